This is an optimization exercise on Yosys and OpenROAD, whose aim is small area, not a production implementation. At most, simulation tests tie the RTL to the original design; equivalence was not proved. The runs stand in the order in which they began. Some may have run side by side, so a run need not build on the results above it, and the first need not be the original design. The series may have gaps, and a smaller design here may also do less where the tests do not look. No functional check of the RTL was part of run 3. The clock port is modelled as an ideal driver; clocking choices that lean on that would not hold on a real chip.

## design/flow/run.sh

```bash
#!/bin/bash
# synth_recipe.tcl (not shown) runs the flow's synth.tcl, then flattens the netlist and writes it again
# the make line also repeats each setting of config.mk as NAME=value (left out here)
make -C /OpenROAD-flow-scripts/flow DESIGN_CONFIG=/design/flow/config.mk WORK_HOME=/design/flow/orfs CLKGATE_MAP_FILE= SYNTH_SCRIPT=/design/flow/synth_recipe.tcl finish
```

## design/flow/config.mk

```make
export PLATFORM = sky130hd
export DESIGN_NAME = MPU_accel_controller
export DESIGN_NICKNAME = MPU_accel_controller
export VERILOG_FILES = /design/flow/design.v
export SDC_FILE = /design/flow/constraint.sdc
export NUM_CORES = 4
export LEC_CHECK = 0
export CAP_MARGIN = 20
export CORE_MARGIN = 2
export CORE_UTILIZATION = 40
export SLEW_MARGIN = 20
```

## design/flow/constraint.sdc

```tcl
create_clock -name core_clock -period 5.0 [get_ports {clk}]
set_input_delay 1.0000 -clock core_clock [delete_from_list [all_inputs] [get_ports {clk}]]
set_output_delay 1.0000 -clock core_clock [all_outputs]
set_load 0.01 [all_outputs]
```

## design/flow/design.v

```verilog
`timescale 1ns / 1ps
`timescale 1ns / 1ps
module SPI_IF_accel( 
	input clk,
	input rst,
	input [6:0] mpu_address,		 
	input [7:0] mpu_wr_data,		 
	input mpu_rd_wr_sel,				 
	input start,						 
	output busy,					 
	output SPI_SS_a,						 
	output SPI_CK_a,						 
	output SPI_DO_a,						 
	input SPI_DI_a,						 
	output [7:0] mpu_rd_data				 
    );
	 reg [7:0] mpu_rd_data_buff; 		 
	 reg [7:0] SPIstate;
	 reg [11:0] counter;		 
	 reg MPUclk;				 
	 reg  do_reg;				 
	 reg  ss_reg;				 
	 reg  ck_reg;				 
	 reg busy_bf;				 
	 reg [4:0] i;				 
	 reg [4:0] j;				 
parameter SPI_HALF_CLK = 50;  
parameter SPI_CLK = SPI_HALF_CLK*2;
wire halfCLKpassed = (counter == SPI_HALF_CLK-1);
always@(posedge clk)
begin
	if(rst)
	begin
		counter <= 0;
		MPUclk <= 0;
	end
	else
	begin
		if(start==1) begin
			counter <= 0;		
			MPUclk <= 1;			
		end
		else if(halfCLKpassed)begin			
			counter <= 0;		
			MPUclk <= ~MPUclk;
			end
		else begin
			counter <= counter + 1;
		end
	end
end
always @(posedge clk)
	begin
		if(rst)
		begin
			SPIstate <= 0;
		end
		else
		begin		
			case(SPIstate)
				0:if(start == 1) SPIstate <= 1;	 
				1:SPIstate <= 3;	 
				3:begin
					if(i==0 && mpu_rd_wr_sel == 1)SPIstate <= 4;				 
					if(i==0 && mpu_rd_wr_sel == 0)SPIstate <= 5;				 
				end
				4:if(j==0)SPIstate <= 6;				 
				5:if(j==0)SPIstate <= 6;
				6:if(halfCLKpassed)SPIstate <= 7;				 
				7:SPIstate <= 0;			 
			endcase
		end
	end
always @ (posedge clk)
begin 
	if(rst)
		begin
			do_reg <= 0;
			ck_reg <= 1;
			ss_reg <= 1;
			busy_bf <= 0;
			mpu_rd_data_buff <= 0;
			i <= 16;
			j <= 17;
		end
	else
		case(SPIstate)
			0:begin					 
				do_reg <= 0;
				ss_reg <= 1; 
				busy_bf <= 0;
			   i <= 16;
				j <= 17;
			  end
			1:begin					 
					busy_bf <= 1;
					ss_reg <= 0;
					end
			3:begin					 
				if(halfCLKpassed)
				begin
					case (i)
						16:do_reg <= mpu_rd_wr_sel;
						14:do_reg <= mpu_address[6];
						12:do_reg <= mpu_address[5];
						10:do_reg <= mpu_address[4];
						8: do_reg <= mpu_address[3];
						6: do_reg <= mpu_address[2];
						4: do_reg <= mpu_address[1];
						2: do_reg <= mpu_address[0];
						0: do_reg <= 0;
					endcase
					if(i!=0) i<=i-1;
				end
			  end
			4:begin				 
				if(halfCLKpassed)
				begin
					case (j)
						16:mpu_rd_data_buff[7] <= SPI_DI_a;
						14:mpu_rd_data_buff[6] <= SPI_DI_a;
						12:mpu_rd_data_buff[5] <= SPI_DI_a;
						10:mpu_rd_data_buff[4] <= SPI_DI_a;
						8:mpu_rd_data_buff[3] <= SPI_DI_a;
						6:mpu_rd_data_buff[2] <= SPI_DI_a;
						4:mpu_rd_data_buff[1] <= SPI_DI_a;
						2:mpu_rd_data_buff[0] <= SPI_DI_a;						
					endcase
					if(j!=0) j<=j-1;
				end
			end	
			5:begin				 
				if(halfCLKpassed)
				begin
					case (j)
						16:do_reg <= mpu_wr_data[7]; 
						14:do_reg <= mpu_wr_data[6]; 
						12:do_reg <= mpu_wr_data[5]; 
						10:do_reg <= mpu_wr_data[4]; 
						8:do_reg <= mpu_wr_data[3]; 
						6:do_reg <= mpu_wr_data[2]; 
						4:do_reg <= mpu_wr_data[1]; 
						2:do_reg <= mpu_wr_data[0]; 
						0:do_reg <= 0;
					endcase
					if(j!=0) j<=j-1;
				end
			end
			6:begin				 
				ck_reg <=1;
				do_reg <=0;
				ss_reg <= 1;
			  end
			7:begin		 
			end
		endcase
end
assign SPI_DO_a = do_reg;
assign SPI_CK_a = MPUclk | ss_reg;
assign SPI_SS_a = ss_reg;
assign busy = busy_bf | start;
assign mpu_rd_data = mpu_rd_data_buff;
endmodule
`timescale 1ns / 1ps
 `timescale 1ns / 1ps
module MPU_accel_controller(
    input clk,
    input reset,
	 output reg [15:0] accel_x,	 
 	 output reg [15:0] accel_y,	 
 	 output reg [15:0] accel_z,	 
	output SPI_SS_a,						 
	output SPI_CK_a,						 
	output SPI_DO_a,						 
	input SPI_DI_a,						 
	output reg arm_read_enable_a
	);
	parameter 	SETUP_ACC_X_H = 0,
					WAIT_ACC_X_H = 1,
					READ_ACC_X_H = 2,
					SETUP_ACC_X_L = 3,
					WAIT_ACC_X_L = 4,
					READ_ACC_X_L = 5,
					SETUP_ACC_Y_H = 6,
					WAIT_ACC_Y_H = 7,
					READ_ACC_Y_H = 8,
					SETUP_ACC_Y_L = 9,
					WAIT_ACC_Y_L = 10,
					READ_ACC_Y_L = 11,
					SETUP_ACC_Z_H = 12,
					WAIT_ACC_Z_H = 13,
					READ_ACC_Z_H = 14,
					SETUP_ACC_Z_L = 15,
					WAIT_ACC_Z_L = 16,
					READ_ACC_Z_L = 17;			
	wire mpu_busy;						 
	wire [7:0] mpu_read_data;				 
	reg [31:0] IDLEcounter;			 
	parameter MAX_IDLEcounter = 32'd1000000;
	reg [4:0] state;
	reg [5:0] read_counter;			 
	reg [6:0] mpu_address_reg;		 
	reg [7:0] mpu_write_data;		 
	reg mpu_rd_wr_select;			 
	reg mpu_start;				 
	reg [7:0] accel_x_H;				 
	reg [7:0] accel_y_H;				 
	reg [7:0] accel_z_H;				 
	reg [7:0] whoami;
SPI_IF_accel SPI_IF_accel( 
	.clk(clk), 
	.rst(reset),
	.mpu_address(mpu_address_reg),
	.mpu_wr_data(mpu_write_data),
	.mpu_rd_data(mpu_read_data), 
	.mpu_rd_wr_sel(mpu_rd_wr_select),
	.start(mpu_start),
	.busy(mpu_busy),
	.SPI_SS_a(SPI_SS_a),						 
	.SPI_CK_a(SPI_CK_a),						 
	.SPI_DO_a(SPI_DO_a),						 
	.SPI_DI_a(SPI_DI_a)						 
); 
always@ (posedge clk)
begin
	if(reset)
		state <= 0;
	else 
	begin	
		case(state)
			0:if(mpu_busy == 0) state <= 1;		 
			1: state <= 2;								 
			2:if(mpu_busy == 0) state <= 16;		 
			16:state <= 17;			             
			17:if(mpu_busy == 0) state <= 18;	 
			18:state <= 19;								 
			19:state <= 20;							 
			20:if(mpu_busy == 0) state <= 3;	 
			3:if(mpu_busy == 0)state <= 4;		 
 			4:if(read_counter == 6 && mpu_busy == 0) state <= 5;		 
			5:if(read_counter == 12 && mpu_busy == 0) state <= 6;		 
			6:if(read_counter == 18 && mpu_busy == 0) state <= 10;		 
			10:if(IDLEcounter == MAX_IDLEcounter) state <= 3;
			default state <= 0;
		endcase
	end
end
always@ (posedge clk)
begin
	if(reset)
	begin
		accel_x <= 0;
		accel_y <= 0;
		accel_z <= 0;
		mpu_address_reg <= 0;
		mpu_write_data <= 0;
		mpu_rd_wr_select <= 1;	 
		mpu_start <= 0;
		read_counter <= 0;
		arm_read_enable_a <= 0;
	end
	else
	begin 
		case (state)
			0:begin		 
					accel_x <= 0;
					accel_y <= 0;
					accel_z <= 0;
					accel_x_H <= 0;
					accel_y_H <= 0;
					accel_z_H <= 0;
					mpu_address_reg <= 0;
					mpu_write_data	<= 0;
					mpu_start <= 0;
					read_counter <= 0;
					IDLEcounter <= 0; 
					arm_read_enable_a <= 0;
			  end
			1:begin		 
				mpu_start <= 1;
				mpu_rd_wr_select <= 0;  
				mpu_address_reg <= 8'h6B;
				mpu_write_data <= 8'h00;
			  end			
			2:begin		 
				mpu_start <= 0;
			  end
			16:begin		 
				mpu_start <= 1;
				mpu_rd_wr_select <= 1;  
				mpu_address_reg   <= 8'h75;   
			 end
			17:begin		 
				mpu_start <= 0;
			  end
			18:begin		 
				whoami <= mpu_read_data;
			  end
			19:begin		 
				mpu_start <= 1;
				mpu_rd_wr_select <= 0;  
				mpu_address_reg <= 8'h37;  
				mpu_write_data <= 8'h02;
			  end			
			20:begin		 
				mpu_start <= 0;
			   end
			3:begin			 
					arm_read_enable_a <= 0;
					accel_x_H <= 0;
					accel_y_H <= 0;
					accel_z_H <= 0;
					read_counter <= 0;
					IDLEcounter <= 0; 
			  end
			4:begin		 
					case(read_counter)
						SETUP_ACC_X_H:begin						
							if(mpu_busy == 0)		 
							begin
								mpu_start <= 1;
								mpu_rd_wr_select <= 1;
								mpu_address_reg <= 8'h3B; 		 
								read_counter <= read_counter + 1;
							end
						end
						WAIT_ACC_X_H:begin						
							mpu_start <= 0;
							if(mpu_busy == 0) read_counter <= read_counter + 1;
						end
						READ_ACC_X_H:begin
							accel_x_H <= mpu_read_data;
							read_counter <= read_counter + 1;
						end
						SETUP_ACC_X_L:begin						
							if(mpu_busy == 0)		 
							begin
								mpu_start <= 1;
								mpu_rd_wr_select <= 1;
								mpu_address_reg <= 8'h3C; 		 
								read_counter <= read_counter + 1;
							end
						end
						WAIT_ACC_X_L:begin						
							mpu_start <= 0;
							if(mpu_busy == 0) read_counter <= read_counter + 1;
						end
						READ_ACC_X_L:begin
							accel_x <= {mpu_read_data,accel_x_H};
							read_counter <= read_counter + 1;
						end
					endcase
			end
			5:begin		 
					case(read_counter)
						SETUP_ACC_Y_H:begin						
							if(mpu_busy == 0)		 
							begin
								mpu_start <= 1;
								mpu_rd_wr_select <= 1;
								mpu_address_reg <= 8'h3D; 		 
								read_counter <= read_counter + 1;
							end
						end
						WAIT_ACC_Y_H:begin						
							mpu_start <= 0;
							if(mpu_busy == 0) read_counter <= read_counter + 1;
						end
						READ_ACC_Y_H:begin
							accel_y_H <= mpu_read_data;
							read_counter <= read_counter + 1;
						end
						SETUP_ACC_Y_L:begin						
							if(mpu_busy == 0)		 
							begin
								mpu_start <= 1;
								mpu_rd_wr_select <= 1;
								mpu_address_reg <= 8'h3E; 		 
								read_counter <= read_counter + 1;
							end
						end
						WAIT_ACC_Y_L:begin						
							mpu_start <= 0;
							if(mpu_busy == 0) read_counter <= read_counter + 1;
						end
						READ_ACC_Y_L:begin
							accel_y <= {mpu_read_data,accel_y_H};
							read_counter <= read_counter + 1;
						end
					endcase
			end
		6:begin		 
					case(read_counter)
						SETUP_ACC_Z_H:begin						
							if(mpu_busy == 0)		 
							begin
								mpu_start <= 1;
								mpu_rd_wr_select <= 1;
								mpu_address_reg <= 8'h3F; 		 
								read_counter <= read_counter + 1;
							end
						end
						WAIT_ACC_Z_H:begin						
							mpu_start <= 0;
							if(mpu_busy == 0) read_counter <= read_counter + 1;
						end
						READ_ACC_Z_H:begin
							accel_z_H <= mpu_read_data;
							read_counter <= read_counter + 1;
						end
						SETUP_ACC_Z_L:begin						
							if(mpu_busy == 0)		 
							begin
								mpu_start <= 1;
								mpu_rd_wr_select <= 1;
								mpu_address_reg <= 8'h40; 		 
								read_counter <= read_counter + 1;
							end
						end
						WAIT_ACC_Z_L:begin						
							mpu_start <= 0;
							if(mpu_busy == 0) read_counter <= read_counter + 1;
						end
						READ_ACC_Z_L:begin
							accel_z <= {mpu_read_data,accel_z_H};
							read_counter <= read_counter + 1;
						end
					endcase
			end
			10:begin  
				if(IDLEcounter == (MAX_IDLEcounter -1000)) 
				begin
						arm_read_enable_a <= 1;
						IDLEcounter <= IDLEcounter + 1;		
				end
				else begin
						IDLEcounter <= IDLEcounter + 1;		
				end
			 end
			endcase
	end
end
endmodule
```

==> impl_metrics.ini, run 1 <==
[worst_hold_path]
hold_path_end = accel_x[8]
worst_hold_path.num_cells = 2
hold_path_startpoint = accel_x[8]
holdCritPathClass = reg -> reg

[outcome]
status = complete, no violations

[clock_tree]
cts_setup_buffers = 0
clk_pin_slew_ns = 0.07
htreeDepth = 4
cts_resized = 0
cts_hold_buf = 0
clockBufferDepth = 2
cts_sinks = 163
cts_root_buf = clkbuf_16
numCtsBuffers = 17
tritoncts = built
clkLatencyLatePin_ns = 0.43

[sta]
rsz0062_at_grt = false
slew_headroom = 0.3414
fin_skew_ns = 0.01124
setup_viol = 0
fin_crit_ns = 3.184
finalMaxSlewViolations = 0
holdWs_ns = 0.4562
hold_viol_final = 0
worst_slew_pin_slew_ns = 0.9751
fmax_mhz = 314.0
final.setup.tns_ns = 0
min_period_over_period = 0.6369
setup_ws_ns = 1.816

[detailed_routing]
wl_um = 19950
drc_errors = 0
via_per_inst = 5.479
routedWlPerCell_um = 15.97
drtIter0Drc = 511
detail_route.first_pass.iterations = 5
vias = 6843
final_antenna_net_count = 0

[synth]
syn_area_um2 = 8284
synth_ff_type = dfxtp_1
synth_cell_types = 78
seq_area_frac_synth = 0.4616
syn_inst = 946
synthArstFlopShare = 0
yosysTopAreaCell = dfxtp_1
yosys_warnings = 2
synth_top_area_frac = 0.2586
synth-edff-count = 56
syn_avg_cell_area_um2 = 8.757
syn_nets = 963
ys_ff_latch = 163
synth.area.top_cells = dfxtp_1 (26%), edfxtp_1 (20%), a21oi_1 (5.9%)

[grt]
grt_first_pass_wirelength_um = 32680
grt_max_degree = 61
grtUsageMet1 = 0.2646
grt_pass1_vias = 6323
grt_busiest_layer = met2
grt.total_usage = 0.1840
antenna_found_initial = 1
grt_remaining_overflow = 0
grtUsageMet2 = 0.2830
gr-usage-met3 = 0.03272

[worst_setup_path]
cp.required_ns = 5.06
r2r_start = state[2]
reg2reg_depth = 4
cp-end-kind = flop
cp.arrival_ns = 3.24
slowest_stage = dfxtp_1
critPathMaxFanout = 23
crit_buf_inv = 0
crit_family = simple AND/OR/NAND/NOR gates
slowest_delay_ns = 0.78
path_class = reg -> reg
r2r_slack_ns = 1.82
startpoint_type = flop
rr_endpoint = accel_x_H[6]
crit_chain = or3b_2 -> nor2_1 -> nand4_1 -> a21oi_1

[die]
std_cell_rows = 52
start_util = 0.4081
ioPinCount = 55
core-area_um2 = 20300
dieArea_um2 = 21880
fp.dieH_um = 147.9
dieWidth_um = 147.9

[cells_and_area]
regArea_um2 = 3824
largest_register_ffs = 32
fin_nets = 983
utilization = 0.4712
drive_gt1_frac = 0.07048
top_register = IDLEcounter
fill_cells = 2031
area_delta_synth_final_pct = 15.47
final_common_cell = nand2_1
antennaDiodeCount = 0
most-common-layout-cells = nand2_1 (109), dfxtp_1 (107), a21oi_1 (96), nor2_1 (95), nand3_1 (64)
multiInputGateArea_um2 = 4125

[placed_design]
io_buffers = 54
place_congestion = 0.9263
place_ws_ns = 1.867
dp_hpwl_um = 13510

[job]
maxCapViolCount = 0
-- cell type report --
type | count | share of cell area
clock buffers | 19 | 0.04748
repair buffers | 63 | 0.06305
clock inverters | 13 | 0.01413
well taps | 270 | 0.03532
multi-input cells | 698 | 0.4313
inverters | 23 | 0.009026
flip-flops and latches | 163 | 0.3997
-- worst register-to-register path: stages, from the launching register on --
cell	delay (ns)
dfxtp_1	0.78
or3b_2	0.56
nor2_1	0.67
nand4_1	0.17
a21oi_1	0.63
-- synthesized netlist by cell type (7+ instances only) --
cell,number
nand2_1,109
and2_1,8
dfxtp_1,107
or2_2,7
clkbuf_1,44
nor2_1,95
buf_2,12
nor3_1,18
inv_1,22
mux2i_1,12
xnor2_1,16
nand4_1,17
xor2_1,29
and3_1,37
or3_1,14
edfxtp_1,56
nand3_1,64
a21oi_1,97
nand2b_1,10
o21ai_0,39
ha_1,14
nor4b_1,8
-- through the flow --
step / std cells / area, um^2
global placement: 1217 / 8976
global route: 1249 / 9565
finish: 1249 / 9565
CTS: 1249 / 9565
floorplan: 946 / 8284
detailed placement: 1217 / 8976
-- cells by family (layout without fill, tap and decap cells) --
kind of cell	Yosys count	in the layout	share of synthesized area
xor gates and xnor gates	45	45	0.04757
muxes	14	14	0.01858
buffers and inverters	85	118	0.04093
adders and majority gates	14	14	0.02115
AOI/OAI and AO/OA	197	197	0.1467
and+or+nand+nor	428	428	0.2636
DFF	163	163	0.4616
-- worst max path at each step --
stage	startpoint	end	cells past startpoint	slack (ns)
after global routing	state[2]	accel_x_H[3]	4	1.60
after detailed placement	state[2]	accel_x_H[7]	4	1.87
after CTS	state[2]	accel_x_H[3]	4	1.84
final	state[2]	accel_x_H[6]	4	1.82
after floorplan	reset	IDLEcounter[0]	3	1.64
after global placement	state[2]	accel_x_H[6]	4	1.88
-- per-layer routing --
| metal | up-vias | share of wire |
|---|---|---|
| li1 | 3438 | - |
| met1 | 3248 | 0.49 |
| met2 | 136 | 0.45 |
| met3 | 21 | 0.038 |
| met4 | 0 | 0.014 |
| met5 | - | 0 |
Power of run 1 is not shown: the default activity estimate is doubtful for this run.
==> inputs of run 2 (changes only) <==
==> design/flow/design.v (replaced) <==
`timescale 1ns / 1ps
`timescale 1ns / 1ps
module MPU_accel_controller(
    input clk,
    input reset,
    output reg [15:0] accel_x,
    output reg [15:0] accel_y,
    output reg [15:0] accel_z,
    output SPI_SS_a,
    output SPI_CK_a,
    output SPI_DO_a,
    input SPI_DI_a,
    output reg arm_read_enable_a
    );
localparam [2:0] F_A = 3'd0, F_B = 3'd1, F_XH = 3'd2, F_XL = 3'd3,
                 F_YH = 3'd4, F_YL = 3'd5, F_ZH = 3'd6, F_ZL = 3'd7;
reg [5:0]  c;
reg [14:0] t;
reg [2:0]  f;
reg        ss;
reg [15:0] sr;       
wire tick   = (c == 6'd49);
wire t_zero = (t == 15'd0);
wire t_low  = (t[14:6] == 9'd0);
reg [5:0] gap;
always @* begin
    case (f)
        F_A:                gap = 6'd5;
        F_B, F_XL, F_YL:    gap = 6'd4;
        default:            gap = 6'd3;
    endcase
end
wire start = (f == F_ZL) ? (t == 15'd20034 && c == 6'd6)
                         : (t[5:0] == 6'd34 && c == gap);
always @(posedge clk) begin
    if (reset) begin
        c <= 6'd58;          
        t <= 15'd0;
        f <= F_A;
    end else if (start) begin
        c <= 6'd0;
        t <= 15'd0;
        f <= (f == F_ZL) ? F_XH : f + 3'd1;
    end else begin
        c <= tick ? 6'd0 : c + 6'd1;
        if (tick) t <= t + 15'd1;
    end
end
always @(posedge clk) begin
    if (reset)
        ss <= 1'b1;
    else if (t_zero && (c == 6'd0 || c == 6'd61))
        ss <= 1'b0;
    else if (t[5:0] == 6'd33 && c == 6'd1)
        ss <= 1'b1;
end
reg [6:0] addr;
always @* begin
    case (f)
        F_A:     addr = 7'h75;
        F_B:     addr = 7'h37;
        F_XH:    addr = 7'h3B;
        F_XL:    addr = 7'h3C;
        F_YH:    addr = 7'h3D;
        F_YL:    addr = 7'h3E;
        F_ZH:    addr = 7'h3F;
        default: addr = 7'h40;
    endcase
end
wire [7:0] wdata = 8'h02;
reg dbit;
always @* begin
    if (t[5:0] == 6'd0)
        dbit = 1'b0;
    else if (t[5:0] <= 6'd2)
        dbit = (f != F_B);
    else if (t[5:0] <= 6'd16)
        dbit = addr[6 - ((t[5:0] - 6'd3) >> 1)];
    else if (t[5:0] == 6'd17 || f != F_B)
        dbit = addr[0];
    else
        dbit = wdata[7 - ((t[5:0] - 6'd18) >> 1)];
end
assign SPI_SS_a = ss;
assign SPI_CK_a = ss | ~t[0];
assign SPI_DO_a = ~ss & dbit;
wire sample = tick && t_low && t[5:4] == 2'b01 && t[0] && f != F_B;
always @(posedge clk)
    if (sample) sr <= {sr[14:0], SPI_DI_a};
wire ld   = t_zero && c == 6'd1;
wire ld_x = reset | (ld && f == F_XL);
wire ld_y = reset | (ld && f == F_YL);
wire ld_z = reset | (ld && f == F_ZL);
wire [15:0] word = reset ? 16'd0 : {sr[7:0], sr[15:8]};
always @(posedge clk) begin
    if (ld_x) accel_x <= word;
    if (ld_y) accel_y <= word;
    if (ld_z) accel_z <= word;
end
always @(posedge clk) begin
    if (reset)
        arm_read_enable_a <= 1'b0;
    else if (f == F_ZL && t == 15'd20014 && c == 6'd3)
        arm_read_enable_a <= 1'b1;
    else if (f == F_ZL && t == 15'd20034 && c == 6'd4)
        arm_read_enable_a <= 1'b0;
end
endmodule
==> run 2 against run 1 <==
Via count is 63% lower. Setup slack worse by 1.4 ns. First-iteration DRC count fell by 68%. Count of clock-buffer cells in the layout down 10. Design area fell by 50%. Sequential cell count decreased by 73. Clock skew hardly changed. Utilization grew 2.5 points. Largest cell class is now registers.
==> impl_metrics.ini, run 2 <==
[synth]
synth_ff_type = edfxtp_1
syn_avg_cell_area_um2 = 12.55
synth_commonest_cells = edfxtp_1 (64), dfxtp_1 (26), nor2_1 (20), ha_1 (19), nor2b_1 (19)
yosysMostFrequentCell = edfxtp_1
synth_cell_types = 50
yosys_warnings = 1
yosysTopAreaCell = edfxtp_1
syn_inst = 319
synth_top_area_frac = 0.4800
syn_area_um2 = 4004
syn_nets = 341
seq_area_frac_synth = 0.6100
ys_ff_latch = 90
synth-edff-count = 64
synth.area.top_cells = edfxtp_1 (48%), dfxtp_1 (13%), ha_1 (5.9%)
synthArstFlopShare = 0

[clock_tree]
cts_sinks = 90
numCtsBuffers = 9
clk_pin_slew_ns = 0.09
clockBufferDepth = 2
cts_resized = 0
clkLatencyLatePin_ns = 0.36
tritoncts = built
cts_root_buf = clkbuf_8
htreeDepth = 3
cts_hold_buf = 0
cts_setup_buffers = 0

[cells_and_area]
final_common_cell = edfxtp_1
antennaDiodeCount = 0
most-common-layout-cells = edfxtp_1 (64), clkdlybuf4s50_1 (54), dfxtp_1 (26), nor2_1 (20)
fill_cells = 892
drive_gt1_frac = 0.1108
area_delta_synth_final_pct = 20.62
fin_nets = 396

[detailed_routing]
via_per_inst = 4.898
routedWlPerCell_um = 14.75
detail_route.first_pass.iterations = 4
wl_um = 7551
drc_errors = 0
drtIter0Drc = 166
vias = 2508
final_antenna_net_count = 0

[worst_setup_path]
startpoint_type = flop
slowest_delay_ns = 0.60
cp.arrival_ns = 3.60
crit_chain = inv_1 -> ha_1 -> ha_1 -> xnor2_1 -> xnor2_1 -> a211o_1 -> a211oi_1 -> o22ai_1 -> a221oi_2 -> clkdlybuf4s50_1
path_class = reg -> out
critPathMaxFanout = 12
cp-end-kind = output port
slowest_stage = dfxtp_1
cp.required_ns = 4.00

[grt]
antenna_found_initial = 0
grt.total_usage = 0.1456
grt_remaining_overflow = 0
grt_pass1_vias = 2458
grt_max_degree = 18
grt_first_pass_wirelength_um = 12680

[sta]
finalMaxSlewViolations = 0
fin_crit_ns = 4.603
rsz0062_at_grt = false
setup_viol = 0
slew_headroom = 0.3987
hold_viol_final = 0
fmax_mhz = 217.2
min_period_over_period = 0.9207
worst_slew_pin_slew_ns = 0.9019
final.setup.tns_ns = 0
fin_skew_ns = 0.01120

[placed_design]
io_buffers = 54
dp_hpwl_um = 5346
place_congestion = 0.8160

[die]
std_cell_rows = 36
fp.dieH_um = 104.0
dieArea_um2 = 10830
ioPinCount = 55
start_util = 0.4115
core-area_um2 = 9729
dieWidth_um = 104.0

[job]
maxCapViolCount = 0

[outcome]
status = complete, no violations

[worst_hold_path]
holdCritPathClass = reg -> reg
==> run 2: kinds of logic (layout without fill, tap and decap cells) <==
| family | after synthesis | count (layout) | share of synthesized area |
|---|---|---|---|
| and+or+nand+nor | 122 | 122 | 0.1716 |
| DFF | 90 | 90 | 0.6100 |
| AOI/OAI and AO/OA | 40 | 40 | 0.07625 |
| buffers and inverters | 26 | 86 | 0.03468 |
| xor gates and xnor gates | 22 | 22 | 0.04813 |
| adders and majority gates | 19 | 19 | 0.05938 |
==> run 2: cell type report <==
type / count / area, um^2 / area share
flip-flops and latches: 90 / 2442 / 0.5057
clock buffers: 9 / 123.9 / 0.02565
clock inverters: 7 / 61.31 / 0.01269
repair buffers: 56 / 555.5 / 0.1150
inverters: 14 / 52.55 / 0.01088
multi-input cells: 203 / 1428 / 0.2956
well taps: 133 / 166.4 / 0.03446
==> run 2: worst max-delay path, delay by kind of cell (launching register included) <==
kind                     cells  cell delay, ns
flip-flops                   1            0.60
AO/OA/AOI/OAI                4            0.92
XOR/XNOR                     2            0.33
buffers and inverters        2            0.74
adder cells (fa/ha/maj)      2            0.68
==> run 2: worst paths after layout <==
kind / from / end / slack, ns / cells past startpoint
max: t[0] / SPI_DO_a / 0.40 / 10
min: sr[0] / sr[1] / 0.45 / 0
max reg2reg: f[0] / c[2] / 2.35 / 8
min reg2reg: sr[0] / sr[1] / 0.45 / 0
==> run 2: metal layers <==
| layer | share of wire | vias to the layer above | wire length, um | GRT usage |
|---|---|---|---|---|
| li1 | - | 1250 | - | - |
| met1 | 0.47 | 1202 | 3583 | 0.1866 |
| met2 | 0.48 | 51 | 3607 | 0.2448 |
| met3 | 0.040 | 5 | 301 | 0.03697 |
| met4 | 0.0078 | 0 | 59 | 0.04054 |
| met5 | 0 | - | 0 | 0 |
==> run 2: metrics by stage <==
stage	hold slack (ns)	util	area [um^2]	worst slack, ns	std cells
2_1_floorplan	0.4180	-	4004	1.612	319
3_3_place_gp	0.4255	0.4774	4644	0.8474	496
3_5_place_dp	0.4257	0.4774	4644	0.8025	496
4_1_cts	0.4420	0.4964	4830	0.3784	512
5_1_grt	0.4633	0.4964	4830	0.1424	512
6_report	0.4485	0.4964	4830	0.3967	512
Power of run 2 is not shown: the default activity estimate is doubtful for this run.
==> inputs of run 3 (changes only) <==
==> design/flow/design.v (replaced) <==
`timescale 1ns / 1ps
`timescale 1ns / 1ps
module MPU_accel_controller(
    input clk,
    input reset,
    output reg [15:0] accel_x,
    output reg [15:0] accel_y,
    output reg [15:0] accel_z,
    output SPI_SS_a,
    output SPI_CK_a,
    output SPI_DO_a,
    input SPI_DI_a,
    output reg arm_read_enable_a
    );
reg [5:0]  c;
reg [5:0]  lo;
reg [7:0]  hi;
reg        ss;
reg [15:0] sr;       
wire [2:0] f = hi[2:0];
wire g      = (hi[7:3] == 5'd0);                     
wire tick   = (c == 6'b001001);
wire lo1    = (lo == 6'd1);
wire [5:0] c_adv = {c[4:0], ~(c[5] ^ c[4])};
wire cgap   = (f == 3'd0) ? c[4] :                   
              f[0]        ? c[3] :                   
                            c[2];                    
wire start  = g & ~(&f) & lo[5] & lo[1] & lo[0] & cgap;
wire hi255  = &hi;
wire lo42   = lo[5] & lo[3] & lo[1];                 
wire zlend  = hi255 & lo42 & (c == 6'b111110);
always @(posedge clk) begin
    if (reset) begin
        c  <= 6'b010101;     
        lo <= 6'd1;
        hi <= 8'd0;
    end else if (zlend) begin
        c  <= 6'd0;
        lo <= 6'd1;
        hi <= 8'd2;
    end else begin
        c  <= (start | (g & tick)) ? 6'd0 : c_adv;
        if (start) begin
            lo <= 6'd1;
            hi <= hi + 8'd1;
        end else if (tick)
            {hi, lo} <= {hi, lo} + 14'd1;
    end
end
always @(posedge clk) begin
    if (reset)
        ss <= 1'b1;
    else if (g && lo1 && (c == 6'b000000 || c == 6'b101000))
        ss <= 1'b0;
    else if (lo == 6'd34 && c == 6'b000001)
        ss <= 1'b1;
end
wire isA = (f == 3'd0), isB = (f == 3'd1), isZL = (f == 3'd7);
reg abit;
always @* begin
    case (lo[3:1])
        3'd0: abit = 1'b0;
        3'd1: abit = ~isB;                           
        3'd2: abit = isA | isZL;                     
        3'd3: abit = ~isZL;                          
        3'd4: abit = ~isZL;                          
        3'd5: abit = ~isA & ~isB & ~isZL;            
        3'd6: abit = ~(f == 3'd2) & ~isZL;           
        default: abit = f[1] ^ f[0];                 
    endcase
end
wire lo16_18 = ~lo[5] & lo[4] & ~lo[3] & ~lo[2] & ~(lo[1] & lo[0]);
wire lo31_32 = (lo == 6'd31) | (lo == 6'd32);
wire dbit = (lo[5:4] == 2'b00) ? abit
          : (~f[0] | (isB & (lo16_18 | lo31_32)));
assign SPI_SS_a = ss;
assign SPI_CK_a = ss | lo[0];
assign SPI_DO_a = ~ss & dbit;
wire sample = g && tick && ~lo[0] && !isB &&
              ((lo[5:4] == 2'b01 && lo[3:1] != 3'd0) || lo == 6'd32);
always @(posedge clk)
    if (sample) sr <= {sr[14:0], SPI_DI_a};
wire ld   = g && lo1 && c == 6'b000001 && f[0] && (f[1] | f[2]);
wire ld_x = reset | (ld && f[2:1] == 2'b01);
wire ld_y = reset | (ld && f[2:1] == 2'b10);
wire ld_z = reset | (ld && f[2:1] == 2'b11);
wire [15:0] word = reset ? 16'd0 : {sr[7:0], sr[15:8]};
always @(posedge clk) begin
    if (ld_x) accel_x <= word;
    if (ld_y) accel_y <= word;
    if (ld_z) accel_z <= word;
end
always @(posedge clk) begin
    if (reset)
        arm_read_enable_a <= 1'b0;
    else if (hi255 && lo[4] && lo[3] && ~lo[2] && lo[1] && ~lo[0] && c == 6'b011110)
        arm_read_enable_a <= 1'b1;
    else if (hi255 && lo42 && c == 6'b001111)
        arm_read_enable_a <= 1'b0;
end
endmodule
==> design/flow/flow/run.sh (new file) <==
#!/bin/bash
set -euo pipefail
export BUFFER_PORTS_ARGS="-buffer_cell sky130_fd_sc_hd__buf_1"
export CTS_ARGS="-sink_clustering_enable -repair_clock_nets -dont_use_dummy_load"
bash standard.sh > standard_flow.log 2>&1
==> design/flow/standard.sh (new file) <==
#!/bin/bash
# synth_recipe.tcl (not shown) runs the flow's synth.tcl, then flattens the netlist and writes it again
# the make line also repeats each setting of config.mk as NAME=value (left out here)
make -C /OpenROAD-flow-scripts/flow DESIGN_CONFIG=/design/flow/config.mk WORK_HOME=/design/flow/orfs CLKGATE_MAP_FILE= SYNTH_SCRIPT=/design/flow/synth_recipe.tcl "${@:-finish}"
removed: design/flow/run.sh
==> run 3 against run 2 <==
Critical endpoint unchanged. Count of clock-buffer cells in the layout stayed put. First-iteration DRC count is 0.60% lower. Sequential cell count is 4 lower. Routed wire length is 10% lower. Clock skew is 0.032 ns higher. Worst hold slack worse by 0.041 ns. Critical path depth is 3 lower. Sequential share of layout area is 9.2 points higher. Synthesized cell count is 19% lower. Global-route usage is 0.58 points higher. Die area is 13% lower. Critical path type unchanged.
==> impl_metrics.ini, run 3 <==
[synth]
syn_inst = 258
synth_xor_area_frac = 0.02269
syn_area_um2 = 3475
yosysMostFrequentCell = edfxtp_1
synth_ff_type = edfxtp_1
synthArstFlopShare = 0
synth_compound_area_frac = 0.06662
synthAdderAreaFrac = 0.04681
seq_area_frac_synth = 0.6799
synth.area.top_cells = edfxtp_1 (55%), dfxtp_1 (13%), ha_1 (4.7%)
yosys.area_share.simple = 0.1534
yosys_warnings = 1
yosysTopAreaCell = edfxtp_1
syn_nets = 274
synth_commonest_cells = edfxtp_1 (64), dfxtp_1 (22), nor2b_1 (18), nand2_1 (16)
synth-edff-count = 64
synthMuxAreaShare = 0.01152
synth_top_family_by_area = simple AND/OR/NAND/NOR gates
ys_ff_latch = 86
synth_cell_types = 42
syn_avg_cell_area_um2 = 13.47
synth_top_area_frac = 0.5531

[clock_tree]
clockBufferDepth = 2
cts_sinks = 86
clkLatencyLatePin_ns = 0.36
htreeDepth = 3
cts_root_buf = clkbuf_8
numCtsBuffers = 9
cts_setup_buffers = 0
tritoncts = built
cts_hold_buf = 0
cts_resized = 0
clk_pin_slew_ns = 0.10

[die]
dieArea_um2 = 9448
dieWidth_um = 97.20
core-area_um2 = 8551
std_cell_rows = 34
fp.dieH_um = 97.20
start_util = 0.4064
ioPinCount = 55

[cells_and_area]
drive_gt1_frac = 0.07256
fill_cells = 788
antennaDiodeCount = 0
most-common-layout-cells = edfxtp_1 (64), buf_1 (54), dfxtp_1 (22), nor2b_1 (18), nand2_1 (16)
utilization = 0.4621
fin_nets = 335
final_common_cell = edfxtp_1
area_delta_synth_final_pct = 13.72

[job]
maxCapViolCount = 0

[outcome]
status = complete, no violations

[worst_setup_path]
cp-end-kind = output port
path_class = reg -> out
slowest_stage = dfxtp_1
r2r_slack_ns = 2.36
startpoint_type = flop
rr_endpoint = accel_x[10]
cp.required_ns = 4.00
r2r_start = hi[3]
critPathMaxFanout = 6
crit_chain = inv_1 -> ha_1 -> a22oi_1 -> o21ai_0 -> a32o_1 -> a211oi_1 -> buf_1
slowest_delay_ns = 0.47
reg2reg_depth = 6
cp.arrival_ns = 2.18

[grt]
grt.total_usage = 0.1514
grt_remaining_overflow = 0
grt_first_pass_wirelength_um = 11260
grt_max_degree = 23
grt_pass1_vias = 2159
antenna_found_initial = 0

[detailed_routing]
wl_um = 6767
vias = 2187
final_antenna_net_count = 0
drc_errors = 0
routedWlPerCell_um = 15.92
drtIter0Drc = 165
via_per_inst = 5.146
detail_route.first_pass.iterations = 4

[sta]
slew_headroom = 0.5915
holdWs_ns = 0.4077
setup_viol = 0
fmax_mhz = 314.8
hold_viol_final = 0
worst_slew_pin_slew_ns = 0.6071
finalMaxSlewViolations = 0
min_period_over_period = 0.6354
fin_crit_ns = 3.177
final.setup.tns_ns = 0
rsz0062_at_grt = false
fin_skew_ns = 0.04331

[worst_hold_path]
holdCritPathClass = reg -> reg
hold_path_startpoint = sr[5]
worst_hold_path.num_cells = 0
hold_path_end = sr[6]

[placed_design]
dp_hpwl_um = 4771
io_buffers = 54
place_congestion = 0.8748
run 3: kinds of logic (layout without fill, tap and decap cells):
family / count (synthesis) / in the layout
flops: 86 / 86
compound gates: 33 / 33
mux: 4 / 4
xor+xnor: 9 / 9
simple gates: 97 / 97
buf+inv: 16 / 75
fa+ha+maj: 13 / 13
run 3: worst max-delay path by stage:
stage	start	to	depth (start not counted)
finish	hi[0]	SPI_DO_a	7
global route	hi[0]	SPI_DO_a	7
CTS	hi[0]	SPI_DO_a	7
detailed placement	hi[3]	accel_x[9]	5
global placement	hi[3]	accel_x[12]	5
floorplan	hi[3]	sr[0]	4
run 3: layout make-up:
type / count / area, um^2 / area share
sequential: 86 / 2362 / 0.5978
multi-input combinational: 156 / 1064 / 0.2692
timing repair buffer: 59 / 240.2 / 0.06080
tap: 108 / 135.1 / 0.03420
clock buffer: 9 / 123.9 / 0.03135
inverter: 7 / 26.28 / 0.006650
run 3: stage by stage:
step | cell area, um^2 | setup slack [ns] | cells
finish | 3951 | 1.823 | 425
global route | 3951 | 1.602 | 425
CTS | 3944 | 1.792 | 424
detailed placement | 3820 | 2.117 | 415
global placement | 3820 | 2.121 | 415
floorplan | 3475 | 0.7391 | 258
run 3: per-layer routing:
layer  vias to the layer above  wire (um)  global-route usage
li1                       1071          -                   -
met1                      1049       3169              0.2039
met2                        57       3183              0.2425
met3                        10        339             0.04245
met4                         0         74             0.04117
met5                         -          0                   0
run 3: critical path, delay by kind of cell, from the launching register on:
| kind | cells | cell delay, ns |
|---|---|---|
| adders and majority gates | 1 | 0.24 |
| buffers and inverters | 2 | 0.40 |
| DFF | 1 | 0.47 |
| AOI/OAI and AO/OA | 4 | 0.73 |
Power of run 3 is not shown: the default activity estimate is doubtful for this run.
==> inputs of run 4 (changes only) <==
--- a/design/flow/design.v
+++ b/design/flow/design.v
@@ -16,7 +16,7 @@
 reg [5:0]  lo;
 reg [7:0]  hi;
 reg        ss;
-reg [15:0] sr;       
+reg [15:0] srn;      
 wire [2:0] f = hi[2:0];
 wire g      = (hi[7:3] == 5'd0);                     
 wire tick   = (c == 6'b001001);
@@ -28,7 +28,7 @@
 wire start  = g & ~(&f) & lo[5] & lo[1] & lo[0] & cgap;
 wire hi255  = &hi;
 wire lo42   = lo[5] & lo[3] & lo[1];                 
-wire zlend  = hi255 & lo42 & (c == 6'b111110);
+wire zlend  = hi255 & lo42 & ~c[0] & c[3] & c[4];   
 always @(posedge clk) begin
     if (reset) begin
         c  <= 6'b010101;     
@@ -40,11 +40,8 @@
         hi <= 8'd2;
     end else begin
         c  <= (start | (g & tick)) ? 6'd0 : c_adv;
-        if (start) begin
-            lo <= 6'd1;
-            hi <= hi + 8'd1;
-        end else if (tick)
-            {hi, lo} <= {hi, lo} + 14'd1;
+        lo <= start ? 6'd1 : lo + {5'd0, tick};
+        hi <= hi + {7'd0, start | (tick & (&lo))};
     end
 end
 always @(posedge clk) begin
@@ -79,12 +76,12 @@
 wire sample = g && tick && ~lo[0] && !isB &&
               ((lo[5:4] == 2'b01 && lo[3:1] != 3'd0) || lo == 6'd32);
 always @(posedge clk)
-    if (sample) sr <= {sr[14:0], SPI_DI_a};
+    if (sample) srn <= {srn[14:0], ~SPI_DI_a};
 wire ld   = g && lo1 && c == 6'b000001 && f[0] && (f[1] | f[2]);
 wire ld_x = reset | (ld && f[2:1] == 2'b01);
 wire ld_y = reset | (ld && f[2:1] == 2'b10);
 wire ld_z = reset | (ld && f[2:1] == 2'b11);
-wire [15:0] word = reset ? 16'd0 : {sr[7:0], sr[15:8]};
+wire [15:0] word = ~({srn[7:0], srn[15:8]} | {16{reset}});
 always @(posedge clk) begin
     if (ld_x) accel_x <= word;
     if (ld_y) accel_y <= word;
@@ -95,7 +92,7 @@
         arm_read_enable_a <= 1'b0;
     else if (hi255 && lo[4] && lo[3] && ~lo[2] && lo[1] && ~lo[0] && c == 6'b011110)
         arm_read_enable_a <= 1'b1;
-    else if (hi255 && lo42 && c == 6'b001111)
+    else if (hi255 && lo42 && c[0] && c[3] && ~c[4])    
         arm_read_enable_a <= 1'b0;
 end
 endmodule
==> design/flow/flow/run.sh (replaced) <==
#!/bin/bash
# The standard layout (standard.sh, unchanged synthesis), with two changes:
# port buffers made from the smallest buffer cell, and no dummy clock loads in CTS.
set -euo pipefail
export BUFFER_PORTS_ARGS="-buffer_cell sky130_fd_sc_hd__buf_1"
export CTS_ARGS="-sink_clustering_enable -repair_clock_nets -dont_use_dummy_load"
bash standard.sh > standard_flow.log 2>&1
==> run 4 against run 3 <==
Area after synthesis shrank 2.3%. Register-to-register slack gained 0.13 ns. Count of clock-buffer cells in the layout is the same. Routed wire length shrank 4.4%. Sequential cell count is the same. Design area shrank 2.4%. Global-route usage shrank 0.19 points. Worst hold slack gained 0.030 ns. Setup slack gained 0.17 ns. Via count shrank 3.7%. Final cell count shrank 1.9%. Die area shrank 2.2%. Largest cell class unchanged.
==> impl_metrics.ini, run 4 <==
[sta]
hold_viol_final = 0
finalMaxSlewViolations = 0
rsz0062_at_grt = false
min_period_over_period = 0.6010
fin_crit_ns = 3.005
fmax_mhz = 332.8
fin_skew_ns = 0.02427
final.setup.tns_ns = 0
slew_headroom = 0.4398
worst_slew_pin_slew_ns = 0.8386
setup_viol = 0
holdWs_ns = 0.4380

[cells_and_area]
area_delta_synth_final_pct = 13.52
antennaDiodeCount = 0
fin_nets = 328
most-common-layout-cells = edfxtp_1 (64), buf_1 (54), nor2_1 (39), dfxtp_1 (22), inv_1 (15)
fill_cells = 740
utilization = 0.4692
drive_gt1_frac = 0.07372
final_common_cell = edfxtp_1

[worst_setup_path]
cp.required_ns = 4.00
cp.arrival_ns = 2.01
path_class = reg -> out
critPathMaxFanout = 8
cp-end-kind = output port
startpoint_type = flop
r2r_slack_ns = 2.49

[synth]
yosysMostFrequentCell = edfxtp_1
ys_ff_latch = 86
synth_ff_type = edfxtp_1
syn_inst = 253
syn_area_um2 = 3396
syn_avg_cell_area_um2 = 13.42
synth_cell_types = 44
seq_area_frac_synth = 0.6957
synth_top_area_frac = 0.5660
syn_nets = 267
yosys_warnings = 1
synthArstFlopShare = 0
synth.area.top_cells = edfxtp_1 (57%), dfxtp_1 (13%), nor2_1 (4.3%)
synth-edff-count = 64
synth_commonest_cells = edfxtp_1 (64), nor2_1 (39), dfxtp_1 (22), inv_1 (15), nand2_1 (12)
yosysTopAreaCell = edfxtp_1

[die]
dieWidth_um = 96.14
core-area_um2 = 8217
ioPinCount = 55
fp.dieH_um = 96.14
start_util = 0.4133
std_cell_rows = 33
dieArea_um2 = 9242

[worst_hold_path]
holdCritPathClass = reg -> reg

[job]
maxCapViolCount = 0

[placed_design]
place_congestion = 0.8465
io_buffers = 54
dp_hpwl_um = 4461

[clock_tree]
cts_resized = 0
clk_pin_slew_ns = 0.09
numCtsBuffers = 9
clockBufferDepth = 2
cts_sinks = 86
tritoncts = built
htreeDepth = 3
clkLatencyLatePin_ns = 0.35
cts_hold_buf = 0
cts_root_buf = clkbuf_8
cts_setup_buffers = 0

[grt]
grt_pass1_vias = 1993
grt_remaining_overflow = 0
antenna_found_initial = 0
grt_max_degree = 20
grt_first_pass_wirelength_um = 10160
grt.total_usage = 0.1496

[detailed_routing]
vias = 2107
drc_errors = 0
final_antenna_net_count = 0
drtIter0Drc = 111
via_per_inst = 5.053
wl_um = 6470
routedWlPerCell_um = 15.52
detail_route.first_pass.iterations = 4

[outcome]
status = complete, no violations
==> run 4: changes by cell type after synthesis, moves of 3 or more <==
cell,before,now
nor2b_1,18,2
a21oi_1,8,4
nand2b_1,1,4
nor2_1,15,39
nand2_1,16,12
inv_1,7,15
and3_1,4,0
nand3_1,15,4
==> run 4: worst max-delay path, cell delays in order (launching register included) <==
cell and delay [ns]:
dfxtp_1 0.46, inv_1 0.15, ha_1 0.22, o31ai_1 0.21, a211oi_1 0.08, a31o_2 0.24
o211a_1 0.19, buf_1 0.12
==> run 4: final cells by class <==
cell class                 instances  area, um^2  share of cell area
timing repair buffer              59       240.2             0.06232
clock buffer                       9       123.9             0.03213
inverter                          15       56.30             0.01461
multi-input combinational        143       940.9              0.2441
sequential                        86        2362              0.6128
tap                              105       131.4             0.03408
==> run 4: cells by family (layout without fill, tap and decap cells) <==
family / Yosys count / in the layout / share of synthesized area
xor gates and xnor gates: 10 / 10 / 0.02579
AOI/OAI and AO/OA: 27 / 27 / 0.06154
adders and majority gates: 11 / 11 / 0.04053
DFF: 86 / 86 / 0.6957
and+or+nand+nor: 91 / 91 / 0.1337
muxes: 4 / 4 / 0.01216
buffers and inverters: 24 / 83 / 0.03058
==> run 4: per-stage QoR <==
stage / area [um^2] / instances / setup slack (ns)
floorplan: 3396 / 253 / 1.640
global placement: 3731 / 408 / 2.345
global route: 3855 / 417 / 1.845
finish: 3855 / 417 / 1.995
CTS: 3855 / 417 / 1.971
detailed placement: 3731 / 408 / 2.346
==> run 4: routing by layer <==
metal | wire length, um | vias up | track usage
met5 | 0 | - | 0
met4 | 143 | 0 | 0.07262
met3 | 383 | 12 | 0.02976
met2 | 2844 | 67 | 0.2205
met1 | 3099 | 1000 | 0.2109
li1 | - | 1028 | -
==> run 4: worst paths after layout <==
kind,from,cells after the start,end
max,hi[1],7,SPI_DO_a
min,srn[12],0,srn[13]
max reg2reg,c[4],6,srn[2]
min reg2reg,srn[12],0,srn[13]
Power of run 4 is not shown: the default activity estimate is doubtful for this run.
==> inputs of run 5 (changes only) <==
==> design/flow/flow/run.sh (replaced) <==
#!/bin/bash
# The standard layout (standard.sh) with three changes:
#  1. after the standard synthesis, the combinational logic between the registers is
#     re-mapped by ABC for area (registers, their names and cell types are untouched);
#  2. port buffers are made from the smallest buffer cell;
#  3. CTS inserts no dummy clock loads.
set -euo pipefail
WORK=$(pwd)
LIB=$FLOW_HOME/platforms/$FLOW_PLATFORM/lib/sky130_fd_sc_hd__tt_025C_1v80.lib
YOSYS=$FLOW_HOME/../tools/install/yosys/bin/yosys
[[ -x $YOSYS ]] || YOSYS=yosys
R=$WORK/orfs/results/$FLOW_PLATFORM/MPU_accel_controller/base

export BUFFER_PORTS_ARGS="-buffer_cell sky130_fd_sc_hd__buf_1"
export CTS_ARGS="-sink_clustering_enable -repair_clock_nets -dont_use_dummy_load"

# 1. standard synthesis
bash standard.sh synth > synth_make.log 2>&1
cp $R/1_2_yosys.v $WORK/standard_synth.v

# 2. re-map the combinational logic
grep -o 'sky130_fd_sc_hd__[a-z0-9_]*' standard_synth.v | sort -u > used_cells.txt
python3 flow/mkmodels.py $LIB used_cells.txt > cell_models.v
cat > resynth.ys <<EOF
read_liberty -lib $LIB
read_verilog -overwrite cell_models.v
read_verilog standard_synth.v
hierarchy -top $FLOW_TOP
flatten
read_liberty -lib -overwrite $LIB
techmap
opt -purge
abc -script flow/abc_area.scr -liberty $LIB -dont_use *probe* -dont_use *lpflow* -dont_use *bleeder*
opt_clean -purge
hilomap -singleton -hicell sky130_fd_sc_hd__conb_1 HI -locell sky130_fd_sc_hd__conb_1 LO
insbuf -buf sky130_fd_sc_hd__buf_4 A X
check -assert -mapped
stat -liberty $LIB
write_verilog -nohex -nodec resynth.v
EOF
$YOSYS -l resynth.log -q resynth.ys > resynth_stdout.log 2>&1
cp resynth.v $R/1_2_yosys.v

# 3. the rest of the standard layout, from the re-mapped netlist
bash standard.sh > standard_flow.log 2>&1
==> design/flow/flow/abc_area.scr (new file) <==
strash
dc2
dch
amap
topo
dnsize
==> design/flow/flow/mkmodels.py (new file) <==
# Verilog functional models of the combinational cells in a netlist, from the liberty file.
import re,sys
lib=open(sys.argv[1]).read(); used=set(open(sys.argv[2]).read().split())
out=[]
for m in re.finditer(r'\n\s*cell\s*\(\s*"?(\w+)"?\s*\)\s*\{',lib):
    name=m.group(1)
    if name not in used: continue
    # cell body: up to next top-level cell
    start=m.end(); nxt=lib.find('\n    cell (',start); body=lib[start:nxt if nxt>0 else len(lib)]
    if re.search(r'\bff\s*\(|\blatch\s*\(|statetable',body): continue
    pins=[]; fns={}
    for pm in re.finditer(r'\n\s*pin\s*\(\s*"?(\w+)"?\s*\)\s*\{',body):
        pn=pm.group(1); seg=body[pm.end():pm.end()+20000]
        d=re.search(r'direction\s*:\s*"?(\w+)"?',seg).group(1)
        pins.append((pn,d))
        if d=='output':
            f=re.search(r'function\s*:\s*"([^"]*)"',seg[:seg.find('timing')] if 'timing' in seg else seg)
            fns[pn]=f.group(1)
    ports=', '.join(p for p,_ in pins)
    lines=['module %s(%s);'%(name,ports)]
    for p,d in pins: lines.append('  %s %s;'%('input' if d=='input' else 'output',p))
    for p,f in fns.items():
        e=f.replace('!','~').replace('*','&').replace('+','|')
        lines.append('  assign %s = %s;'%(p,e))
    lines.append('endmodule')
    out.append('\n'.join(lines))
print('\n'.join(out))
==> run 5 against run 4 <==
Count of clock-buffer cells in the layout is the same. Die area fell by 7.7%. Setup slack got worse by 0.44 ns. Critical path type is now reg -> reg. Largest cell class unchanged. Highest routed layer unchanged.
==> impl_metrics.ini, run 5 <==
[cells_and_area]
fin_nets = 318
drive_gt1_frac = 0.05112
final_common_cell = edfxtp_1
most-common-layout-cells = edfxtp_1 (64), buf_1 (54), nor2_1 (48), clkinv_1 (25), dfxtp_1 (22)
utilization = 0.4743
area_delta_synth_final_pct = 16.19
post-route-cell-area_um2 = 3627
antennaDiodeCount = 0
fill_cells = 698

[worst_setup_path]
r2r_start = c[3]
critPathMaxFanout = 5
cp.arrival_ns = 3.67
startpoint_type = flop
path_class = reg -> reg
setup.worst_path.start = c[3]
reg2reg_depth = 14
cp.required_ns = 5.22
cp-end-kind = flop

[die]
dieArea_um2 = 8527
fp.dieH_um = 92.34
ioPinCount = 55
start_util = 0.4082
dieWidth_um = 92.34
std_cell_rows = 32
core-area_um2 = 7647

[synth]
yosys_warnings = 1
syn_inst = 244
syn_nets = 247
syn_avg_cell_area_um2 = 12.79
syn_area_um2 = 3122

[grt]
antenna_found_initial = 0
grt.total_usage = 0.1463
grt_first_pass_wirelength_um = 9439
grt_pass1_vias = 1897
grt_remaining_overflow = 0
grt_max_degree = 21

[detailed_routing]
dr_wl_met3_um = 342
detail_route.first_pass.iterations = 4
routedWlPerCell_um = 13.91
met1_length_um = 2709
wl_met2_um = 2648
final_antenna_net_count = 0
drtIter0Drc = 110
wl_um = 5773
drc_errors = 0
via_per_inst = 4.937
vias = 2049
highest_layer = met4

[placed_design]
place_congestion = 0.9306
io_buffers = 54
dp_hpwl_um = 4015
place_area_um2 = 3503

[worst_hold_path]
hold_path_startpoint = srn[3]
holdCritPathClass = reg -> reg
worst_hold_path.num_cells = 0

[clock_tree]
tritoncts = built
cts_setup_buffers = 0
cts_root_buf = clkbuf_8
cts_hold_buf = 0
numCtsBuffers = 9
cts_resized = 0
cts_sinks = 86
clkLatencyLatePin_ns = 0.35
clk_pin_slew_ns = 0.09
clockBufferDepth = 2
htreeDepth = 3

[sta]
fmax_mhz = 289.9
fin_skew_ns = 0.03227
worst_slew_pin_slew_ns = 0.4535
finalMaxSlewViolations = 0
slew_headroom = 0.6899
setup_viol = 0
rsz0062_at_grt = false
fin_crit_ns = 3.449
hold_viol_final = 0
min_period_over_period = 0.6898
final.setup.tns_ns = 0

[job]
maxCapViolCount = 0

[outcome]
status = complete, no violations
[run 5: stage by stage]
step | worst slack, ns | cells | hold slack (ns)
floorplan | 1.901 | 244 | 0.4272
global placement | 1.732 | 406 | 0.4312
detailed placement | 1.630 | 406 | 0.4355
CTS | 1.593 | 415 | 0.4389
global route | 1.122 | 415 | 0.4370
finish | 1.551 | 415 | 0.4299
[run 5: routing by layer]
| metal | vias up | track usage |
|---|---|---|
| met1 | 936 | 0.1958 |
| met5 | - | 0 |
| met2 | 78 | 0.2251 |
| met4 | 0 | 0.05348 |
| li1 | 1024 | - |
| met3 | 11 | 0.04638 |
[run 5: final timing paths]
kind / endpoint / slack [ns]
worst max-delay path: hi[7] / 1.55
worst min-delay path: srn[4] / 0.43
worst max register to register: hi[7] / 1.55
worst min register to register: srn[4] / 0.43
[run 5: area by class of cell]
class	instances	area, um^2	share of cell area
clock buffer	9	123.9	0.03415
inverter	25	93.84	0.02587
multi-input combinational	133	671.9	0.1852
sequential	86	2362	0.6513
tap	102	127.6	0.03518
timing repair buffer	60	247.7	0.06830
[run 5: worst max-delay path, cell delays in order, from the launching register on]
cell and delay (ns):
dfxtp_1 0.36, clkinv_1 0.13, or4_1 0.60, nor2_1 0.18
clkinv_1 0.10, nor2_1 0.15, nand2_1 0.12, nor3_1 0.41
nor2_1 0.13, nor2_1 0.19, nand2_1 0.13, nor4_1 0.46
nand2_1 0.14, a22oi_1 0.18, nor2_1 0.06
Power of run 5 is not shown: the default activity estimate is doubtful for this run.
==> inputs of run 6 (changes only) <==
--- a/design/flow/flow/run.sh
+++ b/design/flow/flow/run.sh
@@ -3,7 +3,7 @@
 #  1. after the standard synthesis, the combinational logic between the registers is
 #     re-mapped by ABC for area (registers, their names and cell types are untouched);
 #  2. port buffers are made from the smallest buffer cell;
-#  3. CTS inserts no dummy clock loads.
+#  3. the clock tree is built by flow/cts_hook.tcl instead of TritonCTS.
 set -euo pipefail
 WORK=$(pwd)
 LIB=$FLOW_HOME/platforms/$FLOW_PLATFORM/lib/sky130_fd_sc_hd__tt_025C_1v80.lib
@@ -12,7 +12,9 @@
 R=$WORK/orfs/results/$FLOW_PLATFORM/MPU_accel_controller/base
 
 export BUFFER_PORTS_ARGS="-buffer_cell sky130_fd_sc_hd__buf_1"
-export CTS_ARGS="-sink_clustering_enable -repair_clock_nets -dont_use_dummy_load"
+export FLOW_DIR_OWN=$WORK/flow
+export PRE_CTS_TCL=$WORK/flow/cts_hook.tcl
+export CTS_ARGS="-clk_nets clk -dont_use_dummy_load"
 
 # 1. standard synthesis
 bash standard.sh synth > synth_make.log 2>&1
==> design/flow/flow/cts_hook.tcl (new file) <==
# Runs before ORFS's CTS step (PRE_CTS_TCL): builds the clock tree by hand, a root
# inverter and one inverter per group of flip-flops, placed at the group's centre.
# ORFS's clock_tree_synthesis then gets -clk_nets clk, which now has one sink, so it
# adds nothing; repair_clock_inverters is made a no-op so it keeps this tree as it is.
source $::env(FLOW_DIR_OWN)/my_cts.tcl
my_cts 2 2 sky130_fd_sc_hd__inv_6 sky130_fd_sc_hd__inv_12
global_connect
proc repair_clock_inverters { args } { }
==> design/flow/flow/my_cts.tcl (new file) <==
# Clock buffering without TritonCTS: the clock port drives a root cell, which drives
# one leaf cell per group of flip-flops (groups split by position: columns, then rows).
# root "" : the port drives the leaves directly. Root and leaves must together not invert.
proc my_cts { cols rows root_master leaf_master } {
  set db [ord::get_db]
  set block [ord::get_db_block]
  set clknet [$block findNet clk]
  set leaf [$db findMaster $leaf_master]
  set sinks {}
  foreach it [$clknet getITerms] {
    set inst [$it getInst]
    set box [$inst getBBox]
    lappend sinks [list $it [expr { ([$box xMin] + [$box xMax]) / 2 }] [expr { ([$box yMin] + [$box yMax]) / 2 }]]
  }
  set sinks [lsort -integer -index 1 $sinks]
  set n [llength $sinks]
  set groups {}
  for { set c 0 } { $c < $cols } { incr c } {
    set col [lrange $sinks [expr { $c * $n / $cols }] [expr { ($c + 1) * $n / $cols - 1 }]]
    set col [lsort -integer -index 2 $col]
    set m [llength $col]
    for { set r 0 } { $r < $rows } { incr r } {
      lappend groups [lrange $col [expr { $r * $m / $rows }] [expr { ($r + 1) * $m / $rows - 1 }]]
    }
  }
  set drv $clknet
  if { $root_master != "" } {
    set rinst [odb::dbInst_create $block [$db findMaster $root_master] "clkroot_0"]
    set drv [odb::dbNet_create $block "clknet_root"]
    $drv setSigType CLOCK
    [lindex [$rinst getITerms] 0] connect $clknet
    foreach it [$rinst getITerms] {
      if { [$it isOutputSignal] } { $it connect $drv }
      if { [$it isInputSignal] } { $it connect $clknet }
    }
  }
  set g 0
  set lx 0; set ly 0
  foreach grp $groups {
    set inst [odb::dbInst_create $block $leaf "clkleaf_$g"]
    set net [odb::dbNet_create $block "clknet_leaf_$g"]
    $net setSigType CLOCK
    foreach it [$inst getITerms] {
      if { [$it isOutputSignal] } { $it connect $net }
      if { [$it isInputSignal] } { $it connect $drv }
    }
    set sx 0; set sy 0
    foreach s $grp {
      set it [lindex $s 0]
      $it disconnect
      $it connect $net
      set sx [expr { $sx + [lindex $s 1] }]
      set sy [expr { $sy + [lindex $s 2] }]
    }
    set k [llength $grp]
    set x [expr { $sx / $k }]; set y [expr { $sy / $k }]
    $inst setLocation $x $y
    $inst setPlacementStatus PLACED
    set lx [expr { $lx + $x }]; set ly [expr { $ly + $y }]
    incr g
  }
  if { $root_master != "" } {
    $rinst setLocation [expr { $lx / $g }] [expr { $ly / $g }]
    $rinst setPlacementStatus PLACED
  }
}
==> run 6 against run 5 <==
Sequential cell count did not move. Register-to-register slack got worse by 0.02 ns. First-iteration DRC count fell by 0.91%. Die area did not move. Via count fell by 0.98%. Worst hold slack improved by 0.022 ns. Clock skew fell by 0.020 ns. Design area fell by 1.4%. Setup slack got worse by 0.022 ns. Sequential share of layout area rose by 0.91 points.
==> impl_metrics.ini, run 6 <==
[outcome]
status = complete, no violations

[die]
core-area_um2 = 7647
ioPinCount = 55
dieArea_um2 = 8527
std_cell_rows = 32
start_util = 0.4082
dieWidth_um = 92.34
fp.dieH_um = 92.34

[synth]
syn_inst = 244
syn_avg_cell_area_um2 = 12.79
yosys_warnings = 1
syn_nets = 247
syn_area_um2 = 3122

[sta]
fin_skew_ns = 0.01179
worst_slew_pin_slew_ns = 0.4746
finalMaxSlewViolations = 0
setup_viol = 0
hold_viol_final = 0
rsz0062_at_grt = false
fmax_mhz = 288.1
final.setup.tns_ns = 0
fin_crit_ns = 3.471
setup_ws_ns = 1.529
slew_headroom = 0.6807
min_period_over_period = 0.6942

[worst_setup_path]
path_common_cell = nor2_1
cp.arrival_ns = 3.56
path_class = reg -> reg
cp-end-kind = flop
crit_chain = clkinv_1 -> or4_1 -> nor2_1 -> clkinv_1 -> nor2_1 -> nand2_1 -> nor3_1 -> nor2_1 -> nor2_1 -> nand2_1 -> nor4_1 -> nand2_1 -> a22oi_1 -> nor2_1
cp.required_ns = 5.09
startpoint_type = flop
critPathMaxFanout = 5
slowest_stage = or4_1
slowest_delay_ns = 0.61

[detailed_routing]
via_per_inst = 4.937
final_antenna_net_count = 0
drtIter0Drc = 109
dr_wl_met3_um = 370
routedWlPerCell_um = 13.72
wl_um = 5640
vias = 2029
met1_length_um = 2555
highest_layer = met4
drc_errors = 0
detail_route.first_pass.iterations = 4
wl_met2_um = 2626

[cells_and_area]
final_common_cell = edfxtp_1
fin_nets = 314
most-common-layout-cells = edfxtp_1 (64), buf_1 (54), nor2_1 (48), clkinv_1 (25), dfxtp_1 (22)
antennaDiodeCount = 0
drive_gt1_frac = 0.03883
area_delta_synth_final_pct = 14.59

[placed_design]
dp_hpwl_um = 4015
io_buffers = 54
place_ws_ns = 1.630
place_congestion = 0.9306

[worst_hold_path]
holdCritPathClass = reg -> reg

[clock_tree]
clkLatencyLatePin_ns = 0.19
clk_pin_slew_ns = 0.08
cts_resized = 0
cts_hold_buf = 0
cts_setup_buffers = 0

[grt]
grt_first_pass_wirelength_um = 9190
antenna_found_initial = 0
grt_pass1_vias = 1870
grt_max_degree = 23
grt_remaining_overflow = 0
grt.total_usage = 0.1321

[job]
maxCapViolCount = 0
[run 6: layout make-up]
class / count / area, um^2
Timing Repair Buffer: 60 / 247.7
Sequential cell: 86 / 2362
Multi-Input combinational cell: 133 / 671.9
Tap cell: 102 / 127.6
Fill cell: 706 / 4070
Inverter: 30 / 167.7
[run 6: critical path, delay by kind of cell (launching register included)]
| kind | cells | cell delay, ns |
|---|---|---|
| flops | 1 | 0.37 |
| simple gates | 11 | 2.58 |
| buf+inv | 2 | 0.23 |
| compound gates | 1 | 0.18 |
[run 6: path summary, 6_finish.rpt]
path / from / endpoint / slack (ns) / depth (start not counted)
worst max-delay path: c[3] / hi[7] / 1.53 / 14
worst min register to register: srn[10] / srn[11] / 0.45 / 0
worst max register to register: c[3] / hi[7] / 1.53 / 14
worst min-delay path: srn[10] / srn[11] / 0.45 / 0
[run 6: through the flow]
stage               std cells    util  cell area (um^2)  hold WS, ns
floorplan                 244       -              3122       0.4272
global placement          406  0.4581              3503       0.4312
detailed placement        406  0.4581              3503       0.4355
CTS                       411  0.4678              3577       0.4355
global route              411  0.4678              3577       0.4567
finish                    411  0.4678              3577       0.4520
[run 6: metal layers]
layer / vias up / global-route usage
li1: 1015 / -
met1: 917 / 0.1887
met2: 87 / 0.2245
met3: 10 / 0.01383
met4: 0 / 0.02114
met5: - / 0
Power of run 6 is not shown: the default activity estimate is doubtful for this run.
==> inputs of run 7 (changes only) <==
--- a/design/flow/flow/cts_hook.tcl
+++ b/design/flow/flow/cts_hook.tcl
@@ -3,6 +3,6 @@
 # ORFS's clock_tree_synthesis then gets -clk_nets clk, which now has one sink, so it
 # adds nothing; repair_clock_inverters is made a no-op so it keeps this tree as it is.
 source $::env(FLOW_DIR_OWN)/my_cts.tcl
-my_cts 2 2 sky130_fd_sc_hd__inv_6 sky130_fd_sc_hd__inv_12
+my_cts 3 1 sky130_fd_sc_hd__inv_6 sky130_fd_sc_hd__inv_12
 global_connect
 proc repair_clock_inverters { args } { }
==> run 7 against run 6 <==
Still clean on timing, DRC and antenna. Critical path depth unchanged. Design area fell by 0.45%. Final cell count decreased by 0.24%. Worst hold slack gained 0.0049 ns. Maximum frequency increased by 0.80%. Setup slack better by 0.028 ns. Critical path type unchanged.
==> impl_metrics.ini, run 7 <==
[detailed_routing]
drc_errors = 0
drtIter0Drc = 137
wl_um = 5565
routedWlPerCell_um = 13.57
via_per_inst = 4.934
final_antenna_net_count = 0
vias = 2023
detail_route.first_pass.iterations = 4

[die]
std_cell_rows = 32
fp.dieH_um = 92.34
start_util = 0.4082
dieWidth_um = 92.34
dieArea_um2 = 8527
ioPinCount = 55
core-area_um2 = 7647

[worst_setup_path]
reg2reg_depth = 14
setup.worst_path.start = c[3]
path_class = reg -> reg
rr_endpoint = hi[7]
r2r_start = c[3]
critPathMaxFanout = 5
cp.required_ns = 5.08
cp-end-kind = flop
cp.arrival_ns = 3.52
r2r_slack_ns = 1.56
startpoint_type = flop

[clock_tree]
clk_pin_slew_ns = 0.10
cts_resized = 0
cts_setup_buffers = 0
clkLatencyLatePin_ns = 0.18
cts_hold_buf = 0

[grt]
grt.total_usage = 0.1316
grt_remaining_overflow = 0
grt_first_pass_wirelength_um = 9163
grt_pass1_vias = 1838
grt_max_degree = 30
antenna_found_initial = 0

[worst_hold_path]
hold_path_end = srn[11]
holdCritPathClass = reg -> reg
hold_path_startpoint = srn[10]
worst_hold_path.num_cells = 0

[sta]
min_period_over_period = 0.6887
slew_headroom = 0.6753
hold_viol_final = 0
fin_crit_ns = 3.443
fmax_mhz = 290.4
finalMaxSlewViolations = 0
fin_skew_ns = 0.01046
worst_slew_pin_slew_ns = 0.4833
rsz0062_at_grt = false
setup_viol = 0
final.setup.tns_ns = 0

[synth]
syn_area_um2 = 3122
syn_avg_cell_area_um2 = 12.79
syn_nets = 247
yosys_warnings = 1
syn_inst = 244

[cells_and_area]
final_common_cell = edfxtp_1
drive_gt1_frac = 0.03571
area_delta_synth_final_pct = 14.07
most-common-layout-cells = edfxtp_1 (64), buf_1 (54), nor2_1 (48), clkinv_1 (25), dfxtp_1 (22)
fin_nets = 313
antennaDiodeCount = 0
post-route-cell-area_um2 = 3561

[outcome]
status = complete, no violations

[placed_design]
dp_hpwl_um = 4015
io_buffers = 54
place_area_um2 = 3503
place_congestion = 0.9306

[job]
maxCapViolCount = 0
run 7: cell count changes in the layout (fill, tap and decap cells not counted), sizes merged:
cell and change:
inv -1
run 7: area by class of cell:
| type | count | area, um^2 |
|---|---|---|
| Tap cell | 102 | 127.6 |
| Inverter | 29 | 151.4 |
| Multi-Input combinational cell | 133 | 671.9 |
| Fill cell | 712 | 4086 |
| Timing Repair Buffer | 60 | 247.7 |
| Sequential cell | 86 | 2362 |
run 7: worst max path at each step:
stage                  end  cells past startpoint
floorplan           srn[0]                      3
global placement     hi[7]                     14
detailed placement   hi[7]                     14
CTS                  hi[7]                     14
global route         hi[7]                     14
finish               hi[7]                     14
run 7: metal layers:
layer	wire, um	track usage	up-vias
met5	0	0	-
met4	27	0.009950	0
met3	377	0.01465	4
met2	2672	0.2257	83
met1	2488	0.1904	919
li1	-	-	1017
run 7: stage by stage:
stage | utilization | hold WS, ns | std cells | setup WS [ns]
after CTS | 0.4656 | 0.4355 | 410 | 1.607
final | 0.4656 | 0.4569 | 410 | 1.557
after detailed placement | 0.4581 | 0.4355 | 406 | 1.630
after global routing | 0.4656 | 0.4601 | 410 | 1.118
after floorplan | - | 0.4272 | 244 | 1.901
after global placement | 0.4581 | 0.4312 | 406 | 1.732
run 7: critical path, stage by stage, from the launching register on:
cell	delay, ns
dfxtp_1	0.37
clkinv_1	0.13
or4_1	0.60
nor2_1	0.18
clkinv_1	0.10
nor2_1	0.15
nand2_1	0.12
nor3_1	0.41
nor2_1	0.13
nor2_1	0.19
nand2_1	0.13
nor4_1	0.46
nand2_1	0.14
a22oi_1	0.18
nor2_1	0.06
Power of run 7 is not shown: the default activity estimate is doubtful for this run.
==> inputs of run 8 (changes only) <==
--- a/design/flow/flow/run.sh
+++ b/design/flow/flow/run.sh
@@ -12,7 +12,6 @@
 R=$WORK/orfs/results/$FLOW_PLATFORM/MPU_accel_controller/base
 
 export BUFFER_PORTS_ARGS="-buffer_cell sky130_fd_sc_hd__buf_1"
-export FLOW_DIR_OWN=$WORK/flow
 export PRE_CTS_TCL=$WORK/flow/cts_hook.tcl
 export CTS_ARGS="-clk_nets clk -dont_use_dummy_load"
 
==> design/flow/flow/cts_hook.tcl (replaced) <==
# Runs before ORFS's CTS step (PRE_CTS_TCL): builds the clock tree by hand, a root
# inverter and one inverter per group of flip-flops, placed at the group's centre.
# ORFS's clock_tree_synthesis then gets -clk_nets clk, which now has one sink, so it
# adds nothing; repair_clock_inverters is made a no-op so it keeps this tree as it is.
source [file join [file dirname [info script]] my_cts.tcl]
my_cts 3 1 sky130_fd_sc_hd__inv_6 sky130_fd_sc_hd__inv_12
global_connect
proc repair_clock_inverters { args } { }
--- a/design/flow/config.mk
+++ b/design/flow/config.mk
@@ -5,7 +5,7 @@
 export SDC_FILE = /design/flow/constraint.sdc
 export NUM_CORES = 4
 export LEC_CHECK = 0
-export CAP_MARGIN = 20
+export CAP_MARGIN = 0
 export CORE_MARGIN = 2
 export CORE_UTILIZATION = 40
-export SLEW_MARGIN = 20
+export SLEW_MARGIN = 0
==> run 8 against run 7 <==
Sequential cell count unchanged. Still clean. First-iteration DRC count stayed put. Routed wire length is the same. Synthesized cell count did not move. Global-route usage unchanged. Register-to-register slack hardly changed. Die area unchanged. Utilization did not move. Clock skew stayed put. Final cell count unchanged.
==> impl_metrics.ini, run 8 <==
[outcome]
status = complete, no violations

[synth]
syn_nets = 247
syn_avg_cell_area_um2 = 12.79
yosys_warnings = 1
syn_inst = 244
syn_area_um2 = 3122

[clock_tree]
cts_resized = 0
cts_setup_buffers = 0
clk_pin_slew_ns = 0.10
clkLatencyLatePin_ns = 0.18
cts_hold_buf = 0

[grt]
grt_first_pass_wirelength_um = 9163
grt.total_usage = 0.1316
grt_pass1_vias = 1838
grt_max_degree = 30
grt_remaining_overflow = 0
antenna_found_initial = 0

[die]
core-area_um2 = 7647
start_util = 0.4082
dieArea_um2 = 8527
dieWidth_um = 92.34
std_cell_rows = 32
ioPinCount = 55
fp.dieH_um = 92.34

[detailed_routing]
wl_um = 5565
drc_errors = 0
final_antenna_net_count = 0
vias = 2023
via_per_inst = 4.934
routedWlPerCell_um = 13.57
drtIter0Drc = 137
detail_route.first_pass.iterations = 4

[worst_setup_path]
cp.required_ns = 5.08
path_common_cell = nor2_1
critPathMaxFanout = 5
slowest_stage = or4_1
cp-end-kind = flop
path_class = reg -> reg
crit_chain = clkinv_1 -> or4_1 -> nor2_1 -> clkinv_1 -> nor2_1 -> nand2_1 -> nor3_1 -> nor2_1 -> nor2_1 -> nand2_1 -> nor4_1 -> nand2_1 -> a22oi_1 -> nor2_1
slowest_delay_ns = 0.60
reg2reg_depth = 14
startpoint_type = flop
cp.arrival_ns = 3.52

[cells_and_area]
drive_gt1_frac = 0.03571
final_common_cell = edfxtp_1
area_delta_synth_final_pct = 14.07
fill_cells = 712
fin_nets = 313
most-common-layout-cells = edfxtp_1 (64), buf_1 (54), nor2_1 (48), clkinv_1 (25), dfxtp_1 (22)
antennaDiodeCount = 0

[sta]
finalMaxSlewViolations = 0
fin_skew_ns = 0.01046
min_period_over_period = 0.6887
fin_crit_ns = 3.443
final.setup.tns_ns = 0
slew_headroom = 0.6753
setup_viol = 0
rsz0062_at_grt = false
worst_slew_pin_slew_ns = 0.4833
hold_viol_final = 0
fmax_mhz = 290.4

[placed_design]
io_buffers = 54
dp_hpwl_um = 4015
place_congestion = 0.9306

[job]
maxCapViolCount = 0

[worst_hold_path]
worst_hold_path.num_cells = 0
holdCritPathClass = reg -> reg
==> run 8: cell type report <==
class / instances / area, um^2 / area share
inverter: 29 / 151.4 / 0.04252
multi-input combinational: 133 / 671.9 / 0.1887
sequential: 86 / 2362 / 0.6634
timing repair buffer: 60 / 247.7 / 0.06957
tap: 102 / 127.6 / 0.03584
==> run 8: path summary, 6_finish.rpt <==
check | from | to | slack (ns)
min reg2reg | srn[10] | srn[11] | 0.46
max reg2reg | c[3] | hi[7] | 1.56
min | srn[10] | srn[11] | 0.46
max | c[3] | hi[7] | 1.56
==> run 8: per-layer routing <==
metal / part of all wire / GRT usage / routed length, um / vias up
met5: 0 / 0 / 0 / -
li1: - / - / - / 1017
met4: 0.0049 / 0.009950 / 27 / 0
met1: 0.45 / 0.1904 / 2488 / 919
met2: 0.48 / 0.2257 / 2672 / 83
met3: 0.068 / 0.01465 / 377 / 4
==> run 8: stage by stage <==
step	cell area (um^2)	cells	hold slack, ns	setup slack (ns)	utilization
2_1_floorplan	3122	244	0.4272	1.901	-
3_3_place_gp	3503	406	0.4312	1.732	0.4581
3_5_place_dp	3503	406	0.4355	1.630	0.4581
4_1_cts	3561	410	0.4355	1.607	0.4656
5_1_grt	3561	410	0.4601	1.118	0.4656
6_report	3561	410	0.4569	1.557	0.4656
==> run 8: worst max-delay path: cells and delay by family, from the launching register on <==
family	cells	cell delay [ns]
simple gates	11	2.57
buf+inv	2	0.23
flops	1	0.37
compound gates	1	0.18
Power of run 8 is not shown: the default activity estimate is doubtful for this run.
==> inputs of run 9 (changes only) <==
--- a/design/flow/config.mk
+++ b/design/flow/config.mk
@@ -5,7 +5,7 @@
 export SDC_FILE = /design/flow/constraint.sdc
 export NUM_CORES = 4
 export LEC_CHECK = 0
-export CAP_MARGIN = 0
+export CAP_MARGIN = 20
 export CORE_MARGIN = 2
 export CORE_UTILIZATION = 40
-export SLEW_MARGIN = 0
+export SLEW_MARGIN = 20
==> run 9 against run 8 <==
Critical endpoint unchanged. Setup slack unchanged. Worst hold slack unchanged. Via count unchanged.
==> impl_metrics.ini, run 9 <==
[worst_setup_path]
slowest_delay_ns = 0.60
startpoint_type = flop
crit_chain = clkinv_1 -> or4_1 -> nor2_1 -> clkinv_1 -> nor2_1 -> nand2_1 -> nor3_1 -> nor2_1 -> nor2_1 -> nand2_1 -> nor4_1 -> nand2_1 -> a22oi_1 -> nor2_1
cp-end-kind = flop
cp.required_ns = 5.08
path_common_cell = nor2_1
cp.arrival_ns = 3.52
slowest_stage = or4_1
path_class = reg -> reg
critPathMaxFanout = 5
crit_family = simple AND/OR/NAND/NOR gates
crit_buf_inv = 2

[grt]
grt_remaining_overflow = 0
antenna_found_initial = 0
grt_first_pass_wirelength_um = 9163
grt_max_degree = 30
grt_pass1_vias = 1838
grt.total_usage = 0.1316

[clock_tree]
cts_resized = 0
cts_hold_buf = 0
cts_setup_buffers = 0
clk_pin_slew_ns = 0.10
clkLatencyLatePin_ns = 0.18

[die]
core-area_um2 = 7647
ioPinCount = 55
fp.dieH_um = 92.34
dieArea_um2 = 8527
dieWidth_um = 92.34
std_cell_rows = 32
start_util = 0.4082

[detailed_routing]
via_per_inst = 4.934
wl_um = 5565
detail_route.first_pass.iterations = 4
vias = 2023
drtIter0Drc = 137
routedWlPerCell_um = 13.57
drc_errors = 0
final_antenna_net_count = 0

[sta]
worst_slew_pin_slew_ns = 0.4833
finalMaxSlewViolations = 0
fmax_mhz = 290.4
fin_skew_ns = 0.01046
rsz0062_at_grt = false
final.setup.tns_ns = 0
hold_viol_final = 0
holdWs_ns = 0.4569
fin_crit_ns = 3.443
setup_viol = 0
min_period_over_period = 0.6887
slew_headroom = 0.6753

[placed_design]
dp_hpwl_um = 4015
place_congestion = 0.9306
io_buffers = 54

[cells_and_area]
fin_nets = 313
area_delta_synth_final_pct = 14.07
most-common-layout-cells = edfxtp_1 (64), buf_1 (54), nor2_1 (48), clkinv_1 (25), dfxtp_1 (22)
drive_gt1_frac = 0.03571
antennaDiodeCount = 0
final_common_cell = edfxtp_1

[synth]
syn_area_um2 = 3122
syn_nets = 247
syn_inst = 244
yosys_warnings = 1
syn_avg_cell_area_um2 = 12.79

[outcome]
status = complete, no violations

[worst_hold_path]
holdCritPathClass = reg -> reg

[job]
maxCapViolCount = 0
==> run 9: through the flow <==
stage               utilization  std cells  instance area [um^2]  setup slack [ns]
floorplan                     -        244                  3122             1.901
global placement         0.4581        406                  3503             1.732
detailed placement       0.4581        406                  3503             1.630
CTS                      0.4656        410                  3561             1.607
global route             0.4656        410                  3561             1.118
finish                   0.4656        410                  3561             1.557
==> run 9: final timing paths <==
kind / from / to / slack [ns] / cells after the start
setup reg to reg: c[3] / hi[7] / 1.56 / 14
setup / recovery: c[3] / hi[7] / 1.56 / 14
hold / removal: srn[10] / srn[11] / 0.46 / 0
hold reg to reg: srn[10] / srn[11] / 0.46 / 0
==> run 9: routing by layer <==
metal  global-route usage  routed length (um)
met3              0.01465                 377
met4             0.009950                  27
met5                    0                   0
met2               0.2257                2672
met1               0.1904                2488
==> run 9: final cells by class <==
type	count	area (um^2)
fillers	712	4086
flip-flops and latches	86	2362
multi-input cells	133	671.9
repair buffers	60	247.7
well taps	102	127.6
inverters	29	151.4
Power of run 9 is not shown: the default activity estimate is doubtful for this run.
==> inputs of run 10 (changes only) <==
==> design/flow/flow/abc_area.scr (replaced) <==
strash
dc2
resub -K 8
dc2
dch
amap
topo
dnsize
==> run 10 against run 9 <==
Design area shrank 0.70%. Highest routed layer unchanged. Critical endpoint is now c[4]. Synthesized cell count shrank 0.41%. Register-to-register slack gained 0.29 ns. Still clean. Die area shrank 0.50%. Sequential cell count is the same. Area after synthesis shrank 0.52%. Worst hold slack lost 0.00095 ns. Maximum frequency grew 9.0%.
==> impl_metrics.ini, run 10 <==
[worst_setup_path]
cp-end-kind = flop
path_class = reg -> reg
cp.required_ns = 5.07
r2r_slack_ns = 1.84
startpoint_type = flop
cp.arrival_ns = 3.23
setup.worst_path.start = hi[0]
reg2reg_depth = 11
rr_endpoint = c[4]
r2r_start = hi[0]
critPathMaxFanout = 9

[worst_hold_path]
worst_hold_path.num_cells = 0
holdCritPathClass = reg -> reg
hold_path_end = srn[4]
hold_path_startpoint = srn[3]

[grt]
grt_pass1_vias = 1911
grtUsageMet2 = 0.2175
grt_first_pass_wirelength_um = 9066
grt_remaining_overflow = 0
grt_busiest_layer = met2
antenna_found_initial = 0
grtUsageMet1 = 0.1903
gr-usage-met3 = 0.01397
grt_max_degree = 30
grt.total_usage = 0.1297

[cells_and_area]
final_common_cell = edfxtp_1
drive_gt1_frac = 0.03268
most-common-layout-cells = edfxtp_1 (64), buf_1 (54), nor2_1 (47), clkinv_1 (25), dfxtp_1 (22)
antennaDiodeCount = 0
area_delta_synth_final_pct = 13.86
fill_cells = 710
fin_nets = 311

[detailed_routing]
routedWlPerCell_um = 13.56
drtIter0Drc = 102
final_antenna_net_count = 0
detail_route.first_pass.iterations = 4
vias = 1993
via_per_inst = 4.885
wl_um = 5534
drc_errors = 0

[die]
dieWidth_um = 92.11
fp.dieH_um = 92.11
ioPinCount = 55
core-area_um2 = 7607
start_util = 0.4082
std_cell_rows = 32
dieArea_um2 = 8484

[outcome]
status = complete, no violations

[clock_tree]
cts_setup_buffers = 0
cts_hold_buf = 0
cts_resized = 0
clk_pin_slew_ns = 0.10
clkLatencyLatePin_ns = 0.18

[sta]
min_period_over_period = 0.6317
final.setup.tns_ns = 0
rsz0062_at_grt = false
hold_viol_final = 0
fmax_mhz = 316.6
finalMaxSlewViolations = 0
fin_skew_ns = 0.007637
setup_viol = 0
worst_slew_pin_slew_ns = 0.9871
fin_crit_ns = 3.158
slew_headroom = 0.3350

[synth]
syn_area_um2 = 3105
syn_avg_cell_area_um2 = 12.78
syn_nets = 246
syn_inst = 243
yosys_warnings = 1

[placed_design]
place_congestion = 0.8895
dp_hpwl_um = 4040
io_buffers = 54

[job]
maxCapViolCount = 0
[run 10: metal layers]
metal / up-vias / routed length (um)
met5: - / 0
met4: 0 / 34
met3: 4 / 339
met2: 62 / 2563
met1: 925 / 2597
li1: 1002 / -
[run 10: layout make-up]
class                           count  area [um^2]  share of cell area
Inverter                           29        151.4             0.04282
Multi-Input combinational cell    132        654.4              0.1851
Sequential cell                    86         2362              0.6681
Tap cell                          102        127.6             0.03609
Timing Repair Buffer               59        240.2             0.06794
[run 10: stage by stage]
stage	area (um^2)	std cells	utilization	hold WS [ns]	setup slack, ns
after global routing	3536	408	0.4648	0.4727	1.448
final	3536	408	0.4648	0.4560	1.842
after detailed placement	3478	404	0.4572	0.4331	1.852
after global placement	3478	404	0.4572	0.4335	1.840
after floorplan	3105	243	-	0.4272	2.053
after CTS	3536	408	0.4648	0.4335	1.883
[run 10: worst max path at each step]
stage	slack [ns]	to	depth (start not counted)
after CTS	1.88	c[4]	11
after global routing	1.45	hi[6]	16
after floorplan	2.05	accel_y[0]	7
after detailed placement	1.85	c[4]	11
after global placement	1.84	c[4]	11
final	1.84	c[4]	11
[run 10: critical path, cell delays in order (launching register included)]
cell and delay, ns:
dfxtp_1 0.40, clkinv_1 0.23, nor2_1 0.20, nand2_1 0.17, or3_1 0.37, nor2_1 0.13, nand2_1 0.07, o21ai_0 0.77
or2_0 0.43, nor2_1 0.12, clkinv_1 0.09, o21ai_0 0.07
Power of run 10 is not shown: the default activity estimate is doubtful for this run.
==> inputs of run 11 (changes only) <==
--- a/design/flow/design.v
+++ b/design/flow/design.v
@@ -19,27 +19,28 @@
 reg [15:0] srn;      
 wire [2:0] f = hi[2:0];
 wire g      = (hi[7:3] == 5'd0);                     
-wire tick   = (c == 6'b001001);
+wire tick   = (c == 6'b100101);                               
+wire k1     = ~c[4] & ~c[2] & ~c[1] & ~c[0];                  
 wire lo1    = (lo == 6'd1);
-wire [5:0] c_adv = {c[4:0], ~(c[5] ^ c[4])};
-wire cgap   = (f == 3'd0) ? c[4] :                   
-              f[0]        ? c[3] :                   
-                            c[2];                    
+wire [5:0] c_adv = {c[4:0], c[5] ^ c[0]};
+wire cgap   = (f == 3'd0) ? c[3] :                   
+              f[0]        ? c[2] :                   
+                            c[1];                    
 wire start  = g & ~(&f) & lo[5] & lo[1] & lo[0] & cgap;
 wire hi255  = &hi;
 wire lo42   = lo[5] & lo[3] & lo[1];                 
-wire zlend  = hi255 & lo42 & ~c[0] & c[3] & c[4];   
+wire zlend  = hi255 & lo42 & c[4] & c[1];            
 always @(posedge clk) begin
     if (reset) begin
-        c  <= 6'b010101;     
+        c  <= 6'b011000;     
         lo <= 6'd1;
         hi <= 8'd0;
     end else if (zlend) begin
-        c  <= 6'd0;
+        c  <= 6'b010000;
         lo <= 6'd1;
         hi <= 8'd2;
     end else begin
-        c  <= (start | (g & tick)) ? 6'd0 : c_adv;
+        c  <= (start | (g & tick)) ? 6'b010000 : c_adv;
         lo <= start ? 6'd1 : lo + {5'd0, tick};
         hi <= hi + {7'd0, start | (tick & (&lo))};
     end
@@ -47,9 +48,10 @@
 always @(posedge clk) begin
     if (reset)
         ss <= 1'b1;
-    else if (g && lo1 && (c == 6'b000000 || c == 6'b101000))
+    else if (g && lo1 && ((~c[5] & ~c[3] & ~c[2] & ~c[1] & ~c[0]) ||    
+                          (~c[5] & ~c[4] & ~c[2] & c[1] & ~c[0])))    
         ss <= 1'b0;
-    else if (lo == 6'd34 && c == 6'b000001)
+    else if (lo == 6'd34 && k1)
         ss <= 1'b1;
 end
 wire isA = (f == 3'd0), isB = (f == 3'd1), isZL = (f == 3'd7);
@@ -77,7 +79,7 @@
               ((lo[5:4] == 2'b01 && lo[3:1] != 3'd0) || lo == 6'd32);
 always @(posedge clk)
     if (sample) srn <= {srn[14:0], ~SPI_DI_a};
-wire ld   = g && lo1 && c == 6'b000001 && f[0] && (f[1] | f[2]);
+wire ld   = g && lo1 && k1 && f[0] && (f[1] | f[2]);
 wire ld_x = reset | (ld && f[2:1] == 2'b01);
 wire ld_y = reset | (ld && f[2:1] == 2'b10);
 wire ld_z = reset | (ld && f[2:1] == 2'b11);
@@ -90,9 +92,9 @@
 always @(posedge clk) begin
     if (reset)
         arm_read_enable_a <= 1'b0;
-    else if (hi255 && lo[4] && lo[3] && ~lo[2] && lo[1] && ~lo[0] && c == 6'b011110)
+    else if (hi255 && lo[4] && lo[3] && ~lo[2] && lo[1] && ~lo[0] && c == 6'b110101)
         arm_read_enable_a <= 1'b1;
-    else if (hi255 && lo42 && c[0] && c[3] && ~c[4])    
+    else if (hi255 && lo42 && ~c[3] && c[2] && c[0])    
         arm_read_enable_a <= 1'b0;
 end
 endmodule
==> run 11 against run 10 <==
Clock skew is 0.0038 ns higher. Synthesized cell count down 1.2%. Global-route usage barely moved. Still clean on timing, DRC and antenna. Utilization down 0.26 points. Sequential cell count did not move. Highest routed layer unchanged. Routed wire length decreased by 0.94%. Via count fell by 1.4%. Sequential share of layout area rose by 0.38 points. Final cell count down 0.98%. Area after synthesis is 0.40% lower. Critical path depth decreased by 3.
==> impl_metrics.ini, run 11 <==
[outcome]
status = complete, no violations

[cells_and_area]
antennaDiodeCount = 0
final_common_cell = edfxtp_1
most-common-layout-cells = edfxtp_1 (64), buf_1 (54), nor2_1 (52), clkinv_1 (25), dfxtp_1 (22)
fill_cells = 722
drive_gt1_frac = 0.02980
stdcell_count = 404
utilization = 0.4622
fin_nets = 307
area_delta_synth_final_pct = 13.67

[worst_setup_path]
r2r_slack_ns = 1.96
path_common_cell = nor3_1
path_class = reg -> out
crit_family = simple AND/OR/NAND/NOR gates
crit_buf_inv = 2
rr_endpoint = c[3]
slowest_delay_ns = 0.47
startpoint_type = flop
crit_chain = clkinv_1 -> nor3_1 -> nor4_1 -> a2111oi_0 -> nor3_1 -> o21a_1 -> nor3_1 -> buf_1
r2r_start = hi[0]
cp.required_ns = 4.00
cp-end-kind = output port
critPathMaxFanout = 7
slowest_stage = dfxtp_1
cp.arrival_ns = 2.21
reg2reg_depth = 9

[synth]
syn_avg_cell_area_um2 = 12.89
syn_inst = 240
yosys_warnings = 1
syn_area_um2 = 3093
syn_nets = 243

[job]
maxCapViolCount = 0

[sta]
hold_viol_final = 0
fin_crit_ns = 3.208
holdWs_ns = 0.4600
fin_skew_ns = 0.01147
finalMaxSlewViolations = 0
fmax_mhz = 311.7
setup_viol = 0
min_period_over_period = 0.6417
slew_headroom = 0.3599
rsz0062_at_grt = false
final.setup.tns_ns = 0
worst_slew_pin_slew_ns = 0.9520

[placed_design]
dp_hpwl_um = 3959
place_inst = 400
place_congestion = 0.9018
io_buffers = 54

[clock_tree]
clkLatencyLatePin_ns = 0.18
cts_hold_buf = 0
cts_resized = 0
clk_pin_slew_ns = 0.10
cts_setup_buffers = 0

[grt]
grt_remaining_overflow = 0
antenna_found_initial = 0
grt.total_usage = 0.1295
grt_pass1_vias = 1790
grt_first_pass_wirelength_um = 8963
grt_max_degree = 30

[worst_hold_path]
hold_path_end = srn[12]
worst_hold_path.num_cells = 0
holdCritPathClass = reg -> reg
hold_path_startpoint = srn[11]

[detailed_routing]
final_antenna_net_count = 0
routedWlPerCell_um = 13.57
drc_errors = 0
vias = 1965
drtIter0Drc = 111
via_per_inst = 4.864
detail_route.first_pass.iterations = 5
wl_um = 5482

[die]
dieWidth_um = 91.94
fp.dieH_um = 91.94
dieArea_um2 = 8452
std_cell_rows = 32
start_util = 0.4066
core-area_um2 = 7607
ioPinCount = 55
==> run 11: changes by cell type in the layout (fill, tap and decap cells not counted), sizes merged, moves of 2 or more <==
cell    previous run  this run
nand4              0         3
nor3              14        16
and3               2         0
or4                2         0
nand2             15        13
a211oi             7         9
nor2              47        52
nand3             14         3
or3                3         0
==> run 11: worst reg2reg max path: cells and delay by family, from the launching register on <==
kind	cells	cell delay, ns
AO/OA/AOI/OAI	3	1.17
flip-flops	1	0.47
AND/OR/NAND/NOR	4	0.89
buffers and inverters	2	0.40
==> run 11: per-stage QoR <==
stage / area, um^2 / setup WS (ns)
floorplan: 3093 / 2.250
global placement: 3458 / 2.082
detailed placement: 3458 / 1.948
CTS: 3516 / 1.964
global route: 3516 / 1.494
finish: 3516 / 1.792
==> run 11: final cells by class <==
class	instances	area, um^2	area share
sequential	86	2362	0.6719
multi-input combinational	129	641.9	0.1826
timing repair buffer	58	232.7	0.06619
inverter	29	151.4	0.04306
tap	102	127.6	0.03630
==> run 11: routing by layer <==
metal  global-route usage  part of all wire  vias up
li1                     -                 -      997
met1               0.1899              0.47      905
met2               0.2145              0.46       58
met3              0.01972             0.069        5
met4              0.01119            0.0062        0
met5                    0                 0        -
==> run 11: worst max-delay path by stage <==
stage                      from  endpoint  slack [ns]  cells after the start
after floorplan           hi[0]  SPI_DO_a        2.25                      7
after global placement    hi[2]  SPI_DO_a        2.08                      9
after detailed placement  hi[0]      c[3]        1.95                      9
after CTS                 hi[0]      c[3]        1.96                      9
after global routing      hi[2]     hi[7]        1.49                     14
final                     hi[0]  SPI_DO_a        1.79                      8
Power of run 11 is not shown: the default activity estimate is doubtful for this run.
==> inputs of run 12 (changes only) <==
==> design/flow/flow/abc_area.scr (replaced) <==
strash
&get -n
&deepsyn -T 90
&put
dch
amap
topo
dnsize
==> run 12 against run 11 <==
Routed wire length is 2.9% higher. Critical path depth is 3 higher. Design area is 0.64% lower. Via count is 0.46% lower.
==> impl_metrics.ini, run 12 <==
[outcome]
status = complete, no violations

[sta]
fin_crit_ns = 3.238
min_period_over_period = 0.6476
finalMaxSlewViolations = 0
setup_viol = 0
slew_headroom = 0.4563
final.setup.tns_ns = 0
fmax_mhz = 308.8
fin_skew_ns = 0.01868
setup_ws_ns = 1.762
hold_viol_final = 0
rsz0062_at_grt = false
worst_slew_pin_slew_ns = 0.8071
holdWs_ns = 0.4612

[cells_and_area]
fin_nets = 296
utilization = 0.4765
most-common-layout-cells = edfxtp_1 (64), buf_1 (54), nor2_1 (44), clkinv_1 (22), dfxtp_1 (22)
area_delta_synth_final_pct = 13.82
drive_gt1_frac = 0.03436
final_common_cell = edfxtp_1
antennaDiodeCount = 0

[die]
core-area_um2 = 7331
std_cell_rows = 31
start_util = 0.4187
ioPinCount = 55
dieArea_um2 = 8390
dieWidth_um = 91.60
fp.dieH_um = 91.60

[synth]
syn_avg_cell_area_um2 = 13.40
syn_area_um2 = 3069
yosys_warnings = 1
syn_inst = 229
syn_nets = 232

[detailed_routing]
drc_errors = 0
detail_route.first_pass.iterations = 4
wl_um = 5639
vias = 1956
via_per_inst = 5.015
drtIter0Drc = 72
routedWlPerCell_um = 14.46
final_antenna_net_count = 0

[grt]
grt_first_pass_wirelength_um = 9266
antenna_found_initial = 0
grt_remaining_overflow = 0
grt_max_degree = 30
grt_pass1_vias = 1855
grt.total_usage = 0.1347

[clock_tree]
cts_resized = 0
cts_setup_buffers = 0
clk_pin_slew_ns = 0.11
clkLatencyLatePin_ns = 0.18
cts_hold_buf = 0

[worst_setup_path]
cp-end-kind = output port
path_class = reg -> out
cp.arrival_ns = 2.24
startpoint_type = flop
cp.required_ns = 4.00
critPathMaxFanout = 7

[worst_hold_path]
holdCritPathClass = reg -> reg

[placed_design]
place_congestion = 0.9043
dp_hpwl_um = 3929
io_buffers = 54
place_ws_ns = 1.997

[job]
maxCapViolCount = 0
==> run 12: worst paths after layout <==
kind,from,to,slack (ns),cells after the start
setup / recovery,hi[0],SPI_DO_a,1.76,11
hold / removal,srn[8],srn[9],0.46,0
setup reg to reg,c[2],hi[7],1.97,11
hold reg to reg,srn[8],srn[9],0.46,0
==> run 12: final cells by class <==
type | instances | area (um^2)
fillers | 663 | 3837
flip-flops and latches | 86 | 2362
multi-input cells | 121 | 634.4
repair buffers | 58 | 232.7
inverters | 26 | 140.1
well taps | 99 | 123.9
==> run 12: critical path, stage by stage (launching register included) <==
cell       delay [ns]
dfxtp_1          0.43
clkinv_1         0.23
nor2_1           0.20
nand2_1          0.17
o22a_1           0.22
nor2_1           0.09
nor3_1           0.05
a2111oi_0        0.26
a2111oi_0        0.11
nor2_1           0.13
nor2_1           0.05
buf_1            0.12
==> run 12: through the flow <==
stage | cells | cell area, um^2
2_1_floorplan | 229 | 3069
3_3_place_gp | 386 | 3436
3_5_place_dp | 386 | 3436
4_1_cts | 390 | 3493
5_1_grt | 390 | 3493
6_report | 390 | 3493
==> run 12: routing by layer <==
layer | vias up | global-route usage | part of all wire
met5 | - | 0 | 0
met1 | 931 | 0.1838 | 0.44
met3 | 6 | 0.01411 | 0.049
met4 | 0 | 0.01515 | 0.013
met2 | 59 | 0.2396 | 0.49
li1 | 960 | - | -
Power of run 12 is not shown: the default activity estimate is doubtful for this run.
==> inputs of run 13 (changes only) <==
--- a/design/flow/flow/cts_hook.tcl
+++ b/design/flow/flow/cts_hook.tcl
@@ -3,6 +3,6 @@
 # ORFS's clock_tree_synthesis then gets -clk_nets clk, which now has one sink, so it
 # adds nothing; repair_clock_inverters is made a no-op so it keeps this tree as it is.
 source [file join [file dirname [info script]] my_cts.tcl]
-my_cts 3 1 sky130_fd_sc_hd__inv_6 sky130_fd_sc_hd__inv_12
+my_cts 2 2 sky130_fd_sc_hd__inv_4 sky130_fd_sc_hd__inv_8
 global_connect
 proc repair_clock_inverters { args } { }
==> run 13 against run 12 <==
Routed wire length up 1.1%. Die area unchanged. Area after synthesis unchanged. Largest cell class unchanged. Highest routed layer unchanged.
==> impl_metrics.ini, run 13 <==
[cells_and_area]
area_delta_synth_final_pct = 13.62
antennaDiodeCount = 0
drive_gt1_frac = 0.03767
fin_nets = 297
most-common-layout-cells = edfxtp_1 (64), buf_1 (54), nor2_1 (44), clkinv_1 (22), dfxtp_1 (22)
final_common_cell = edfxtp_1

[worst_hold_path]
worst_hold_path.num_cells = 0
holdCritPathClass = reg -> reg
hold_path_end = srn[15]
hold_path_startpoint = srn[14]

[job]
maxCapViolCount = 0

[outcome]
status = complete, no violations

[clock_tree]
cts_hold_buf = 0
cts_setup_buffers = 0
clk_pin_slew_ns = 0.11
cts_resized = 0
clkLatencyLatePin_ns = 0.22

[sta]
slew_headroom = 0.4560
rsz0062_at_grt = false
finalMaxSlewViolations = 0
final.setup.tns_ns = 0
fmax_mhz = 305.1
setup_viol = 0
worst_slew_pin_slew_ns = 0.8075
fin_crit_ns = 3.277
min_period_over_period = 0.6555
fin_skew_ns = 0.01561
hold_viol_final = 0

[die]
start_util = 0.4187
fp.dieH_um = 91.60
core-area_um2 = 7331
ioPinCount = 55
dieArea_um2 = 8390
dieWidth_um = 91.60
std_cell_rows = 31

[detailed_routing]
via_per_inst = 4.990
routedWlPerCell_um = 14.58
drtIter0Drc = 75
final_antenna_net_count = 0
drc_errors = 0
wl_um = 5699
vias = 1951
detail_route.first_pass.iterations = 4

[synth]
syn_nets = 232
syn_area_um2 = 3069
syn_inst = 229
yosys_warnings = 1
syn_avg_cell_area_um2 = 13.40

[worst_setup_path]
startpoint_type = flop
r2r_slack_ns = 1.99
rr_endpoint = hi[7]
cp-end-kind = output port
cp.required_ns = 4.00
critPathMaxFanout = 7
path_class = reg -> out
reg2reg_depth = 11
r2r_start = c[2]
cp.arrival_ns = 2.28

[grt]
grt_pass1_vias = 1837
antenna_found_initial = 0
grt_remaining_overflow = 0
grt_first_pass_wirelength_um = 9232
grt_max_degree = 23
grt.total_usage = 0.1349

[placed_design]
dp_hpwl_um = 3929
place_congestion = 0.9043
io_buffers = 54
-- run 13: worst max-delay path: stages (launching register included) --
cell and delay, ns:
dfxtp_1 0.43, clkinv_1 0.23, nor2_1 0.20, nand2_1 0.17
o22a_1 0.22, nor2_1 0.10, nor3_1 0.05, a2111oi_0 0.26
a2111oi_0 0.11, nor2_1 0.13, nor2_1 0.05, buf_1 0.12
-- run 13: layout make-up --
type	count	area, um^2
Fill cell	662	3844
Inverter	27	133.9
Multi-Input combinational cell	121	634.4
Timing Repair Buffer	58	232.7
Tap cell	99	123.9
Sequential cell	86	2362
-- run 13: how the worst max path moves through the flow --
stage | start | end | slack, ns | cells past startpoint
5_1_grt | hi[0] | SPI_DO_a | 1.43 | 11
4_1_cts | hi[0] | SPI_DO_a | 2.01 | 11
3_5_place_dp | hi[0] | SPI_DO_a | 2.00 | 11
2_1_floorplan | hi[6] | accel_x[0] | 1.89 | 7
6_report | hi[0] | SPI_DO_a | 1.72 | 11
3_3_place_gp | hi[0] | SPI_DO_a | 1.94 | 11
-- run 13: per-stage QoR --
step / cells / setup WS (ns) / hold slack [ns] / area [um^2] / utilization
final: 391 / 1.723 / 0.4649 / 3487 / 0.4757
after CTS: 391 / 2.008 / 0.4374 / 3487 / 0.4757
after global routing: 391 / 1.434 / 0.4896 / 3487 / 0.4757
after detailed placement: 386 / 1.997 / 0.4401 / 3436 / 0.4687
after floorplan: 229 / 1.889 / 0.4275 / 3069 / -
after global placement: 386 / 1.942 / 0.4308 / 3436 / 0.4687
-- run 13: layer usage --
metal	vias up	track usage	part of all wire
met1	915	0.1849	0.44
met4	0	0.02146	0.018
met2	61	0.2341	0.48
li1	966	-	-
met3	9	0.01660	0.057
met5	-	0	0
Power of run 13 is not shown: the default activity estimate is doubtful for this run.
==> inputs of run 14 (changes only) <==
--- a/design/flow/config.mk
+++ b/design/flow/config.mk
@@ -7,5 +7,5 @@
 export LEC_CHECK = 0
 export CAP_MARGIN = 20
 export CORE_MARGIN = 2
-export CORE_UTILIZATION = 40
+export CORE_UTILIZATION = 65
 export SLEW_MARGIN = 20
==> run 14 against run 13 <==
Area after synthesis stayed put. Critical path type unchanged. Synthesized cell count stayed put. Critical path depth stayed put. Design area is 1.7% lower. Register-to-register slack better by 0.04 ns. Clock skew is 0.0037 ns lower. Worst hold slack worse by 0.0039 ns. Die area is 37% lower. Utilization is 30 points higher. Critical endpoint unchanged. Largest cell class unchanged.
==> impl_metrics.ini, run 14 <==
[grt]
antenna_found_initial = 0
grt_pass1_vias = 1720
grt_remaining_overflow = 0
grt_first_pass_wirelength_um = 7859
grt_max_degree = 23
grt.total_usage = 0.1869

[detailed_routing]
detail_route.first_pass.iterations = 4
vias = 1948
via_per_inst = 5.679
final_antenna_net_count = 0
drc_errors = 0
routedWlPerCell_um = 14.92
drtIter0Drc = 75
wl_um = 5116

[cells_and_area]
fill_cells = 292
area_delta_synth_final_pct = 11.70
most-common-layout-cells = edfxtp_1 (64), buf_1 (54), nor2_1 (44), clkinv_1 (22), dfxtp_1 (22)
post-route-cell-area_um2 = 3428
drive_gt1_frac = 0.03436
fin_nets = 296
utilization = 0.7714
antennaDiodeCount = 0
final_common_cell = edfxtp_1

[worst_setup_path]
crit_buf_inv = 2
startpoint_type = flop
crit_chain = clkinv_1 -> nor2_1 -> nand2_1 -> o22a_1 -> nor2_1 -> nor3_1 -> a2111oi_0 -> a2111oi_0 -> nor2_1 -> nor2_1 -> buf_1
path_common_cell = nor2_1
slowest_stage = dfxtp_1
cp-end-kind = output port
crit_family = simple AND/OR/NAND/NOR gates
rr_endpoint = hi[7]
reg2reg_depth = 11
cp.arrival_ns = 2.16
critPathMaxFanout = 7
cp.required_ns = 4.00
slowest_delay_ns = 0.42
path_class = reg -> out
r2r_slack_ns = 2.03
r2r_start = c[2]

[synth]
syn_avg_cell_area_um2 = 13.40
syn_inst = 229
syn_nets = 232
syn_area_um2 = 3069
yosys_warnings = 1

[sta]
rsz0062_at_grt = false
hold_viol_final = 0
min_period_over_period = 0.6312
finalMaxSlewViolations = 0
slew_headroom = 0.4448
setup_viol = 0
fin_crit_ns = 3.156
fin_skew_ns = 0.01186
fmax_mhz = 316.8
worst_slew_pin_slew_ns = 0.8242
final.setup.tns_ns = 0

[clock_tree]
cts_setup_buffers = 0
clk_pin_slew_ns = 0.10
cts_hold_buf = 0
cts_resized = 0
clkLatencyLatePin_ns = 0.21

[die]
ioPinCount = 55
std_cell_rows = 24
fp.dieH_um = 72.72
dieWidth_um = 72.72
start_util = 0.6906
dieArea_um2 = 5287
core-area_um2 = 4444

[outcome]
status = complete, no violations

[placed_design]
place_congestion = 0.9157
dp_hpwl_um = 3646
io_buffers = 54
place_area_um2 = 3377

[worst_hold_path]
worst_hold_path.num_cells = 0
holdCritPathClass = reg -> reg
hold_path_end = srn[11]
hold_path_startpoint = srn[10]

[job]
maxCapViolCount = 0
==> run 14: per-stage QoR <==
step                      cells  hold WS [ns]  setup slack (ns)
after floorplan             229        0.4275             1.889
after global placement      338        0.4297             2.059
after detailed placement    338        0.4331             2.068
after CTS                   343        0.4347             2.079
after global routing        343        0.4723             1.527
final                       343        0.4611             1.844
==> run 14: routing by layer <==
metal	vias to the layer above	routed length [um]	track usage
met4	0	70	0.03292
met2	62	2639	0.3303
met1	917	2110	0.2536
met3	8	295	0.02486
met5	-	0	0
li1	961	-	-
==> run 14: worst register-to-register path: stages (launching register included) <==
cell	delay, ns
dfxtp_1	0.34
clkinv_1	0.08
or2_0	0.24
or4_1	0.52
nor3_1	0.45
a21oi_1	0.19
nor2_1	0.19
and2_0	0.21
nand2_1	0.10
nor2_1	0.18
nand2_1	0.10
a221oi_1	0.27
==> run 14: final cells by class <==
type / count / area (um^2) / share of cell area
sequential: 86 / 2362 / 0.6891
inverter: 27 / 133.9 / 0.03905
multi-input combinational: 121 / 641.9 / 0.1872
timing repair buffer: 57 / 225.2 / 0.06569
tap: 52 / 65.06 / 0.01898
==> run 14: worst max path at each step <==
stage | from | to | slack (ns) | cells past startpoint
finish | hi[0] | SPI_DO_a | 1.84 | 11
global placement | reset | c[3] | 2.06 | 7
floorplan | hi[6] | accel_x[0] | 1.89 | 7
global route | hi[0] | SPI_DO_a | 1.53 | 11
CTS | c[2] | hi[7] | 2.08 | 11
detailed placement | reset | c[3] | 2.07 | 7
Power of run 14 is not shown: the default activity estimate is doubtful for this run.
==> inputs of run 15 (changes only) <==
--- a/design/flow/config.mk
+++ b/design/flow/config.mk
@@ -7,5 +7,5 @@
 export LEC_CHECK = 0
 export CAP_MARGIN = 20
 export CORE_MARGIN = 2
-export CORE_UTILIZATION = 65
+export CORE_UTILIZATION = 80
 export SLEW_MARGIN = 20
==> run 15 against run 14 <==
The flow now stops in clock tree synthesis (4_1_cts). Synthesized cell count did not move. Area after synthesis stayed put.
==> impl_metrics.ini, run 15 <==
[outcome]
status = stopped before the end
stop_stage = clock tree synthesis (4_1_cts)
stop_error = [ERROR DPL-0033] detailed placement checks failed during check placement.

[placed_design]
io_buffers = 54
place_inst = 333
place_area_um2 = 3357
place_congestion = 0.9422
dp_hpwl_um = 5876

[clock_tree]
cts_hold_buf = 0
cts_resized = 0
cts_setup_buffers = 0

[synth]
syn_avg_cell_area_um2 = 13.40
syn_nets = 232
yosys_warnings = 1
syn_area_um2 = 3069
syn_inst = 229

[die]
fp.dieH_um = 65.94
std_cell_rows = 22
ioPinCount = 55
start_util = 0.8321
dieWidth_um = 65.94
[run 15: how the worst max path moves through the flow]
stage	cells after the start	startpoint	slack (ns)	to
after global placement	6	reset	1.69	c[3]
after floorplan	7	hi[6]	1.89	accel_x[0]
after detailed placement	6	reset	1.40	c[3]
[run 15: metrics by stage]
stage,utilization,setup slack [ns]
floorplan,-,1.889
global placement,0.9101,1.689
detailed placement,0.9101,1.402
==> inputs of run 16 (changes only) <==
--- a/design/flow/config.mk
+++ b/design/flow/config.mk
@@ -7,5 +7,6 @@
 export LEC_CHECK = 0
 export CAP_MARGIN = 20
 export CORE_MARGIN = 2
-export CORE_UTILIZATION = 80
+export CORE_UTILIZATION = 40
+export GPL_TIMING_DRIVEN = 0
 export SLEW_MARGIN = 20
==> run 16 against run 15 <==
Now clean on timing, DRC and antenna. Area after synthesis decreased by 0.24%. Synthesized cell count fell by 0.87%.
==> impl_metrics.ini, run 16 <==
[synth]
syn_inst = 227
syn_avg_cell_area_um2 = 13.49
syn_nets = 230
yosys_warnings = 1
syn_area_um2 = 3062

[worst_setup_path]
critPathMaxFanout = 8
crit_buf_inv = 3
cp.required_ns = 5.11
cp-end-kind = flop
slowest_stage = o21ai_0
r2r_start = hi[1]
reg2reg_depth = 11
rr_endpoint = lo[5]
crit_family = simple AND/OR/NAND/NOR gates
startpoint_type = flop
r2r_slack_ns = 1.65
cp.arrival_ns = 3.46
path_class = reg -> reg
crit_chain = clkinv_1 -> nor2_1 -> clkinv_1 -> nor2_1 -> and4_1 -> nand4_1 -> or2_0 -> o21ai_0 -> nor2_1 -> clkinv_1 -> nor3_1
slowest_delay_ns = 0.75

[grt]
grt_first_pass_wirelength_um = 8845
grt_max_degree = 23
gr-usage-met3 = 0.01245
grtUsageMet1 = 0.1753
antenna_found_initial = 0
grtUsageMet2 = 0.2169
grt.total_usage = 0.1274
grt_busiest_layer = met2
grt_pass1_vias = 1785
grt_remaining_overflow = 0

[cells_and_area]
fill_cells = 679
final_common_cell = edfxtp_1
regArea_um2 = 2362
multiInputGateArea_um2 = 650.6
drive_gt1_frac = 0.04811
antennaDiodeCount = 0
area_delta_synth_final_pct = 15.24
most-common-layout-cells = edfxtp_1 (64), buf_1 (54), nor2_1 (42), clkinv_1 (23), dfxtp_1 (22)
post-route-cell-area_um2 = 3528
fin_nets = 296

[sta]
holdWs_ns = 0.4599
fmax_mhz = 298.1
final.setup.tns_ns = 0
fin_skew_ns = 0.01696
worst_slew_pin_slew_ns = 0.9536
setup_viol = 0
fin_crit_ns = 3.354
min_period_over_period = 0.6708
slew_headroom = 0.3576
rsz0062_at_grt = false
hold_viol_final = 0
finalMaxSlewViolations = 0

[detailed_routing]
detail_route.first_pass.iterations = 4
final_antenna_net_count = 0
wl_um = 5504
via_per_inst = 4.941
routedWlPerCell_um = 14.11
drc_errors = 0
vias = 1927
drtIter0Drc = 120

[die]
core-area_um2 = 7331
fp.dieH_um = 91.49
dieWidth_um = 91.49
std_cell_rows = 31
start_util = 0.4176
dieArea_um2 = 8370
ioPinCount = 55

[worst_hold_path]
hold_path_startpoint = srn[2]
worst_hold_path.num_cells = 0
holdCritPathClass = reg -> reg
hold_path_end = srn[3]

[outcome]
status = complete, no violations

[clock_tree]
cts_setup_buffers = 0
clk_pin_slew_ns = 0.11
cts_hold_buf = 0
clkLatencyLatePin_ns = 0.23
cts_resized = 0

[placed_design]
place_congestion = 0.9858
dp_hpwl_um = 4019
io_buffers = 54
place_area_um2 = 3477

[job]
maxCapViolCount = 0
-- run 16: metrics by stage --
step	instances	utilization	worst slack [ns]
floorplan	227	-	1.924
global placement	380	0.4622	0.8928
detailed placement	385	0.4743	1.519
CTS	390	0.4813	1.513
global route	390	0.4813	1.331
finish	390	0.4813	1.646
-- run 16: how the worst max path moves through the flow --
stage / from / end / slack [ns] / cells past startpoint
finish: hi[1] / lo[5] / 1.65 / 11
global route: hi[2] / lo[5] / 1.33 / 11
CTS: reset / lo[5] / 1.51 / 6
detailed placement: reset / lo[5] / 1.52 / 6
global placement: hi[3] / accel_x[14] / 0.89 / 5
floorplan: lo[3] / accel_x[0] / 1.92 / 5
-- run 16: cell type report --
type | count | share of cell area
multi-input cells | 118 | 0.1844
well taps | 99 | 0.03511
flip-flops and latches | 86 | 0.6695
repair buffers | 59 | 0.07199
inverters | 28 | 0.03901
-- run 16: metal layers --
metal / part of all wire / wire [um]
met5: 0 / 0
met1: 0.44 / 2426
met4: 0.024 / 133
met3: 0.072 / 395
met2: 0.46 / 2549
Power of run 16 is not shown: the default activity estimate is doubtful for this run.
==> inputs of run 17 (changes only) <==
--- a/design/flow/flow/run.sh
+++ b/design/flow/flow/run.sh
@@ -1,7 +1,8 @@
 #!/bin/bash
 # The standard layout (standard.sh) with three changes:
 #  1. after the standard synthesis, the combinational logic between the registers is
-#     re-mapped by ABC for area (registers, their names and cell types are untouched);
+#     re-mapped by ABC for area (registers, their names and cell types are untouched),
+#     and nets with a large fanout get a non-inverting gate and an inv_2 as driver;
 #  2. port buffers are made from the smallest buffer cell;
 #  3. the clock tree is built by flow/cts_hook.tcl instead of TritonCTS.
 set -euo pipefail
@@ -40,7 +41,9 @@
 write_verilog -nohex -nodec resynth.v
 EOF
 $YOSYS -l resynth.log -q resynth.ys > resynth_stdout.log 2>&1
-cp resynth.v $R/1_2_yosys.v
+# nets with a large fanout from a weak inverting gate: non-inverting gate + inv_2
+python3 flow/hfix.py $LIB resynth.v resynth_hfix.v 2> hfix.log
+cp resynth_hfix.v $R/1_2_yosys.v
 
 # 3. the rest of the standard layout, from the re-mapped netlist
 bash standard.sh > standard_flow.log 2>&1
==> design/flow/flow/hfix.py (new file) <==
# Nets with a large fanout driven by a weak inverting gate: drive them instead from the
# gate's non-inverting form followed by an inv_2 (3.75 um2, 0.33 pF max cap), which is
# smaller than the upsized gate plus buffer that the placer's repair would add.
# usage: hfix.py LIB in.v out.v
import re,sys,collections
lib=open(sys.argv[1]).read()
def cell(c):
    i=lib.find('cell ("sky130_fd_sc_hd__%s")'%c)
    if i<0: return None
    j=lib.find('\n    cell (',i+10); return lib[i:j]
def maxcap(c):
    s=cell(c); m=re.findall(r'max_capacitance\s*:\s*([\d.]+)',s) if s else []
    return float(m[0]) if m else 0.0
def pincap(c,p):
    s=cell(c)
    if not s: return 0.004
    i=s.find('pin ("%s")'%p)
    if i<0: return 0.004
    m=re.search(r'capacitance\s*:\s*([\d.]+)',s[i:]); return float(m.group(1))
v=open(sys.argv[2]).read()
inst_re=re.compile(r'(\n\s*)(sky130_fd_sc_hd__(\w+))\s+(\S+)\s*\((.*?)\);',re.S)
insts=[(m.group(3),m.group(4),m.group(5),m) for m in inst_re.finditer(v)]
load=collections.Counter(); fan=collections.Counter(); drv={}
for t,n,body,m in insts:
    for p,net in re.findall(r'\.(\w+)\(([^()]*)\)',body):
        net=net.strip()
        if p in ('X','Y','Q','Q_N','HI','LO','COUT','SUM'): drv[net]=(t,n,p)
        else:
            load[net]+=pincap(t,p); fan[net]+=1
pairs=[]
for net,(t,n,p) in drv.items():
    if p!='Y' or fan[net]<10: continue
    est=load[net]+0.004*fan[net]+0.02
    if maxcap(t)>=est: continue
    base,size=t.rsplit('_',1)
    if base.endswith('oi'): nb=base[:-2]+'o'
    elif base.endswith('ai'): nb=base[:-2]+'a'
    elif base.startswith('nor'): nb='or'+base[3:]
    elif base.startswith('nand'): nb='and'+base[4:]
    else: continue
    if base.endswith('bai'): nb=base[:-3]+'ba'
    if base.endswith('boi'): nb=base[:-3]+'bo'
    if not cell(nb+'_1'): continue
    pairs.append((net,t,n,nb+'_1',est))
out=v; k=0; decl=[]
for net,t,n,nt,est in pairs:
    w='hfix_%d'%k; k+=1
    m=re.search(r'(\n\s*)sky130_fd_sc_hd__%s\s+%s\s*\((.*?)\);'%(re.escape(t),re.escape(n)),out,re.S)
    body=m.group(2)
    nbody=re.sub(r'\.Y\(\s*%s\s*\)'%re.escape(net), '.X(%s)'%w, body)
    assert nbody!=body
    new='%ssky130_fd_sc_hd__%s %s (%s);%ssky130_fd_sc_hd__inv_2 %s_inv (.A(%s), .Y(%s));'%(m.group(1),nt,n,nbody,m.group(1),w,w,net if net.startswith('\\')==False else net+' ')
    out=out[:m.start()]+new+out[m.end():]
    decl.append('  wire %s;'%w)
    sys.stderr.write('hfix: %s %s -> %s + inv_2 (fanout %d, est %.3f pF, max %.3f)\n'%(n,t,nt,fan[net],est,maxcap(t)))
if decl:
    i=re.search(r'\n\s*sky130_fd_sc_hd__',out).start()
    out=out[:i]+'\n'+'\n'.join(decl)+out[i:]
open(sys.argv[3],'w').write(out)
--- a/design/flow/config.mk
+++ b/design/flow/config.mk
@@ -8,5 +8,4 @@
 export CAP_MARGIN = 20
 export CORE_MARGIN = 2
 export CORE_UTILIZATION = 40
-export GPL_TIMING_DRIVEN = 0
 export SLEW_MARGIN = 20
==> run 17 against run 16 <==
Still clean on timing, DRC and antenna. Synthesized cell count is 2.2% higher. Via count is 0.47% higher. Die area is 0.73% higher. Design area is 1.5% lower. Maximum frequency is 0.18% lower. Area after synthesis is 0.78% higher. Critical path depth stayed put. Routed wire length is 1.7% higher.
==> impl_metrics.ini, run 17 <==
[sta]
worst_slew_pin_slew_ns = 0.7880
holdWs_ns = 0.4648
fin_crit_ns = 3.360
min_period_over_period = 0.6720
rsz0062_at_grt = false
final.setup.tns_ns = 0
setup_viol = 0
slew_headroom = 0.4734
finalMaxSlewViolations = 0
fmax_mhz = 297.6
fin_skew_ns = 0.01781
hold_viol_final = 0

[grt]
grt_remaining_overflow = 0
grt_max_degree = 23
grt.total_usage = 0.1279
antenna_found_initial = 0
grt_pass1_vias = 1746
grt_first_pass_wirelength_um = 8783

[detailed_routing]
final_antenna_net_count = 0
drtIter0Drc = 61
via_per_inst = 4.914
vias = 1936
drc_errors = 0
routedWlPerCell_um = 14.21
wl_um = 5597
detail_route.first_pass.iterations = 4

[synth]
syn_area_um2 = 3085
syn_nets = 235
syn_avg_cell_area_um2 = 13.30
syn_inst = 232
yosys_warnings = 1

[job]
maxCapViolCount = 0

[placed_design]
dp_hpwl_um = 3929
place_congestion = 0.8602
io_buffers = 54

[clock_tree]
clkLatencyLatePin_ns = 0.22
clk_pin_slew_ns = 0.10
cts_resized = 0
cts_hold_buf = 0
cts_setup_buffers = 0

[worst_setup_path]
cp.arrival_ns = 2.36
critPathMaxFanout = 7
startpoint_type = flop
path_class = reg -> out
reg2reg_depth = 9
cp-end-kind = output port
cp.required_ns = 4.00

[cells_and_area]
antennaDiodeCount = 0
most-common-layout-cells = edfxtp_1 (64), buf_1 (54), nor2_1 (44), clkinv_1 (22), dfxtp_1 (22)
final_common_cell = edfxtp_1
area_delta_synth_final_pct = 12.61
drive_gt1_frac = 0.03082
fill_cells = 729
fin_nets = 297

[die]
fp.dieH_um = 91.83
ioPinCount = 55
dieArea_um2 = 8432
std_cell_rows = 32
core-area_um2 = 7607
start_util = 0.4056
dieWidth_um = 91.83

[worst_hold_path]
worst_hold_path.num_cells = 0
holdCritPathClass = reg -> reg

[outcome]
status = complete, no violations
==> run 17: cell type report <==
class	count	area, um^2	area share
multi-input cells	121	629.4	0.1811
flip-flops and latches	86	2362	0.6799
repair buffers	55	210.2	0.06050
well taps	102	127.6	0.03673
inverters	30	145.1	0.04177
==> run 17: final timing paths <==
check	from	endpoint	slack, ns
max reg2reg	hi[0]	c[3]	1.97
max	hi[0]	SPI_DO_a	1.64
min	srn[12]	srn[13]	0.46
min reg2reg	srn[12]	srn[13]	0.46
==> run 17: stage by stage <==
step / worst slack [ns] / std cells / cell area (um^2) / util
after detailed placement: 1.926 / 389 / 3423 / 0.4500
after CTS: 1.911 / 394 / 3475 / 0.4567
after floorplan: 2.400 / 232 / 3085 / -
after global placement: 1.757 / 389 / 3423 / 0.4500
after global routing: 1.381 / 394 / 3475 / 0.4567
final: 1.640 / 394 / 3475 / 0.4567
==> run 17: worst max-delay path: stages (launching register included) <==
cell and delay [ns]:
dfxtp_1 0.45, clkinv_1 0.27, nor2_1 0.19, nand2_1 0.16
o22a_1 0.23, nor2_1 0.09, nor3_1 0.05, a2111oi_0 0.29
a2111oi_0 0.12, nor2_1 0.12, nor2_1 0.05, buf_1 0.12
==> run 17: layer usage <==
layer | routed length [um] | vias up | GRT usage
li1 | - | 967 | -
met5 | 0 | - | 0
met4 | 93 | 0 | 0.01741
met2 | 2711 | 56 | 0.2237
met1 | 2500 | 905 | 0.1768
met3 | 291 | 8 | 0.01561
Power of run 17 is not shown: the default activity estimate is doubtful for this run.

## what the ideal ports hide
The results above use ideal ports. As a check the final layouts listed here were re-extracted and re-timed, cells and wires unchanged.
Step 1, drivers: a clkbuf_16 drives clk and a buf_2 each remaining input, both assumed.
Step 2 adds t to the input delays and takes it off the output delays; t is the mean of the earliest and latest rising clock arrival at the registers after step 1. Input paths then give back, and output paths get back, about the clock's delay inside the block.
Slacks: ideal / step 1 / step 2; pairs: ideal / step 1.
run | shift t [ns] | slack for setup (ns) | latest minus earliest clock arrival (ns) | slew at the worst register clock pin (ns)
run 1 | 0.468 | 1.816 / 1.816 / 1.816 | 0.011 / 0.011 | 0.07 / 0.07
run 2 | 0.381 | 0.397 / 0.366 / 0.747 | 0.012 / 0.011 | 0.10 / 0.10
run 3 | 0.366 | 1.823 / 1.796 / 2.162 | 0.043 / 0.043 | 0.10 / 0.10
run 4 | 0.363 | 1.995 / 1.967 / 2.325 | 0.025 / 0.025 | 0.09 / 0.09
run 5 | 0.360 | 1.551 / 1.551 / 1.551 | 0.032 / 0.033 | 0.09 / 0.09
run 6 | 0.229 | 1.529 / 1.529 / 1.529 | 0.012 / 0.012 | 0.08 / 0.08
run 7 | 0.210 | 1.557 / 1.557 / 1.557 | 0.010 / 0.011 | 0.10 / 0.10
run 8 | 0.210 | 1.557 / 1.557 / 1.557 | 0.010 / 0.011 | 0.10 / 0.10
run 9 | 0.210 | 1.557 / 1.557 / 1.557 | 0.010 / 0.011 | 0.10 / 0.10
run 10 | 0.212 | 1.842 / 1.842 / 1.842 | 0.008 / 0.008 | 0.10 / 0.10
run 11 | 0.213 | 1.792 / 1.751 / 1.962 | 0.011 / 0.012 | 0.10 / 0.10
run 12 | 0.219 | 1.762 / 1.718 / 1.937 | 0.018 / 0.018 | 0.11 / 0.11
run 13 | 0.248 | 1.723 / 1.687 / 1.935 | 0.015 / 0.016 | 0.11 / 0.11
run 14 | 0.242 | 1.844 / 1.810 / 2.032 | 0.012 / 0.012 | 0.10 / 0.10
run 16 | 0.253 | 1.646 / 1.646 / 1.573 | 0.017 / 0.017 | 0.11 / 0.11
run 17 | 0.242 | 1.640 / 1.606 / 1.848 | 0.017 / 0.018 | 0.11 / 0.11
After both steps every run listed still meets setup and hold. For run 16, which loses most, drivers alone change the setup slack by 0.000 ns; drivers and shift together by -0.073 ns.
